Context: an optimization exercise on an open-source flow, tuned for small area and a short achievable clock period. The choices shown serve that exercise and are no tape-out recipe. Only simulation tests tie the RTL to the original design; equivalence was not proved. Runs are listed by start time; runs that overlapped did not see each other's results, and the first one shown may already differ from the original design. Not every run is shown, and edits may drop behaviour that the tests do not exercise.

$ cat run.sh
#!/bin/bash
# synth_recipe.tcl (not shown) runs the flow's synth.tcl, then flattens the netlist and writes it again
# the make line also repeats each setting of config.mk as NAME=value (left out here)
make -C /OpenROAD-flow-scripts/flow DESIGN_CONFIG=/design/flow/config.mk WORK_HOME=/design/flow/orfs CLKGATE_MAP_FILE= SYNTH_SCRIPT=/design/flow/synth_recipe.tcl finish
$ cat config.mk
export PLATFORM = sky130hd
export DESIGN_NAME = GPPM
export DESIGN_NICKNAME = GPPM
export VERILOG_FILES = /design/flow/design.v
export SDC_FILE = /design/flow/constraint.sdc
export NUM_CORES = 4
export LEC_CHECK = 0
export CAP_MARGIN = 20
export CORE_MARGIN = 2
export CORE_UTILIZATION = 35
export SLEW_MARGIN = 20
$ cat constraint.sdc
create_clock -name core_clock -period 125.0 [get_ports {clk}]
set_input_delay 25.0000 -clock core_clock [delete_from_list [all_inputs] [get_ports {clk}]]
set_output_delay 25.0000 -clock core_clock [all_outputs]
set_load 0.01 [all_outputs]
$ cat design.v
module ALU(
    input [31:0] a,
    input [31:0] b,
    input [3:0] func,
    output reg [31:0] res,
    output isZero
);
    assign isZero = ~|res;
    always @ (*) begin
    case (func)
        4'd0: res = a + b;
        4'd1: res = a - b;
        4'd2: res = a * b;
        4'd3: res = (b == 32'h0) ? 32'hffffffff : a / b;
        4'd4: res = a & b;
        4'd5: res = a | b;
        4'd6: res = a ^ b;
        4'd7: res = ~a;
        4'd8: res = a << b;
        4'd9: res = a >> b;
        4'd10: res = {31'h0, $signed(a) < $signed(b)};
        4'd11: res = {31'h0, a < b};
        default:
            res = 32'h0;
    endcase
end
endmodule
module RegFile(
    input clk,
    input [3:0] raddr1,
    input [3:0] raddr2,
    input wen,
    input [3:0] waddr,
    input [31:0] wdata,
    output [31:0] rdata1,
    output [31:0] rdata2
);
    reg [31:0] memory [0:15];
    assign rdata1 = memory[raddr1];
    assign rdata2 = memory[raddr2];
    always @ (posedge clk) begin
        if (wen)
            memory[waddr] <= wdata;
    end
endmodule
module GPPM(
    input clk,
    input [3:0] raddr1,
    input [3:0] raddr2,
    input wen,
    input [3:0] waddr,
    input wdsrc,
    input [3:0] func,
    input [31:0] constant,
    output isZero,
    output [31:0] result
);
    wire [31:0] rdata1;
    wire [31:0] rdata2;
    wire [31:0] wdata;
    wire [31:0] ares;
    assign result=ares;
    assign wdata = (wdsrc)? ares : constant;
    RegFile rf (
        .clk (clk),
        .raddr1 (raddr1),
        .raddr2 (raddr2),
        .wen (wen),
        .waddr (waddr),
        .wdata (wdata),
        .rdata1 (rdata1),
        .rdata2 (rdata2)
    );
    ALU alu (
        .a (rdata1),
        .b (rdata2),
        .func (func),
        .res (ares),
        .isZero (isZero)
    );
endmodule
==> results of run 1 <==
## synthesized netlist by cell type, types with 148 or more instances
master,count
nand3_1,175
xor2_1,152
fa_1,410
nand2_1,932
a21oi_1,537
edfxtp_1,512
clkbuf_1,269
o21a_1,148
mux4_2,307
o21ai_0,347
ha_1,751
xnor2_1,262
inv_1,740
nor2_1,789
nor3_1,219
a21o_1,189
## layout make-up
cell class / count / area (sq um) / share of cell area (%)
repair buffers: 1277 / 10150 / 11.06
inverters: 772 / 2899 / 3.159
flip-flops and latches: 512 / 15370 / 16.75
clock buffers: 58 / 1196 / 1.303
diodes: 10 / 25.02 / 0.02727
clock inverters: 20 / 240.2 / 0.2618
multi-input cells: 6857 / 58310 / 63.54
well taps: 2854 / 3571 / 3.891
## through the flow
step	hold slack (ns)	setup TNS (ns)	cell area, sq um
2_1_floorplan	1.478	0	76840
3_3_place_gp	2.294	-0.7892	88860
3_5_place_dp	2.333	-2.557	88890
4_1_cts	2.351	0	90550
5_1_grt	2.441	-0.3037	91750
6_report	2.374	0	91770
## worst max-delay path, delay by kind of cell
kind,cells,cell delay [ns]
multiplexers,15,5.45
XOR/XNOR,1,0.22
buffers and inverters,47,7.72
AO/OA/AOI/OAI,154,32.00
AND/OR/NAND/NOR,93,16.54
adder cells (fa/ha/maj),31,9.37
## final timing paths
kind	startpoint	end
worst min-delay path	rf.memory[6][3]	rf.memory[9][0]
worst min register to register	rf.memory[6][3]	rf.memory[9][0]
worst max register to register	rf.memory[13][26]	rf.memory[0][0]
worst max-delay path	raddr2[0]	isZero
## cells in the final DEF (no fill, tap or decap), types with 57 or more instances in the layout
master / instances
buf_4: 1158
nand2_1: 927
nor2_1: 761
ha_1: 747
inv_1: 734
edfxtp_1: 512
a21oi_1: 493
fa_1: 410
o21ai_0: 318
mux4_2: 307
xnor2_1: 261
nor3_1: 197
a21o_1: 189
nand3_1: 171
xor2_1: 152
o21a_1: 147
mux2i_1: 122
mux2_2: 104
a31oi_1: 81
clkdlybuf4s50_1: 72
or3_1: 70
nor2b_1: 67
o211ai_1: 66
nand4_1: 64
nand2b_1: 62
or2_2: 57
a211oi_1: 57
## repair_timing
action / 4_1_cts / 5_1_grt
gates resized for setup: 39 / 226
setup buffers: 1 / 27
pin swaps: 2 / 43
gates cloned: 1 / 3
endpoints found under the setup margin: 2 / 3
## layer usage
| metal | global-route usage (%) | up-vias | wire length [um] |
|---|---|---|---|
| li1 | - | 33028 | - |
| met1 | 40.54 | 37763 | 144000 |
| met2 | 53.29 | 4282 | 172300 |
| met3 | 6.791 | 1061 | 35770 |
| met4 | 21.01 | 16 | 29270 |
| met5 | 0 | - | 106 |
## logic make-up after synthesis
kind of cell,Yosys count
compound gates,2082
fa+ha+maj,1161
buf+inv,1177
xor+xnor,414
flops,512
mux,537
simple gates,2661
==> results.json, run 1 <==
{
  "outcome": "timing/DRC/antenna clean",
  "worst_pin_slew_ns": 1.197,
  "clock-sinks": 512,
  "drc_errors": 0,
  "finalSetupViolCount": 0,
  "synthFlopType": "edfxtp_1",
  "grt_first_pass_wirelength_mm": 539.3,
  "ys_seq_elements": 512,
  "antenna_left": 0,
  "reg2reg_depth": 337,
  "pin_count": 84,
  "utilization_pct": 42.18,
  "crit_fanout": 22,
  "rows": 171,
  "hold_viol_final": 0,
  "postSynthCellCount": 8544,
  "synth-edff-count": 512,
  "slowest_stage": "mux4_2",
  "grt_max_degree": 77,
  "post-dp-hpwl_mm": 292.9,
  "start_util_pct": 35.26,
  "drv_cap": 0,
  "core_area_sq_um": 217600,
  "largest_register_ffs": 512,
  "cp.arrival_ns": 96.43,
  "synth-async-reset-ratio_pct": 0,
  "cts_hold_buf": 0,
  "syn_area_sq_um": 76730,
  "ys_types": 109,
  "endpoint_kind": "primary output",
  "fill_cells": 21382,
  "synth_nets": 9756,
  "yosys_warnings": 2,
  "cts.clk_slew.worst_paths_ns": 0.06,
  "r2r_setup_slack_ns": 54.04,
  "clock_skew_ns": 0.02355,
  "place_ws_ns": -1.749,
  "synth_top_area_cell": "edfxtp_1",
  "fin_crit_sh_pct": 97.14,
  "hold_depth": 11,
  "cp_data_required_time_ns": 100.00,
  "start_kind": "primary input",
  "yosysTopAreaCellShare_pct": 20.04,
  "wire_per_inst_um": 30.86,
  "clockBufferDepth": 3,
  "numPortBuffers": 83,
  "critical_path_class": "in -> out",
  "slowest_delay_ns": 0.53,
  "dp.cells": 12239,
  "cts_tree": "done",
  "die_h_um": 472.2,
  "seq_area_frac_synth_pct": 20.04,
  "finalWorstSetupSlack_ns": 3.573,
  "synth_top_family_by_area": "adder cells",
  "drt_iter0_drc": 8155,
  "drtPass1Iterations": 6,
  "min_path_type": "reg -> reg",
  "first_global_vias": 75566,
  "slew_viol_final": 0,
  "drt_wl_total_mm": 381.5,
  "area_growth_pct": 19.60,
  "synth_compound_area_share_pct": 18.36,
  "max_slew_margin_pct": 19.93,
  "grt_use_total_pct": 33.15,
  "drive_gt1_share_pct": 21.84,
  "synth_mux_area_share_pct": 12.19,
  "path_common_cell": "ha_1",
  "reg_top3": "rf.memory: 512 flops",
  "post_drt_via_cell_ratio": 6.161,
  "num_vias": 76150,
  "final.min_clock_period_ns": 121.43,
  "fmax_ghz": 0.008235,
  "synth.area.top_cells": "edfxtp_1 (20%), ha_1 (12%), fa_1 (11%)",
  "regMostFlops": "rf.memory",
  "synthAdderAreaFrac_pct": 22.94,
  "synthSimpleGateAreaFrac_pct": 15.68,
  "clock_latency_ns": 0.58,
  "grt_overflow": 0,
  "antenna_found_initial": 23,
  "routabilityCongestion": 1.043,
  "fp.dieW_um": 472.2,
  "stdcell_count": 12360,
  "root_buffer": "clkbuf_16",
  "numCtsBuffers": 45,
  "die_area_sq_um": 223000,
  "htreeDepth": 2,
  "synth_xor_area_share_pct": 4.726,
  "fin_nets": 10677,
  "synth.avg_cell_area_sq_um": 8.981
}
Power of run 1 is left out: the tool's default activity adds up to more than one toggle a clock period on the data nets, which glitch-free logic cannot reach.
==> run 2: changes to the inputs <==
--- a/design.v
+++ b/design.v
@@ -3,26 +3,207 @@
     input [31:0] b,
     input [3:0] func,
-    output reg [31:0] res,
+    output [31:0] res,
     output isZero
 );
-    assign isZero = ~|res;
-    always @ (*) begin
-    case (func)
-        4'd0: res = a + b;
-        4'd1: res = a - b;
-        4'd2: res = a * b;
-        4'd3: res = (b == 32'h0) ? 32'hffffffff : a / b;
-        4'd4: res = a & b;
-        4'd5: res = a | b;
-        4'd6: res = a ^ b;
-        4'd7: res = ~a;
-        4'd8: res = a << b;
-        4'd9: res = a >> b;
-        4'd10: res = {31'h0, $signed(a) < $signed(b)};
-        4'd11: res = {31'h0, a < b};
-        default:
-            res = 32'h0;
-    endcase
-end
+    wire        sub = (func != 4'd0);
+    wire [32:0] sum = {1'b0, a} + {1'b0, b ^ {32{sub}}} + {32'h0, sub};
+    wire        ltu = ~sum[32];
+    wire        lts = (a[31] ^ b[31]) ? a[31] : sum[31];
+    wire [31:0] a_rev;
+    genvar gi;
+    generate for (gi = 0; gi < 32; gi = gi + 1) begin : rev
+        assign a_rev[gi] = a[31-gi];
+    end endgenerate
+    wire        shl = ~func[0];
+    wire [31:0] sh_in = shl ? a_rev : a;
+    wire [31:0] sh_out = (|b[31:5]) ? 32'h0 : (sh_in >> b[4:0]);
+    wire [31:0] sh_rev;
+    generate for (gi = 0; gi < 32; gi = gi + 1) begin : rev2
+        assign sh_rev[gi] = sh_out[31-gi];
+    end endgenerate
+    wire [31:0] prod = a * b;
+    wire [31:0] quo;
+    DIV div (.a(a), .b(b), .q(quo));
+    reg [31:0] r;
+    always @(*) begin
+        case (func)
+            4'd0, 4'd1: r = sum[31:0];
+            4'd2: r = prod;
+            4'd4: r = a & b;
+            4'd5:  r = a | b;
+            4'd6: r = a ^ b;
+            4'd7: r = ~a;
+            4'd8: r = sh_rev;
+            4'd9: r = sh_out;
+            4'd10: r = {31'h0, lts};
+            4'd11: r = {31'h0, ltu};
+            default: r = 32'h0;
+        endcase
+    end
+    wire isdiv = (func == 4'd3);
+    assign res = isdiv ? quo : r;
+    assign isZero = isdiv ? (ltu & (|b)) : ~|r;
+endmodule
+module DIV(input [31:0] a, input [31:0] b, output [31:0] q);
+wire [33:0] B1 = {2'b0,b}; wire [33:0] B2 = {1'b0,b,1'b0}; wire [33:0] B3 = B1 + B2;
+wire [1:0] p15 = a[31:30];
+wire [2:0] d1_15 = {1'b0,p15} - {1'b0,B1[1:0]};
+wire c1_15 = (b <= 32'd3) & ~d1_15[2];
+wire [2:0] d2_15 = {1'b0,p15} - {1'b0,B2[1:0]};
+wire c2_15 = (b <= 32'd1) & ~d2_15[2];
+wire [2:0] d3_15 = {1'b0,p15} - {1'b0,B3[1:0]};
+wire c3_15 = (b <= 32'd1) & ~d3_15[2];
+assign q[31] = c2_15;
+assign q[30] = c3_15 | (c1_15 & ~c2_15);
+wire [1:0] r15 = c3_15 ? d3_15[1:0] : c2_15 ? d2_15[1:0] : c1_15 ? d1_15[1:0] : p15;
+wire [3:0] p14 = {r15, a[29:28]};
+wire [4:0] d1_14 = {1'b0,p14} - {1'b0,B1[3:0]};
+wire c1_14 = (b <= 32'd15) & ~d1_14[4];
+wire [4:0] d2_14 = {1'b0,p14} - {1'b0,B2[3:0]};
+wire c2_14 = (b <= 32'd7) & ~d2_14[4];
+wire [4:0] d3_14 = {1'b0,p14} - {1'b0,B3[3:0]};
+wire c3_14 = (b <= 32'd5) & ~d3_14[4];
+assign q[29] = c2_14;
+assign q[28] = c3_14 | (c1_14 & ~c2_14);
+wire [3:0] r14 = c3_14 ? d3_14[3:0] : c2_14 ? d2_14[3:0] : c1_14 ? d1_14[3:0] : p14;
+wire [5:0] p13 = {r14, a[27:26]};
+wire [6:0] d1_13 = {1'b0,p13} - {1'b0,B1[5:0]};
+wire c1_13 = (b <= 32'd63) & ~d1_13[6];
+wire [6:0] d2_13 = {1'b0,p13} - {1'b0,B2[5:0]};
+wire c2_13 = (b <= 32'd31) & ~d2_13[6];
+wire [6:0] d3_13 = {1'b0,p13} - {1'b0,B3[5:0]};
+wire c3_13 = (b <= 32'd21) & ~d3_13[6];
+assign q[27] = c2_13;
+assign q[26] = c3_13 | (c1_13 & ~c2_13);
+wire [5:0] r13 = c3_13 ? d3_13[5:0] : c2_13 ? d2_13[5:0] : c1_13 ? d1_13[5:0] : p13;
+wire [7:0] p12 = {r13, a[25:24]};
+wire [8:0] d1_12 = {1'b0,p12} - {1'b0,B1[7:0]};
+wire c1_12 = (b <= 32'd255) & ~d1_12[8];
+wire [8:0] d2_12 = {1'b0,p12} - {1'b0,B2[7:0]};
+wire c2_12 = (b <= 32'd127) & ~d2_12[8];
+wire [8:0] d3_12 = {1'b0,p12} - {1'b0,B3[7:0]};
+wire c3_12 = (b <= 32'd85) & ~d3_12[8];
+assign q[25] = c2_12;
+assign q[24] = c3_12 | (c1_12 & ~c2_12);
+wire [7:0] r12 = c3_12 ? d3_12[7:0] : c2_12 ? d2_12[7:0] : c1_12 ? d1_12[7:0] : p12;
+wire [9:0] p11 = {r12, a[23:22]};
+wire [10:0] d1_11 = {1'b0,p11} - {1'b0,B1[9:0]};
+wire c1_11 = (b <= 32'd1023) & ~d1_11[10];
+wire [10:0] d2_11 = {1'b0,p11} - {1'b0,B2[9:0]};
+wire c2_11 = (b <= 32'd511) & ~d2_11[10];
+wire [10:0] d3_11 = {1'b0,p11} - {1'b0,B3[9:0]};
+wire c3_11 = (b <= 32'd341) & ~d3_11[10];
+assign q[23] = c2_11;
+assign q[22] = c3_11 | (c1_11 & ~c2_11);
+wire [9:0] r11 = c3_11 ? d3_11[9:0] : c2_11 ? d2_11[9:0] : c1_11 ? d1_11[9:0] : p11;
+wire [11:0] p10 = {r11, a[21:20]};
+wire [12:0] d1_10 = {1'b0,p10} - {1'b0,B1[11:0]};
+wire c1_10 = (b <= 32'd4095) & ~d1_10[12];
+wire [12:0] d2_10 = {1'b0,p10} - {1'b0,B2[11:0]};
+wire c2_10 = (b <= 32'd2047) & ~d2_10[12];
+wire [12:0] d3_10 = {1'b0,p10} - {1'b0,B3[11:0]};
+wire c3_10 = (b <= 32'd1365) & ~d3_10[12];
+assign q[21] = c2_10;
+assign q[20] = c3_10 | (c1_10 & ~c2_10);
+wire [11:0] r10 = c3_10 ? d3_10[11:0] : c2_10 ? d2_10[11:0] : c1_10 ? d1_10[11:0] : p10;
+wire [13:0] p9 = {r10, a[19:18]};
+wire [14:0] d1_9 = {1'b0,p9} - {1'b0,B1[13:0]};
+wire c1_9 = (b <= 32'd16383) & ~d1_9[14];
+wire [14:0] d2_9 = {1'b0,p9} - {1'b0,B2[13:0]};
+wire c2_9 = (b <= 32'd8191) & ~d2_9[14];
+wire [14:0] d3_9 = {1'b0,p9} - {1'b0,B3[13:0]};
+wire c3_9 = (b <= 32'd5461) & ~d3_9[14];
+assign q[19] = c2_9;
+assign q[18] = c3_9 | (c1_9 & ~c2_9);
+wire [13:0] r9 = c3_9 ? d3_9[13:0] : c2_9 ? d2_9[13:0] : c1_9 ? d1_9[13:0] : p9;
+wire [15:0] p8 = {r9, a[17:16]};
+wire [16:0] d1_8 = {1'b0,p8} - {1'b0,B1[15:0]};
+wire c1_8 = (b <= 32'd65535) & ~d1_8[16];
+wire [16:0] d2_8 = {1'b0,p8} - {1'b0,B2[15:0]};
+wire c2_8 = (b <= 32'd32767) & ~d2_8[16];
+wire [16:0] d3_8 = {1'b0,p8} - {1'b0,B3[15:0]};
+wire c3_8 = (b <= 32'd21845) & ~d3_8[16];
+assign q[17] = c2_8;
+assign q[16] = c3_8 | (c1_8 & ~c2_8);
+wire [15:0] r8 = c3_8 ? d3_8[15:0] : c2_8 ? d2_8[15:0] : c1_8 ? d1_8[15:0] : p8;
+wire [17:0] p7 = {r8, a[15:14]};
+wire [18:0] d1_7 = {1'b0,p7} - {1'b0,B1[17:0]};
+wire c1_7 = (b <= 32'd262143) & ~d1_7[18];
+wire [18:0] d2_7 = {1'b0,p7} - {1'b0,B2[17:0]};
+wire c2_7 = (b <= 32'd131071) & ~d2_7[18];
+wire [18:0] d3_7 = {1'b0,p7} - {1'b0,B3[17:0]};
+wire c3_7 = (b <= 32'd87381) & ~d3_7[18];
+assign q[15] = c2_7;
+assign q[14] = c3_7 | (c1_7 & ~c2_7);
+wire [17:0] r7 = c3_7 ? d3_7[17:0] : c2_7 ? d2_7[17:0] : c1_7 ? d1_7[17:0] : p7;
+wire [19:0] p6 = {r7, a[13:12]};
+wire [20:0] d1_6 = {1'b0,p6} - {1'b0,B1[19:0]};
+wire c1_6 = (b <= 32'd1048575) & ~d1_6[20];
+wire [20:0] d2_6 = {1'b0,p6} - {1'b0,B2[19:0]};
+wire c2_6 = (b <= 32'd524287) & ~d2_6[20];
+wire [20:0] d3_6 = {1'b0,p6} - {1'b0,B3[19:0]};
+wire c3_6 = (b <= 32'd349525) & ~d3_6[20];
+assign q[13] = c2_6;
+assign q[12] = c3_6 | (c1_6 & ~c2_6);
+wire [19:0] r6 = c3_6 ? d3_6[19:0] : c2_6 ? d2_6[19:0] : c1_6 ? d1_6[19:0] : p6;
+wire [21:0] p5 = {r6, a[11:10]};
+wire [22:0] d1_5 = {1'b0,p5} - {1'b0,B1[21:0]};
+wire c1_5 = (b <= 32'd4194303) & ~d1_5[22];
+wire [22:0] d2_5 = {1'b0,p5} - {1'b0,B2[21:0]};
+wire c2_5 = (b <= 32'd2097151) & ~d2_5[22];
+wire [22:0] d3_5 = {1'b0,p5} - {1'b0,B3[21:0]};
+wire c3_5 = (b <= 32'd1398101) & ~d3_5[22];
+assign q[11] = c2_5;
+assign q[10] = c3_5 | (c1_5 & ~c2_5);
+wire [21:0] r5 = c3_5 ? d3_5[21:0] : c2_5 ? d2_5[21:0] : c1_5 ? d1_5[21:0] : p5;
+wire [23:0] p4 = {r5, a[9:8]};
+wire [24:0] d1_4 = {1'b0,p4} - {1'b0,B1[23:0]};
+wire c1_4 = (b <= 32'd16777215) & ~d1_4[24];
+wire [24:0] d2_4 = {1'b0,p4} - {1'b0,B2[23:0]};
+wire c2_4 = (b <= 32'd8388607) & ~d2_4[24];
+wire [24:0] d3_4 = {1'b0,p4} - {1'b0,B3[23:0]};
+wire c3_4 = (b <= 32'd5592405) & ~d3_4[24];
+assign q[9] = c2_4;
+assign q[8] = c3_4 | (c1_4 & ~c2_4);
+wire [23:0] r4 = c3_4 ? d3_4[23:0] : c2_4 ? d2_4[23:0] : c1_4 ? d1_4[23:0] : p4;
+wire [25:0] p3 = {r4, a[7:6]};
+wire [26:0] d1_3 = {1'b0,p3} - {1'b0,B1[25:0]};
+wire c1_3 = (b <= 32'd67108863) & ~d1_3[26];
+wire [26:0] d2_3 = {1'b0,p3} - {1'b0,B2[25:0]};
+wire c2_3 = (b <= 32'd33554431) & ~d2_3[26];
+wire [26:0] d3_3 = {1'b0,p3} - {1'b0,B3[25:0]};
+wire c3_3 = (b <= 32'd22369621) & ~d3_3[26];
+assign q[7] = c2_3;
+assign q[6] = c3_3 | (c1_3 & ~c2_3);
+wire [25:0] r3 = c3_3 ? d3_3[25:0] : c2_3 ? d2_3[25:0] : c1_3 ? d1_3[25:0] : p3;
+wire [27:0] p2 = {r3, a[5:4]};
+wire [28:0] d1_2 = {1'b0,p2} - {1'b0,B1[27:0]};
+wire c1_2 = (b <= 32'd268435455) & ~d1_2[28];
+wire [28:0] d2_2 = {1'b0,p2} - {1'b0,B2[27:0]};
+wire c2_2 = (b <= 32'd134217727) & ~d2_2[28];
+wire [28:0] d3_2 = {1'b0,p2} - {1'b0,B3[27:0]};
+wire c3_2 = (b <= 32'd89478485) & ~d3_2[28];
+assign q[5] = c2_2;
+assign q[4] = c3_2 | (c1_2 & ~c2_2);
+wire [27:0] r2 = c3_2 ? d3_2[27:0] : c2_2 ? d2_2[27:0] : c1_2 ? d1_2[27:0] : p2;
+wire [29:0] p1 = {r2, a[3:2]};
+wire [30:0] d1_1 = {1'b0,p1} - {1'b0,B1[29:0]};
+wire c1_1 = (b <= 32'd1073741823) & ~d1_1[30];
+wire [30:0] d2_1 = {1'b0,p1} - {1'b0,B2[29:0]};
+wire c2_1 = (b <= 32'd536870911) & ~d2_1[30];
+wire [30:0] d3_1 = {1'b0,p1} - {1'b0,B3[29:0]};
+wire c3_1 = (b <= 32'd357913941) & ~d3_1[30];
+assign q[3] = c2_1;
+assign q[2] = c3_1 | (c1_1 & ~c2_1);
+wire [29:0] r1 = c3_1 ? d3_1[29:0] : c2_1 ? d2_1[29:0] : c1_1 ? d1_1[29:0] : p1;
+wire [31:0] p0 = {r1, a[1:0]};
+wire [32:0] d1_0 = {1'b0,p0} - {1'b0,B1[31:0]};
+wire c1_0 = 1'b1 & ~d1_0[32];
+wire [32:0] d2_0 = {1'b0,p0} - {1'b0,B2[31:0]};
+wire c2_0 = (b <= 32'd2147483647) & ~d2_0[32];
+wire [32:0] d3_0 = {1'b0,p0} - {1'b0,B3[31:0]};
+wire c3_0 = (b <= 32'd1431655765) & ~d3_0[32];
+assign q[1] = c2_0;
+assign q[0] = c3_0 | (c1_0 & ~c2_0);
 endmodule
 module RegFile(
--- a/config.mk
+++ b/config.mk
@@ -6,4 +6,5 @@
 export NUM_CORES = 4
 export LEC_CHECK = 0
+export ABC_AREA = 1
 export CAP_MARGIN = 20
 export CORE_MARGIN = 2
==> run 2 against run 1 <==
Against the previous run: still clean; wire length decreased by 12%; via count grew 6.4%; clock skew shrank 0.0093 ns; count of clock-buffer cells in the layout decreased by 4; sequential share of layout area rose by 0.20 points; register-to-register slack improved by 13 ns; cell area down 1.2%; critical path depth down 29; global-route usage fell by 6.6 points; first-iteration DRC count rose by 7.8%; non-clock buffer count decreased by 964; critical path type unchanged; highest routed layer unchanged.
==> results.json, run 2 <==
{
  "slowest_stage": "o311ai_0",
  "crit_fanout": 86,
  "post_drt_via_cell_ratio": 5.633,
  "die_area_sq_um": 245200,
  "fp.dieW_um": 495.2,
  "path_common_cell": "nand2_1",
  "grt_first_pass_wirelength_mm": 494.0,
  "max_slew_margin_pct": 11.37,
  "slew_viol_final": 0,
  "postSynthCellCount": 11240,
  "synthFlopType": "edfxtp_1",
  "grt_overflow": 0,
  "synth_nets": 12871,
  "cts_hold_buf": 0,
  "outcome": "timing/DRC/antenna clean",
  "clock_latency_ns": 0.59,
  "numPortBuffers": 83,
  "start_kind": "primary input",
  "routabilityCongestion": 1.050,
  "grt_use_total_pct": 26.51,
  "clock_skew_ns": 0.01429,
  "root_buffer": "clkbuf_16",
  "drtPass1Iterations": 7,
  "num_vias": 81049,
  "fmax_ghz": 0.009169,
  "layout_commonest_cell": "nand2_1",
  "wire_per_inst_um": 23.28,
  "first_global_vias": 77016,
  "pin_count": 84,
  "drt_wl_total_mm": 334.9,
  "reg_top3": "rf.memory: 512 flops",
  "area_growth_pct": 7.393,
  "synth-async-reset-ratio_pct": 0,
  "timing.critical_path.buf_inv": 48,
  "synth.area.top_cells": "edfxtp_1 (18%), ha_1 (17%), fa_1 (11%)",
  "numCtsBuffers": 47,
  "critical_path_class": "in -> out",
  "antenna_left": 0,
  "cp.arrival_ns": 84.06,
  "postCtsSetupBuffers": 0,
  "worst_pin_slew_ns": 1.321,
  "drt_iter0_drc": 8791,
  "synth-edff-count": 512,
  "largest_register_ffs": 512,
  "finalWorstSetupSlack_ns": 15.94,
  "syn_area_sq_um": 84430,
  "synth_common_cells": "nand2_1 (1,936), inv_1 (1,461), o21ai_0 (1,202)",
  "final.min_clock_period_ns": 109.06,
  "synth.avg_cell_area_sq_um": 7.512,
  "yosysTopAreaCellShare_pct": 18.21,
  "yosys_warnings": 2,
  "clock-sinks": 512,
  "htreeDepth": 2,
  "synth_top_area_cell": "edfxtp_1",
  "antenna_found_initial": 22,
  "drc_errors": 0,
  "post_cts_resized": 0,
  "critPathTopFamily": "compound AO/OA/AOI/OAI gates",
  "finalSetupViolCount": 0,
  "hold_viol_final": 0,
  "cp_data_required_time_ns": 100.00,
  "slowest_delay_ns": 0.91,
  "drive_gt1_share_pct": 5.519,
  "rows": 180,
  "endpoint_kind": "primary output",
  "drv_cap": 0,
  "core_area_sq_um": 240300,
  "fin_nets": 12795,
  "utilization_pct": 37.73,
  "regMostFlops": "rf.memory",
  "min_path_type": "reg -> reg",
  "die_h_um": 495.2,
  "seq_area_frac_synth_pct": 18.21,
  "cts_tree": "done",
  "place_ws_ns": 17.18,
  "grt_max_degree": 92,
  "ys_seq_elements": 512,
  "final_cell_mix": "nand2_1 (1,921), inv_1 (1,452), o21ai_0 (1,191)",
  "post-dp-hpwl_mm": 244.2,
  "start_util_pct": 35.14,
  "clockBufferDepth": 3,
  "fin_crit_sh_pct": 87.25,
  "cts.clk_slew.worst_paths_ns": 0.07,
  "ys_types": 81,
  "tns_ns": 0,
  "rsz0062_at_grt": "false",
  "synth.most_common_cell": "nand2_1"
}
[run 2: tightest hold or removal path: cells and delay by family, from the launching register on]
kind	cells	cell delay (ns)
AO/OA/AOI/OAI	5	0.72
multiplexers	1	0.35
flip-flops	1	0.37
buffers and inverters	3	0.54
AND/OR/NAND/NOR	3	0.21
[run 2: routing by layer]
| metal | GRT usage, % | wire length [um] | vias up |
|---|---|---|---|
| met3 | 4.345 | 29250 | 772 |
| met5 | 0 | 134 | - |
| li1 | - | - | 38251 |
| met2 | 42.57 | 148900 | 3536 |
| met4 | 13.08 | 19460 | 22 |
| met1 | 34.43 | 137200 | 38468 |
[run 2: layout make-up]
type	count	area (sq um)
inverters	1510	5688
flip-flops and latches	512	15370
well taps	3185	3985
multi-input cells	8780	61560
repair buffers	313	2560
clock buffers	54	1245
clock inverters	28	241.5
fillers	25191	149600
diodes	7	17.52
[run 2: metrics by stage]
| step | instances | cell area [sq um] | hold slack [ns] |
|---|---|---|---|
| after floorplan | 11240 | 84430 | 1.586 |
| after global placement | 14300 | 89170 | 2.279 |
| after detailed placement | 14300 | 89170 | 2.305 |
| after CTS | 14382 | 90650 | 2.336 |
| after global routing | 14385 | 90660 | 2.516 |
| final | 14389 | 90670 | 2.388 |
[run 2: worst paths after layout]
check | startpoint | end | slack [ns] | cells after the start
hold reg to reg | rf.memory[11][25] | rf.memory[6][25] | 2.39 | 12
setup / recovery | raddr2[2] | result[0] | 15.94 | 312
hold / removal | rf.memory[11][25] | rf.memory[6][25] | 2.39 | 12
setup reg to reg | rf.memory[13][6] | rf.memory[8][0] | 67.17 | 311
[run 2: cell families (layout without fill, tap and decap cells)]
family          count (synthesis)  after routing  synth area share [%]
buf+inv                      1948           1905                 9.241
xor+xnor                      614            614                 6.369
fa+ha+maj                    1580           1580                 27.45
simple gates                 3228           3228                 15.82
mux                            39             39                0.5098
flops                         512            512                 18.21
other cells                     0              7                     0
compound gates               3319           3319                 22.40
Power of run 2 is left out for the same reason.
--- run 3: outline of the changes from run 2 ---
design.v: 262 -> 6086 lines; modules unchanged: 2
  ALU: edited, 46 -> 47 lines
  DIV: edited, 162 -> 5151 lines, shown in part
  MUL: new, 834 lines, not shown
==> module ALU, changes in run 3 <==
@@ -22,5 +22,6 @@
         assign sh_rev[gi] = sh_out[31-gi];
     end endgenerate
-    wire [31:0] prod = a * b;
+    wire [31:0] prod;
+    MUL mul (.a(a), .b(b), .p(prod));
     wire [31:0] quo;
     DIV div (.a(a), .b(b), .q(quo));
==> module DIV, changes in run 3, first 49 of 5261 lines <==
@@ -2,160 +2,5149 @@
 wire [33:0] B1 = {2'b0,b}; wire [33:0] B2 = {1'b0,b,1'b0}; wire [33:0] B3 = B1 + B2;
 wire [1:0] p15 = a[31:30];
-wire [2:0] d1_15 = {1'b0,p15} - {1'b0,B1[1:0]};
-wire c1_15 = (b <= 32'd3) & ~d1_15[2];
-wire [2:0] d2_15 = {1'b0,p15} - {1'b0,B2[1:0]};
-wire c2_15 = (b <= 32'd1) & ~d2_15[2];
-wire [2:0] d3_15 = {1'b0,p15} - {1'b0,B3[1:0]};
-wire c3_15 = (b <= 32'd1) & ~d3_15[2];
+wire t1 = p15[0] ^ B1[0];
+wire t2 = p15[1] ^ B1[1];
+wire t3 = t2 | t1;
+wire t4 = t2 ? p15[1] : p15[0];
+wire t5 = ~t1 | p15[0];
+wire t6 = ~t3 | t4;
+wire c1_15 = (b <= 32'd3) & t6;
+wire [1:0] d1_15 = {~t2 ^ t5, ~t1 ^ 1'b1};
+wire t7 = p15[0] ^ B2[0];
+wire t8 = p15[1] ^ B2[1];
+wire t9 = t8 | t7;
+wire t10 = t8 ? p15[1] : p15[0];
+wire t11 = ~t7 | p15[0];
+wire t12 = ~t9 | t10;
+wire c2_15 = (b <= 32'd1) & t12;
+wire [1:0] d2_15 = {~t8 ^ t11, ~t7 ^ 1'b1};
+wire t13 = p15[0] ^ B3[0];
+wire t14 = p15[1] ^ B3[1];
+wire t15 = t14 | t13;
+wire t16 = t14 ? p15[1] : p15[0];
+wire t17 = ~t13 | p15[0];
+wire t18 = ~t15 | t16;
+wire c3_15 = (b <= 32'd1) & t18;
+wire [1:0] d3_15 = {~t14 ^ t17, ~t13 ^ 1'b1};
 assign q[31] = c2_15;
 assign q[30] = c3_15 | (c1_15 & ~c2_15);
-wire [1:0] r15 = c3_15 ? d3_15[1:0] : c2_15 ? d2_15[1:0] : c1_15 ? d1_15[1:0] : p15;
+wire [1:0] r15 = c3_15 ? d3_15 : c2_15 ? d2_15 : c1_15 ? d1_15 : p15;
 wire [3:0] p14 = {r15, a[29:28]};
-wire [4:0] d1_14 = {1'b0,p14} - {1'b0,B1[3:0]};
-wire c1_14 = (b <= 32'd15) & ~d1_14[4];
-wire [4:0] d2_14 = {1'b0,p14} - {1'b0,B2[3:0]};
-wire c2_14 = (b <= 32'd7) & ~d2_14[4];
-wire [4:0] d3_14 = {1'b0,p14} - {1'b0,B3[3:0]};
-wire c3_14 = (b <= 32'd5) & ~d3_14[4];
+wire t19 = p14[0] ^ B1[0];
+wire t20 = p14[1] ^ B1[1];
+wire t21 = p14[2] ^ B1[2];
+wire t22 = p14[3] ^ B1[3];
+wire t23 = t20 | t19;
==> run 3 against run 2 <==
Against the previous run: still clean; critical endpoint unchanged; largest cell class unchanged; critical path type unchanged; die area increased by 24%; non-clock buffer count rose by 41; cell area is 21% higher; register-to-register slack improved by 22 ns; fmax rose by 26%; wire length rose by 43%; count of clock-buffer cells in the layout up 15.
==> results.json, run 3 <==
{
  "antenna_left": 0,
  "synth_nets": 16968,
  "tns_ns": 0,
  "drc_errors": 0,
  "r2r_setup_slack_ns": 89.56,
  "worst_pin_slew_ns": 1.259,
  "clock-sinks": 512,
  "synth_top_family_by_area": "simple AND/OR/NAND/NOR gates",
  "reg_top3": "rf.memory: 512 flops",
  "timing.rr.end": "rf.memory[6][1]",
  "cp.arrival_ns": 61.40,
  "max_slew_margin_pct": 15.93,
  "synthSimpleGateAreaFrac_pct": 45.71,
  "synth.area.top_cells": "nand2_1 (17%), edfxtp_1 (15%), nand3_1 (8.1%)",
  "fp.dieW_um": 551.3,
  "synth_top_area_cell": "nand2_1",
  "fin_crit_sh_pct": 69.12,
  "crit_fanout": 156,
  "final.min_clock_period_ns": 86.40,
  "rows": 200,
  "post-dp-hpwl_mm": 352.4,
  "synth.avg_cell_area_sq_um": 6.385,
  "drtPass1Iterations": 9,
  "hold_start": "rf.memory[4][16]",
  "grt_max_degree": 164,
  "first_global_vias": 102799,
  "ys_seq_elements": 512,
  "yosysTopAreaCellShare_pct": 16.91,
  "outcome": "timing/DRC/antenna clean",
  "fin_nets": 16719,
  "post_drt_via_cell_ratio": 5.694,
  "numCtsBuffers": 53,
  "die_area_sq_um": 303900,
  "drv_cap": 0,
  "holdWs_ns": 1.981,
  "synth-edff-count": 512,
  "seq_area_frac_synth_pct": 14.66,
  "wire_per_inst_um": 23.79,
  "hold_viol_final": 0,
  "root_buffer": "clkbuf_16",
  "synthFlopType": "edfxtp_1",
  "path_common_cell": "nand2_1",
  "slowest_stage": "nand2_2",
  "area_growth_pct": 4.329,
  "cp_data_required_time_ns": 100.00,
  "start_util_pct": 35.24,
  "drt_iter0_drc": 14994,
  "min_path_type": "reg -> reg",
  "synth_common_cells": "nand2_1 (4,724), nand3_1 (1,700), inv_1 (1,502)",
  "drt_wl_total_mm": 479.6,
  "core_area_sq_um": 297500,
  "num_vias": 114806,
  "grt_use_total_pct": 30.27,
  "largest_register_ffs": 512,
  "final_cell_mix": "nand2_1 (4,710), nand3_1 (1,700), inv_1 (1,492)",
  "grt_first_pass_wirelength_mm": 689.7,
  "clockBufferDepth": 3,
  "cts_tree": "done",
  "clock_skew_ns": 0.03735,
  "rsz0062_at_grt": "false",
  "start_kind": "primary input",
  "r2r-start": "rf.memory[13][31]",
  "hold_depth": 11,
  "dp.cells": 20055,
  "clock_latency_ns": 0.62,
  "yosys_warnings": 2,
  "numPortBuffers": 83,
  "finalSetupViolCount": 0,
  "synth_mux_area_share_pct": 0.1659,
  "pin_count": 84,
  "layout_commonest_cell": "nand2_1",
  "cts_hold_buf": 0,
  "stdcell_count": 20164,
  "regMostFlops": "rf.memory",
  "postCtsSetupBuffers": 0,
  "slew_viol_final": 0,
  "cts.clk_slew.worst_paths_ns": 0.06,
  "drive_gt1_share_pct": 16.88,
  "htreeDepth": 2,
  "syn_area_sq_um": 104800,
  "slowest_delay_ns": 0.80,
  "synth.most_common_cell": "nand2_1",
  "die_h_um": 551.3,
  "reg2reg_depth": 212,
  "grt_overflow": 0,
  "fill_cells": 32272,
  "hold_end": "rf.memory[8][16]",
  "antenna_found_initial": 26,
  "routabilityCongestion": 1.035,
  "critical_path_class": "in -> out",
  "postSynthCellCount": 16420,
  "synth_xor_area_share_pct": 6.032,
  "ys_types": 102,
  "endpoint_kind": "primary output",
  "synth-async-reset-ratio_pct": 0,
  "fmax_ghz": 0.01157,
  "post_cts_resized": 0,
  "synthAdderAreaFrac_pct": 7.528,
  "synth_compound_area_share_pct": 14.00
}
## run 3: worst max-delay path by stage
stage	startpoint	to	slack [ns]	cells after the start
finish	raddr2[0]	result[0]	38.60	216
global placement	raddr2[0]	result[0]	39.88	216
detailed placement	raddr2[0]	result[0]	39.75	217
floorplan	raddr2[0]	result[0]	46.97	230
CTS	raddr2[0]	result[0]	39.66	216
global route	raddr2[0]	result[0]	36.05	214
## run 3: cell type report
type,count,area [sq um],area share (%)
Clock inverter,25,165.2,0.1510
Antenna cell,15,37.54,0.03432
Sequential cell,512,15370,14.06
Tap cell,3939,4928,4.506
Inverter,1832,7078,6.471
Timing Repair Buffer,354,2880,2.633
Multi-Input combinational cell,13418,77490,70.84
Clock buffer,69,1429,1.306
## run 3: per-layer routing
| metal | track usage (%) | wire length [um] | share of wire [%] |
|---|---|---|---|
| met4 | 17.18 | 31650 | 6.6 |
| met1 | 40.31 | 192500 | 40 |
| met3 | 6.670 | 58240 | 12 |
| met2 | 44.95 | 197200 | 41 |
| met5 | 0 | 78 | 0.016 |
## run 3: cells by family after synthesis
logic type	count (synthesis)
and+or+nand+nor	9660
AOI/OAI and AO/OA	2522
buffers and inverters	2490
xor gates and xnor gates	719
DFF	512
adders and majority gates	500
muxes	17
## run 3: stage by stage
| step | area, sq um | setup WS [ns] | util [%] |
|---|---|---|---|
| after floorplan | 104800 | 46.97 | - |
| after global placement | 107700 | 39.88 | 36.20 |
| after detailed placement | 107700 | 39.75 | 36.20 |
| after CTS | 109300 | 39.66 | 36.74 |
| after global routing | 109300 | 36.05 | 36.75 |
| final | 109400 | 38.60 | 36.76 |
## run 3: worst max-delay path: cells and delay by family
kind	cells	cell delay (ns)
and+or+nand+nor	184	27.49
buffers and inverters	20	5.50
AOI/OAI and AO/OA	11	2.54
adders and majority gates	1	0.38
Power of run 3 is left out for the same reason.
--- run 4: outline of the changes from run 3 ---
design.v: 6086 -> 4537 lines; modules unchanged: 2
  ALU: edited, 47 -> 48 lines
  DIV: edited, 5151 -> 3591 lines, shown in part
  MUL: edited, 834 -> 834 lines, not shown
  RADD: new, 10 lines
==> module ALU, changes in run 4 <==
@@ -7,5 +7,6 @@
 );
     wire        sub = (func != 4'd0);
-    wire [32:0] sum = {1'b0, a} + {1'b0, b ^ {32{sub}}} + {32'h0, sub};
+    wire [32:0] sum;
+    RADD #(32) add (.x(a), .y(b ^ {32{sub}}), .ci(sub), .s(sum[31:0]), .co(sum[32]));
     wire        ltu = ~sum[32];
     wire        lts = (a[31] ^ b[31]) ? a[31] : sum[31];
==> module DIV, changes in run 4, first 59 of 8647 lines <==
@@ -6,24 +6,24 @@
 wire t3 = t2 | t1;
 wire t4 = t2 ? p15[1] : p15[0];
-wire t5 = ~t1 | p15[0];
-wire t6 = ~t3 | t4;
-wire c1_15 = (b <= 32'd3) & t6;
-wire [1:0] d1_15 = {~t2 ^ t5, ~t1 ^ 1'b1};
+wire t5 = ~t3 | t4;
+wire t6 = t1 ? p15[0] : 1'b1;
+wire c1_15 = (b <= 32'd3) & t5;
+wire [1:0] d1_15 = {~t2 ^ t6, ~t1 ^ 1'b1};
 wire t7 = p15[0] ^ B2[0];
 wire t8 = p15[1] ^ B2[1];
 wire t9 = t8 | t7;
 wire t10 = t8 ? p15[1] : p15[0];
-wire t11 = ~t7 | p15[0];
-wire t12 = ~t9 | t10;
-wire c2_15 = (b <= 32'd1) & t12;
-wire [1:0] d2_15 = {~t8 ^ t11, ~t7 ^ 1'b1};
+wire t11 = ~t9 | t10;
+wire t12 = t7 ? p15[0] : 1'b1;
+wire c2_15 = (b <= 32'd1) & t11;
+wire [1:0] d2_15 = {~t8 ^ t12, ~t7 ^ 1'b1};
 wire t13 = p15[0] ^ B3[0];
 wire t14 = p15[1] ^ B3[1];
 wire t15 = t14 | t13;
 wire t16 = t14 ? p15[1] : p15[0];
-wire t17 = ~t13 | p15[0];
-wire t18 = ~t15 | t16;
-wire c3_15 = (b <= 32'd1) & t18;
-wire [1:0] d3_15 = {~t14 ^ t17, ~t13 ^ 1'b1};
+wire t17 = ~t15 | t16;
+wire t18 = t13 ? p15[0] : 1'b1;
+wire c3_15 = (b <= 32'd1) & t17;
+wire [1:0] d3_15 = {~t14 ^ t18, ~t13 ^ 1'b1};
 assign q[31] = c2_15;
 assign q[30] = c3_15 | (c1_15 & ~c2_15);
@@ -36,5115 +36,3555 @@
 wire t23 = t20 | t19;
 wire t24 = t20 ? p14[1] : p14[0];
-wire t25 = t22 | t21;
-wire t26 = t22 ? p14[3] : p14[2];
-wire t27 = t21 | t23;
-wire t28 = t21 ? p14[2] : t24;
-wire t29 = t25 | t23;
-wire t30 = t25 ? t26 : t24;
-wire t31 = ~t19 | p14[0];
-wire t32 = ~t23 | t24;
-wire t33 = ~t27 | t28;
-wire t34 = ~t29 | t30;
-wire c1_14 = (b <= 32'd15) & t34;
-wire [3:0] d1_14 = {~t22 ^ t33, ~t21 ^ t32, ~t20 ^ t31, ~t19 ^ 1'b1};
-wire t35 = p14[0] ^ B2[0];
-wire t36 = p14[1] ^ B2[1];
-wire t37 = p14[2] ^ B2[2];
-wire t38 = p14[3] ^ B2[3];
-wire t39 = t36 | t35;
-wire t40 = t36 ? p14[1] : p14[0];
-wire t41 = t38 | t37;
==> module RADD as of run 4 <==
module RADD #(parameter W = 32) (input [W-1:0] x, input [W-1:0] y, input ci, output [W-1:0] s, output co);
    wire [W:0] c;
    assign c[0] = ci;
    genvar i;
    generate for (i = 0; i < W; i = i + 1) begin : stage
        assign s[i] = x[i] ^ y[i] ^ c[i];
        assign c[i+1] = (x[i] & y[i]) | (x[i] & c[i]) | (y[i] & c[i]);
    end endgenerate
    assign co = c[W];
endmodule
==> run 4 against run 3 <==
Against the previous run: die area decreased by 4.8%; still clean on timing, DRC and antenna; worst setup slack improved by 1.4 ns; non-clock buffer count decreased by 12; critical path type unchanged; wire length decreased by 10%.
==> results.json, run 4 <==
{
  "outcome": "timing/DRC/antenna clean",
  "hold_depth": 10,
  "start_util_pct": 35.27,
  "slew_viol_final": 0,
  "grt_use_total_pct": 28.53,
  "clock_skew_ns": 0.04511,
  "dp.cells": 18360,
  "synth.avg_cell_area_sq_um": 6.687,
  "critPathTopFamily": "simple AND/OR/NAND/NOR gates",
  "design_area_sq_um": 104200,
  "fmax_ghz": 0.01176,
  "min_path_type": "reg -> reg",
  "regMostFlops": "rf.memory",
  "dpl_cell_area_sq_um": 102600,
  "postSynthCellCount": 14915,
  "hold_viol_final": 0,
  "drc_errors": 0,
  "start_kind": "primary input",
  "core_area_sq_um": 282800,
  "seq_area_frac_synth_pct": 15.41,
  "route.met2.wl_mm": 181.0,
  "first_global_vias": 94287,
  "path_common_cell": "nand2_1",
  "ys_types": 104,
  "regArea_sq_um": 15370,
  "tns_ns": 0,
  "synth_top_area_cell": "nand2_1",
  "synth.most_common_cell": "nand2_1",
  "reg2reg_depth": 224,
  "synth-edff-count": 512,
  "clock-sinks": 512,
  "crit_fanout": 131,
  "maxUsedRoutingLayer": "met5",
  "stdcell_count": 18457,
  "die_h_um": 537.8,
  "clock_latency_ns": 0.62,
  "grt_max_degree": 132,
  "area_growth_pct": 4.504,
  "synth-async-reset-ratio_pct": 0,
  "critical_path_class": "in -> out",
  "final_cell_mix": "nand2_1 (4,089), nand3_1 (1,278), inv_1 (1,080)",
  "reg_top3": "rf.memory: 512 flops",
  "wl_met3_mm": 47.28,
  "multi_input_area_sq_um": 73400,
  "timing.critical_path.buf_inv": 34,
  "final.min_clock_period_ns": 85.01,
  "yosys_warnings": 2,
  "rsz0062_at_grt": "false",
  "synth_nets": 15475,
  "synthFlopType": "edfxtp_1",
  "antenna_left": 0,
  "drt_wl_total_mm": 429.4,
  "routabilityCongestion": 1.038,
  "cp_data_required_time_ns": 100.00,
  "htreeDepth": 2,
  "ys_seq_elements": 512,
  "max_slew_margin_pct": 12.94,
  "hold_start": "rf.memory[4][15]",
  "grt_first_pass_wirelength_mm": 622.4,
  "drt-met1-wl_mm": 175.0,
  "fp.dieW_um": 537.8,
  "wire_per_inst_um": 23.27,
  "cts_hold_buf": 0,
  "root_buffer": "clkbuf_16",
  "worst_pin_slew_ns": 1.292,
  "syn_area_sq_um": 99740,
  "post_cts_resized": 0,
  "antenna_found_initial": 29,
  "layout_commonest_cell": "nand2_1",
  "finalSetupViolCount": 0,
  "fin_crit_sh_pct": 68.01,
  "r2r_setup_slack_ns": 91.31,
  "drive_gt1_share_pct": 21.38,
  "die_area_sq_um": 289300,
  "cts_tree": "done",
  "clockBufferDepth": 3,
  "cts.clk_slew.worst_paths_ns": 0.06,
  "cp.arrival_ns": 60.01,
  "slowest_stage": "a21oi_4",
  "num_vias": 103148,
  "fill_cells": 30353,
  "post-dp-hpwl_mm": 315.1,
  "largest_register_ffs": 512,
  "numPortBuffers": 83,
  "drt_iter0_drc": 11998,
  "postCtsSetupBuffers": 0,
  "slowest_delay_ns": 0.78,
  "endpoint_kind": "primary output",
  "synth.area.top_cells": "nand2_1 (15%), edfxtp_1 (15%), nand2_2 (6.7%)",
  "r2r-start": "rf.memory[5][31]",
  "fin_nets": 15230,
  "drtPass1Iterations": 7,
  "drv_cap": 0,
  "rows": 195,
  "synth_common_cells": "nand2_1 (4,102), nand3_1 (1,278), inv_1 (1,095)",
  "yosysTopAreaCellShare_pct": 15.44,
  "hold_end": "rf.memory[9][15]",
  "numCtsBuffers": 51,
  "grt_overflow": 0,
  "timing.rr.end": "rf.memory[10][0]",
  "utilization_pct": 36.86,
  "post_drt_via_cell_ratio": 5.589,
  "pin_count": 84
}
## run 4: layout make-up
type,count,area share (%)
Multi-Input combinational cell,12175,70.42
Sequential cell,512,14.75
Inverter,1588,6.110
Tap cell,3743,4.493
Timing Repair Buffer,342,2.672
Clock buffer,64,1.292
Clock inverter,26,0.2437
Antenna cell,7,0.01681
## run 4: worst max-delay path by stage
stage | startpoint | endpoint | depth (start not counted)
2_1_floorplan | raddr2[0] | result[0] | 227
3_3_place_gp | raddr2[0] | result[0] | 211
3_5_place_dp | raddr2[0] | result[0] | 223
4_1_cts | raddr2[0] | result[0] | 218
5_1_grt | raddr2[0] | result[0] | 223
6_report | raddr2[0] | result[0] | 224
## run 4: per-stage QoR
step                      setup WS [ns]  hold WS (ns)
after floorplan                   46.50         1.519
after global routing              37.36         2.440
final                             39.99         2.312
after global placement            41.39         2.234
after detailed placement          41.01         2.256
after CTS                         40.92         2.265
## run 4: cell families (layout without fill, tap and decap cells)
| group | count (synthesis) | after routing | synth area share [%] |
|---|---|---|---|
| adders and majority gates | 509 | 509 | 8.259 |
| DFF | 512 | 512 | 15.41 |
| muxes | 19 | 19 | 0.1919 |
| other | 0 | 7 | 0 |
| xor gates and xnor gates | 697 | 697 | 6.203 |
| AOI/OAI and AO/OA | 2340 | 2340 | 13.63 |
| buffers and inverters | 2228 | 2020 | 11.41 |
| and+or+nand+nor | 8610 | 8610 | 44.88 |
## run 4: metal layers
| layer | vias up | global-route usage [%] |
|---|---|---|
| met2 | 5539 | 43.37 |
| met4 | 38 | 14.77 |
| met3 | 1124 | 6.307 |
| li1 | 48449 | - |
| met5 | - | 0 |
| met1 | 47998 | 37.70 |
## run 4: worst reg2reg max path: cells and delay by family (launching register included)
kind	cells	cell delay, ns
buffers and inverters	30	5.45
adders and majority gates	1	0.18
and+or+nand+nor	186	25.53
DFF	1	0.50
AOI/OAI and AO/OA	7	1.75
Power of run 4 is left out for the same reason.
==> run 5: changes to the inputs <==
--- a/config.mk
+++ b/config.mk
@@ -10,3 +10,4 @@
 export CORE_MARGIN = 2
 export CORE_UTILIZATION = 35
+export PLACE_DENSITY = 0.7
 export SLEW_MARGIN = 20
==> run 5 against run 4 <==
Against the previous run: still clean on timing, DRC and antenna; wire length shrank 2.1%; global-route usage shrank 0.61 points; via count grew 1.5%; core utilization is essentially flat; flip-flop and latch count is the same; die area is the same; register-to-register slack lost 0.35 ns; non-clock buffer count shrank 1.
==> results.json, run 5 <==
{
  "outcome": "timing/DRC/antenna clean",
  "layout_commonest_cell": "nand2_1",
  "synth.most_common_cell": "nand2_1",
  "drt_iter0_drc": 13220,
  "die_area_sq_um": 289300,
  "largest_register_ffs": 512,
  "regMostFlops": "rf.memory",
  "synth.area.top_cells": "nand2_1 (15%), edfxtp_1 (15%), nand2_2 (6.7%)",
  "max_slew_margin_pct": 8.708,
  "root_buffer": "clkbuf_16",
  "cp_data_required_time_ns": 100.00,
  "cts.clk_slew.worst_paths_ns": 0.07,
  "cp.arrival_ns": 59.96,
  "final.min_clock_period_ns": 84.96,
  "grt_overflow": 0,
  "fmax_ghz": 0.01177,
  "met3_usage_pct": 7.316,
  "drive_gt1_share_pct": 21.40,
  "clock_latency_ns": 0.63,
  "synth_common_cells": "nand2_1 (4,102), nand3_1 (1,278), inv_1 (1,095)",
  "routabilityCongestion": 1.027,
  "drv_cap": 0,
  "path_common_cell": "nand2_1",
  "numCtsBuffers": 55,
  "final_cell_mix": "nand2_1 (4,089), nand3_1 (1,278), inv_1 (1,080)",
  "timing.critical_path.buf_inv": 27,
  "wire_per_inst_um": 22.75,
  "rows": 195,
  "fin_nets": 15233,
  "tns_ns": 0,
  "core_area_sq_um": 282800,
  "min_path_type": "reg -> reg",
  "synth_top_area_cell": "nand2_1",
  "cts_hold_buf": 0,
  "start_util_pct": 35.27,
  "clock_skew_ns": 0.03526,
  "area_growth_pct": 4.573,
  "grt_use_total_pct": 27.93,
  "use_met1_pct": 36.36,
  "critical_path_class": "in -> out",
  "clockBufferDepth": 3,
  "slew_viol_final": 0,
  "drtPass1Iterations": 7,
  "grt_most_used_layer": "met2",
  "post-dp-hpwl_mm": 309.5,
  "drc_errors": 0,
  "die_h_um": 537.8,
  "hold_viol_final": 0,
  "slowest_stage": "a21oi_4",
  "r2r_setup_slack_ns": 90.96,
  "reg_top3": "rf.memory: 512 flops",
  "fin_crit_sh_pct": 67.96,
  "synthFlopType": "edfxtp_1",
  "ys_seq_elements": 512,
  "endpoint_kind": "primary output",
  "cts_tree": "done",
  "syn_area_sq_um": 99740,
  "antenna_left": 0,
  "synth.avg_cell_area_sq_um": 6.687,
  "yosysTopAreaCellShare_pct": 15.44,
  "holdWs_ns": 2.300,
  "postCtsSetupBuffers": 0,
  "rsz0062_at_grt": "false",
  "postSynthCellCount": 14915,
  "synth-edff-count": 512,
  "antenna_found_initial": 24,
  "yosys_warnings": 2,
  "num_vias": 104701,
  "use_met2_pct": 41.44,
  "crit_fanout": 63,
  "slowest_delay_ns": 0.73,
  "grt_first_pass_wirelength_mm": 613.3,
  "htreeDepth": 2,
  "fp.dieW_um": 537.8,
  "drt_wl_total_mm": 420.3,
  "worst_pin_slew_ns": 1.355,
  "seq_area_frac_synth_pct": 15.41,
  "pin_count": 84,
  "first_global_vias": 95474,
  "synth-async-reset-ratio_pct": 0,
  "post_cts_resized": 0,
  "synth_nets": 15475,
  "numPortBuffers": 83,
  "ys_types": 104,
  "start_kind": "primary input",
  "finalSetupViolCount": 0,
  "clock-sinks": 512,
  "post_drt_via_cell_ratio": 5.668,
  "grt_max_degree": 164,
  "critPathTopFamily": "simple AND/OR/NAND/NOR gates"
}
## run 5: cell counts after synthesis
No cell type changed its count.
## run 5: cell families after synthesis
logic type,share of synthesized area [%]
XOR/XNOR,6.203
AO/OA/AOI/OAI,13.63
AND/OR/NAND/NOR,44.88
buffers and inverters,11.41
multiplexers,0.1919
adder cells (fa/ha/maj),8.259
flip-flops,15.41
## run 5: stage by stage
step	worst slack, ns	area, sq um	cells	util [%]
2_1_floorplan	46.50	99740	14915	-
3_3_place_gp	41.62	102600	18357	36.27
3_5_place_dp	41.14	102600	18359	36.28
4_1_cts	41.05	104300	18461	36.87
5_1_grt	37.89	104300	18462	36.87
6_report	40.04	104300	18473	36.88
## run 5: path summary, 6_finish.rpt
check,from,end,cells past startpoint
setup / recovery,raddr2[0],result[0],210
hold / removal,rf.memory[15][31],rf.memory[0][30],10
setup reg to reg,rf.memory[5][11],rf.memory[4][0],210
hold reg to reg,rf.memory[15][31],rf.memory[0][30],10
## run 5: per-layer routing
layer / up-vias / share of wire, %
met5: - / 0.040
met4: 28 / 6.8
met3: 1277 / 13
met2: 6429 / 41
met1: 48488 / 39
li1: 48479 / -
## run 5: area by class of cell
type	count	area [sq um]
repair buffers	341	2791
multi-input cells	12175	73380
clock buffers	63	1406
clock inverters	39	272.8
diodes	12	30.03
flip-flops and latches	512	15370
inverters	1588	6366
fillers	29900	178500
well taps	3743	4683
## run 5: tightest hold or removal path, stage by stage (launching register included)
cell and delay [ns]:
edfxtp_1 0.39, o21ai_1 0.15, nand3_2 0.08, nand3_2 0.09, nand2_4 0.15, nand2_2 0.14
nand2_2 0.07, nand4_1 0.16, a31oi_1 0.32, nand2_1 0.14, nand2_1 0.32
Power of run 5 is left out for the same reason.
==> run 6: changes to the inputs <==
--- a/config.mk
+++ b/config.mk
@@ -7,7 +7,6 @@
 export LEC_CHECK = 0
 export ABC_AREA = 1
-export CAP_MARGIN = 20
+export CAP_MARGIN = 70
 export CORE_MARGIN = 2
 export CORE_UTILIZATION = 35
-export PLACE_DENSITY = 0.7
-export SLEW_MARGIN = 20
+export SLEW_MARGIN = 70
==> run 6 against run 5 <==
Against the previous run: die area is the same; flip-flop and latch count is the same; core utilization increased by 1.0 points; fmax up 2.8%; critical path depth up 18; cell area rose by 2.8%; critical endpoint is now result[1]; highest routed layer unchanged.
==> results.json, run 6 <==
{
  "postSynthCellCount": 14915,
  "drive_gt1_share_pct": 22.79,
  "cp_data_required_time_ns": 100.00,
  "crit_fanout": 49,
  "drc_errors": 0,
  "slew_viol_final": 0,
  "drtPass1Iterations": 7,
  "num_vias": 103816,
  "drt_wl_total_mm": 431.4,
  "regArea_sq_um": 15370,
  "cts_tree": "done",
  "synth_top_family_by_area": "simple AND/OR/NAND/NOR gates",
  "slowest_stage": "clkdlybuf4s50_1",
  "grt_use_total_pct": 28.76,
  "final_cell_mix": "nand2_1 (4,050), nand3_1 (1,277), nand2_2 (1,090)",
  "ys_types": 104,
  "fmax_ghz": 0.01210,
  "start_kind": "primary input",
  "largest_register_ffs": 512,
  "yosys_warnings": 2,
  "hold_viol_final": 0,
  "synth-async-reset-ratio_pct": 0,
  "endpoint_kind": "primary output",
  "first_global_vias": 95049,
  "synth.avg_cell_area_sq_um": 6.687,
  "wire_per_inst_um": 23.27,
  "synth_xor_area_share_pct": 6.203,
  "rows": 195,
  "final.min_clock_period_ns": 82.66,
  "synth_compound_area_share_pct": 13.63,
  "clock_latency_ns": 0.63,
  "synth_top_area_cell": "nand2_1",
  "critical_path_class": "in -> out",
  "die_h_um": 537.8,
  "cts.clk_slew.worst_paths_ns": 0.06,
  "fin_crit_sh_pct": 66.13,
  "fill_cells": 30121,
  "cts_hold_buf": 0,
  "antenna_left": 0,
  "numPortBuffers": 83,
  "clockBufferDepth": 3,
  "start_util_pct": 35.27,
  "finalSetupViolCount": 0,
  "synthFlopType": "edfxtp_1",
  "synth.area.top_cells": "nand2_1 (15%), edfxtp_1 (15%), nand2_2 (6.7%)",
  "cp.arrival_ns": 57.66,
  "worst_pin_slew_ns": 0.5036,
  "clock-sinks": 512,
  "yosysTopAreaCellShare_pct": 15.44,
  "synthSimpleGateAreaFrac_pct": 44.88,
  "slowest_delay_ns": 0.49,
  "die_area_sq_um": 289300,
  "seq_area_frac_synth_pct": 15.41,
  "fin_nets": 15308,
  "synth_nets": 15475,
  "reg_top3": "rf.memory: 512 flops",
  "max_slew_margin_pct": 66.42,
  "regMostFlops": "rf.memory",
  "post_drt_via_cell_ratio": 5.600,
  "ys_seq_elements": 512,
  "routabilityCongestion": 1.038,
  "grt_overflow": 0,
  "root_buffer": "clkbuf_16",
  "synth_mux_area_share_pct": 0.1919,
  "synthAdderAreaFrac_pct": 8.259,
  "layout_commonest_cell": "nand2_1",
  "post-dp-hpwl_mm": 322.8,
  "grt_max_degree": 76,
  "clock_skew_ns": 0.03430,
  "synth-edff-count": 512,
  "outcome": "timing/DRC/antenna clean",
  "holdWs_ns": 2.003,
  "fp.dieW_um": 537.8,
  "synth_common_cells": "nand2_1 (4,102), nand3_1 (1,278), inv_1 (1,095)",
  "htreeDepth": 2,
  "min_path_type": "reg -> reg",
  "tns_ns": 0,
  "multi_input_area_sq_um": 74430,
  "rsz0062_at_grt": "false",
  "antenna_found_initial": 26,
  "synth.most_common_cell": "nand2_1",
  "core_area_sq_um": 282800,
  "numCtsBuffers": 52,
  "grt_first_pass_wirelength_mm": 627.7,
  "path_common_cell": "nand2_2",
  "postCtsSetupBuffers": 0,
  "post_cts_resized": 0,
  "drt_iter0_drc": 12289,
  "drv_cap": 0,
  "area_growth_pct": 7.487,
  "pin_count": 84,
  "syn_area_sq_um": 99740
}
-- run 6: cell counts after synthesis --
Identical to the previous run, type by type.
-- run 6: critical path, delay by kind of cell --
| kind | cells | cell delay [ns] |
|---|---|---|
| AO/OA/AOI/OAI | 7 | 1.36 |
| adder cells (fa/ha/maj) | 1 | 0.26 |
| buffers and inverters | 36 | 7.05 |
| AND/OR/NAND/NOR | 184 | 23.60 |
-- run 6: final timing paths --
check                                 startpoint                end  slack (ns)  cells after the start
worst min-delay path            rf.memory[4][15]  rf.memory[11][15]        2.00                     10
worst min register to register  rf.memory[4][15]  rf.memory[11][15]        2.00                     10
worst max register to register  rf.memory[5][31]    rf.memory[2][0]       93.41                    223
worst max-delay path                   raddr2[0]          result[1]       42.34                    228
-- run 6: metal layers --
layer	up-vias	track usage (%)	routed length (um)
li1	48635	-	-
met1	48516	38.43	176400
met2	5612	43.91	181600
met3	1033	5.962	48170
met4	20	13.95	25130
met5	-	0	119
-- run 6: cell families (layout without fill, tap and decap cells) --
logic type      Yosys count  after routing
mux                      19             19
xor+xnor                697            697
fa+ha+maj               509            509
flops                   512            512
compound gates         2340           2340
other cells               0              5
buf+inv                2228           2105
simple gates           8610           8610
-- run 6: final cells by class --
type	count	share of cell area [%]
multi-input cells	12175	69.42
flip-flops and latches	512	14.34
inverters	1588	5.999
well taps	3743	4.368
repair buffers	419	4.330
clock buffers	64	1.276
clock inverters	34	0.2521
diodes	5	0.01167
-- run 6: per-stage QoR --
stage / setup slack, ns / area (sq um) / utilization (%) / instances
detailed placement: 43.11 / 105200 / 37.21 / 18428
CTS: 43.04 / 106900 / 37.79 / 18526
global placement: 41.39 / 102600 / 36.28 / 18358
finish: 42.34 / 107200 / 37.91 / 18540
global route: 39.69 / 107200 / 37.91 / 18535
floorplan: 46.50 / 99740 / - / 14915
Power of run 6 is left out for the same reason.
==> run 7: changes to the inputs <==
--- a/design.v
+++ b/design.v
@@ -27,4 +27,17 @@
     wire [31:0] quo;
     DIV div (.a(a), .b(b), .q(quo));
+    reg [3:0] tt;
+    always @(*) begin
+        case (func[1:0])
+            2'd0: tt = 4'b1000;    
+            2'd1: tt = 4'b1110;    
+            2'd2: tt = 4'b0110;    
+            default: tt = 4'b0011;  
+        endcase
+    end
+    wire [31:0] lu;
+    generate for (gi = 0; gi < 32; gi = gi + 1) begin : lut
+        assign lu[gi] = tt[{a[gi], b[gi]}];
+    end endgenerate
     reg [31:0] r;
     always @(*) begin
@@ -32,8 +45,5 @@
             4'd0, 4'd1: r = sum[31:0];
             4'd2: r = prod;
-            4'd4: r = a & b;
-            4'd5:  r = a | b;
-            4'd6: r = a ^ b;
-            4'd7: r = ~a;
+            4'd4, 4'd5, 4'd6, 4'd7: r = lu;
             4'd8: r = sh_rev;
             4'd9: r = sh_out;
==> run 7 against run 6 <==
Against the previous run: still clean on timing, DRC and antenna; largest cell class unchanged; synthesized cell count decreased by 1.2%; first-iteration DRC count increased by 17%; count of clock-buffer cells in the layout increased by 2; worst hold slack got worse by 0.044 ns; critical path type unchanged; cell area decreased by 0.28%.
==> results.json, run 7 <==
{
  "outcome": "timing/DRC/antenna clean",
  "drt_wl_total_mm": 468.0,
  "htreeDepth": 2,
  "drive_gt1_share_pct": 23.60,
  "wire_per_inst_um": 25.43,
  "final_cell_mix": "nand2_1 (3,965), nand3_1 (1,273), nand2_2 (1,119)",
  "grt_max_degree": 75,
  "stdcell_count": 18404,
  "hold_viol_final": 0,
  "grt_use_total_pct": 31.40,
  "fin_crit_sh_pct": 65.94,
  "rows": 195,
  "area_growth_pct": 8.174,
  "path_common_cell": "nand2_1",
  "drc_errors": 0,
  "cp.arrival_ns": 57.42,
  "numCtsBuffers": 54,
  "routabilityCongestion": 1.047,
  "fmax_ghz": 0.01213,
  "rsz0062_at_grt": "false",
  "post_cts_resized": 0,
  "final.min_clock_period_ns": 82.42,
  "crit_fanout": 50,
  "clock-sinks": 512,
  "clock_skew_ns": 0.07451,
  "cts_tree": "done",
  "yosysTopAreaCellShare_pct": 15.56,
  "fin_nets": 15093,
  "cp_data_required_time_ns": 100.00,
  "num_vias": 105465,
  "slowest_stage": "clkdlybuf4s50_1",
  "seq_area_frac_synth_pct": 15.56,
  "largest_register_ffs": 512,
  "endpoint_kind": "primary output",
  "first_global_vias": 95570,
  "hold_depth": 10,
  "tns_ns": 0,
  "synthFlopType": "edfxtp_1",
  "regMostFlops": "rf.memory",
  "numPortBuffers": 83,
  "synth-async-reset-ratio_pct": 0,
  "start_util_pct": 35.10,
  "clock_latency_ns": 0.64,
  "pin_count": 84,
  "start_kind": "primary input",
  "r2r_setup_slack_ns": 93.47,
  "die_h_um": 535.4,
  "drt_iter0_drc": 14428,
  "cts.clk_slew.worst_paths_ns": 0.06,
  "drv_cap": 0,
  "critical_path_class": "in -> out",
  "synth_top_area_cell": "edfxtp_1",
  "max_slew_margin_pct": 65.08,
  "design_area_sq_um": 106900,
  "antenna_found_initial": 31,
  "yosys_warnings": 2,
  "grt_first_pass_wirelength_mm": 667.8,
  "postSynthCellCount": 14742,
  "synth_nets": 15230,
  "syn_area_sq_um": 98830,
  "worst_pin_slew_ns": 0.5228,
  "min_path_type": "reg -> reg",
  "root_buffer": "clkbuf_16",
  "slowest_delay_ns": 0.62,
  "synth_common_cells": "nand2_1 (4,014), nand3_1 (1,275), nand2_2 (1,101)",
  "post-dp-hpwl_mm": 347.6,
  "layout_commonest_cell": "nand2_1",
  "synth.most_common_cell": "nand2_1",
  "cts_hold_buf": 0,
  "core_area_sq_um": 281600,
  "dpl_cell_area_sq_um": 104700,
  "dp.cells": 18276,
  "grt_overflow": 0,
  "reg_top3": "rf.memory: 512 flops",
  "ys_seq_elements": 512,
  "drtPass1Iterations": 9,
  "finalSetupViolCount": 0,
  "synth.avg_cell_area_sq_um": 6.704,
  "postCtsSetupBuffers": 0,
  "post_drt_via_cell_ratio": 5.731,
  "fp.dieW_um": 535.4,
  "die_area_sq_um": 286600,
  "synth.area.top_cells": "edfxtp_1 (16%), nand2_1 (15%), nand2_2 (7.0%)",
  "holdWs_ns": 1.959,
  "ys_types": 102,
  "synth-edff-count": 512,
  "slew_viol_final": 0,
  "antenna_left": 0,
  "reg2reg_depth": 228,
  "clockBufferDepth": 3
}
run 7: changes by cell type after synthesis, sizes merged, moves of 21 or more:
cell and change:
ha -72, inv -74, nor2 -65, nand4 -28, a21oi +39, nand2 -54, o2111ai -22, xor2 +26
a31oi +21, clkinv +28
run 7: worst paths after layout:
path / start / to
worst min-delay path: rf.memory[12][29] / rf.memory[4][29]
worst max-delay path: raddr2[2] / result[0]
worst min register to register: rf.memory[12][29] / rf.memory[4][29]
worst max register to register: rf.memory[5][27] / rf.memory[3][0]
run 7: logic make-up (layout without fill, tap and decap cells):
| family | Yosys count | count (layout) | share of synthesized area [%] |
|---|---|---|---|
| multiplexers | 22 | 22 | 0.2228 |
| other | 0 | 14 | 0 |
| AO/OA/AOI/OAI | 2398 | 2398 | 14.19 |
| flip-flops | 512 | 512 | 15.56 |
| adder cells (fa/ha/maj) | 437 | 437 | 7.424 |
| XOR/XNOR | 720 | 720 | 6.472 |
| buffers and inverters | 2195 | 2100 | 11.44 |
| AND/OR/NAND/NOR | 8458 | 8458 | 44.69 |
run 7: final cells by class:
| type | instances | area [sq um] |
|---|---|---|
| Antenna cell | 14 | 35.03 |
| Clock buffer | 66 | 1396 |
| Clock inverter | 32 | 244.0 |
| Fill cell | 30229 | 174600 |
| Inverter | 1544 | 6212 |
| Multi-Input combinational cell | 12035 | 73760 |
| Sequential cell | 512 | 15370 |
| Tap cell | 3743 | 4683 |
| Timing Repair Buffer | 458 | 5201 |
run 7: worst max-delay path, delay by kind of cell:
| kind | cells | cell delay (ns) |
|---|---|---|
| AO/OA/AOI/OAI | 9 | 2.13 |
| adder cells (fa/ha/maj) | 1 | 0.27 |
| buffers and inverters | 37 | 6.38 |
| AND/OR/NAND/NOR | 179 | 23.24 |
run 7: stage by stage:
stage / setup slack [ns] / utilization, %
2_1_floorplan: 46.13 / -
3_3_place_gp: 40.94 / 36.13
3_5_place_dp: 43.20 / 37.20
4_1_cts: 43.12 / 37.78
5_1_grt: 40.53 / 37.96
6_report: 42.58 / 37.97
run 7: per-layer routing:
layer | up-vias | global-route usage, % | share of wire (%)
li1 | 48194 | - | -
met2 | 6377 | 45.42 | 40
met3 | 1169 | 8.237 | 13
met5 | - | 0.2665 | 0.085
met1 | 49689 | 43.10 | 41
met4 | 36 | 14.72 | 5.7
Power of run 7 is left out for the same reason.
==> run 8: changes to the inputs <==
--- a/design.v
+++ b/design.v
@@ -58,5 +58,6 @@
 endmodule
 module DIV(input [31:0] a, input [31:0] b, output [31:0] q);
-wire [33:0] B1 = {2'b0,b}; wire [33:0] B2 = {1'b0,b,1'b0}; wire [33:0] B3 = B1 + B2;
+wire [33:0] B1 = {2'b0,b}; wire [33:0] B2 = {1'b0,b,1'b0}; wire [33:0] B3;
+RADD #(33) b3 (.x(B1[32:0]), .y(B2[32:0]), .ci(1'b0), .s(B3[32:0]), .co(B3[33]));
 wire [1:0] p15 = a[31:30];
 wire t1 = p15[0] ^ B1[0];
==> run 8 against run 7 <==
Against the previous run: cell area fell by 0.81%; sequential share of layout area rose by 0.12 points; worst setup slack got worse by 0.74 ns; clock skew fell by 0.029 ns; worst hold slack improved by 0.038 ns; area after synthesis barely moved; global-route usage fell by 0.11 points; flip-flop and latch count did not move; fmax fell by 0.89%; first-iteration DRC count fell by 3.7%; critical path type unchanged.
==> results.json, run 8 <==
{
  "clock_skew_ns": 0.04505,
  "post-dp-hpwl_mm": 351.0,
  "fill_cells": 30291,
  "num_vias": 105467,
  "min_path_type": "reg -> reg",
  "synth-async-reset-ratio_pct": 0,
  "die_area_sq_um": 286700,
  "endpoint_kind": "primary output",
  "drc_errors": 0,
  "final_cell_mix": "nand2_1 (4,058), nand3_1 (1,537), nand2_2 (1,091)",
  "drt_wl_total_mm": 467.5,
  "post_cts_resized": 0,
  "clock_latency_ns": 0.64,
  "hold_viol_final": 0,
  "grt_first_pass_wirelength_mm": 666.2,
  "critical_path_class": "in -> out",
  "synthFlopType": "edfxtp_1",
  "fin_nets": 15116,
  "synth.avg_cell_area_sq_um": 6.675,
  "numPortBuffers": 83,
  "cp_data_required_time_ns": 100.00,
  "route.met2.wl_mm": 190.3,
  "synth-edff-count": 512,
  "die_h_um": 535.5,
  "drt_iter0_drc": 13899,
  "htreeDepth": 2,
  "multi_input_area_sq_um": 73910,
  "clock-sinks": 512,
  "synth_top_area_cell": "nand2_1",
  "syn_area_sq_um": 98870,
  "path_common_cell": "nand2_1",
  "clockBufferDepth": 3,
  "postCtsSetupBuffers": 0,
  "wire_per_inst_um": 25.40,
  "rows": 195,
  "final.min_clock_period_ns": 83.16,
  "drtPass1Iterations": 10,
  "postSynthCellCount": 14811,
  "fmax_ghz": 0.01203,
  "synth.area.top_cells": "nand2_1 (16%), edfxtp_1 (16%), nand3_1 (7.8%)",
  "seq_area_frac_synth_pct": 15.55,
  "regMostFlops": "rf.memory",
  "drt-met1-wl_mm": 191.3,
  "wl_met3_mm": 57.73,
  "start_util_pct": 35.11,
  "ys_types": 106,
  "r2r-start": "rf.memory[5][30]",
  "drive_gt1_share_pct": 21.62,
  "slowest_delay_ns": 0.64,
  "synth_nets": 15314,
  "cts_tree": "done",
  "drv_cap": 0,
  "critPathTopFamily": "simple AND/OR/NAND/NOR gates",
  "cp.arrival_ns": 58.16,
  "antenna_left": 0,
  "fp.dieW_um": 535.5,
  "fin_crit_sh_pct": 66.53,
  "crit_fanout": 50,
  "root_buffer": "clkbuf_16",
  "layout_commonest_cell": "nand2_1",
  "post_drt_via_cell_ratio": 5.729,
  "timing.critical_path.buf_inv": 30,
  "rsz0062_at_grt": "false",
  "hold_start": "rf.memory[6][31]",
  "timing.rr.end": "rf.memory[10][0]",
  "yosys_warnings": 2,
  "reg_top3": "rf.memory: 512 flops",
  "core_area_sq_um": 281600,
  "hold_end": "rf.memory[10][30]",
  "routabilityCongestion": 1.045,
  "start_kind": "primary input",
  "numCtsBuffers": 55,
  "slew_viol_final": 0,
  "synth_common_cells": "nand2_1 (4,113), nand3_1 (1,538), inv_1 (1,128)",
  "first_global_vias": 94645,
  "grt_max_degree": 75,
  "pin_count": 84,
  "hold_depth": 12,
  "regArea_sq_um": 15370,
  "yosysTopAreaCellShare_pct": 15.62,
  "max_slew_margin_pct": 66.38,
  "finalSetupViolCount": 0,
  "antenna_found_initial": 21,
  "worst_pin_slew_ns": 0.5043,
  "largest_register_ffs": 512,
  "reg2reg_depth": 209,
  "synth.most_common_cell": "nand2_1",
  "tns_ns": 0,
  "cts_hold_buf": 0,
  "ys_seq_elements": 512,
  "grt_use_total_pct": 31.29,
  "r2r_setup_slack_ns": 93.04,
  "slowest_stage": "clkdlybuf4s50_1",
  "cts.clk_slew.worst_paths_ns": 0.06,
  "grt_overflow": 0,
  "area_growth_pct": 7.257,
  "maxUsedRoutingLayer": "met5",
  "outcome": "timing/DRC/antenna clean"
}
run 8: cell count changes after synthesis, sizes merged, moves of 30 or more:
| cell | change |
|---|---|
| xor2 | -53 |
| o21ai | -37 |
| clkinv | -30 |
| nand3 | +188 |
| inv | -37 |
| clkbuf | +33 |
| a21oi | -89 |
| nand2 | +65 |
run 8: cell type report:
cell class	instances	share of cell area [%]
Multi-Input combinational cell	12155	69.69
Sequential cell	512	14.50
Inverter	1470	5.432
Tap cell	3743	4.416
Timing Repair Buffer	419	4.334
Clock buffer	68	1.344
Clock inverter	31	0.2560
Antenna cell	10	0.02360
run 8: cells by family after synthesis:
family | after synthesis | synth area share (%)
and+or+nand+nor | 8754 | 45.74
DFF | 512 | 15.55
AOI/OAI and AO/OA | 2262 | 13.35
adders and majority gates | 453 | 7.826
muxes | 16 | 0.1620
buffers and inverters | 2144 | 11.29
xor gates and xnor gates | 670 | 6.072
run 8: per-layer routing:
layer | GRT usage [%] | vias to the layer above
met5 | 0 | -
met4 | 15.42 | 12
met3 | 7.837 | 1089
met2 | 45.64 | 6267
met1 | 42.62 | 49712
li1 | - | 48387
run 8: worst min-delay path, stage by stage (launching register included):
cell and delay, ns:
edfxtp_1 0.35, inv_1 0.07, o21ai_1 0.05, nand2_1 0.05, nand3_1 0.08, nand3_2 0.09
nand2_4 0.15, o21ai_2 0.17, inv_2 0.04, nand2_2 0.13, a31oi_4 0.22, nand2_1 0.11
nand2_2 0.20
run 8: worst max-delay path by stage:
stage | endpoint | cells past startpoint | slack [ns] | startpoint
2_1_floorplan | result[0] | 235 | 46.14 | raddr2[0]
3_3_place_gp | result[0] | 215 | 40.06 | raddr2[2]
3_5_place_dp | result[0] | 224 | 42.69 | raddr2[2]
4_1_cts | result[0] | 226 | 42.63 | raddr2[2]
5_1_grt | result[0] | 217 | 39.77 | raddr2[2]
6_report | result[0] | 214 | 41.84 | raddr2[2]
run 8: through the flow:
| stage | setup slack (ns) | cells | util, % | area (sq um) | hold slack, ns |
|---|---|---|---|---|---|
| 2_1_floorplan | 46.14 | 14811 | - | 98870 | 1.567 |
| 3_3_place_gp | 40.06 | 18238 | 35.98 | 101300 | 2.326 |
| 3_5_place_dp | 42.69 | 18285 | 36.88 | 103800 | 1.933 |
| 4_1_cts | 42.63 | 18384 | 37.49 | 105500 | 1.936 |
| 5_1_grt | 39.77 | 18398 | 37.65 | 106000 | 2.056 |
| 6_report | 41.84 | 18408 | 37.66 | 106000 | 1.997 |
Power of run 8 is left out for the same reason.

## what the ideal ports hide
The results above use ideal ports. As a check the final layouts listed here were re-extracted and re-timed, cells and wires unchanged.
Step 1 sets driving cells, clkbuf_16 on the clock port and buf_2 on the other inputs (assumed; they add their load-dependent delay and slew).
Step 2 also shifts input and output timing later by t, the mid clock arrival at the registers, as if the neighbouring blocks saw the same clock.
a / b / c = ideal / step 1 / step 2; a / b = the first two.
run | shift t [ns] | setup slack, ns | cell pins on the clock port's net
run 1 | 0.609 | 3.573 / 3.363 / 3.363 | 1
run 2 | 0.627 | 15.939 / 15.919 / 15.919 | 1
run 3 | 0.655 | 38.603 / 38.560 / 38.560 | 1
run 4 | 0.663 | 39.993 / 39.956 / 39.956 | 1
run 5 | 0.674 | 40.045 / 40.002 / 40.002 | 1
run 6 | 0.682 | 42.341 / 42.304 / 42.304 | 1
run 7 | 0.660 | 42.577 / 42.550 / 42.550 | 1
run 8 | 0.669 | 41.840 / 41.817 / 41.817 | 1
After both steps setup and hold are still met in every run listed. For run 1, which loses most, drivers alone change the setup slack by -0.210 ns; drivers and shift together by -0.210 ns.
